From an optimization exercise on the open Yosys and OpenROAD flow, aimed at small area and a short achievable clock period; shortcuts taken in it are not production practice.
At most, simulation tests tie the RTL to the original design; equivalence was not proved.
Order is by start time. A run may have started before the one above it ended, and the first run may already hold edits.
Not every run is shown, and edits may drop behaviour that the tests do not exercise.
No functional check of the RTL was part of runs 2 to 5.

$ cat config.mk
export PLATFORM = sky130hd
export DESIGN_NAME = vgg
export DESIGN_NICKNAME = vgg
export VERILOG_FILES = /design/flow/design.v
export SDC_FILE = /design/flow/constraint.sdc
export NUM_CORES = 8
export LEC_CHECK = 0
export CAP_MARGIN = 20
export CORE_MARGIN = 2
export CORE_UTILIZATION = 40
export SLEW_MARGIN = 20
$ cat constraint.sdc
create_clock -name core_clock -period 25.0 [get_ports {clk}]
set_input_delay 5.0000 -clock core_clock [delete_from_list [all_inputs] [get_ports {clk}]]
set_output_delay 5.0000 -clock core_clock [all_outputs]
set_load 0.01 [all_outputs]
$ cat design.v
module control #(
    parameter img_w = 32,
    parameter img_h = 32,
    parameter buffer_total_size = (img_w+2)*2+3,
    parameter convolution_times = (img_w+2)*img_h-2
) (
    input clk,reset,
    input start,
    output reg [3:0]  state,
    output reg [3:0]  next_state,
    output reg        mode,
    output reg        input_en,
    output reg [15:0] input_addr,
    output reg [5:0]  input_offset,
    output reg        read_en,
    output reg [15:0] read_addr,
    output reg        write_en,
    output reg [15:0] write_addr,
    output reg [7:0]  kernel_addr,
    output reg [5:0]  bias_addr,
    output reg        write_l1_picture_en,
    output reg [7:0]  write_picture_counter,
    output reg [15:0] write_picture_total_counter,
    output reg        finish
);
    localparam [15:0] input_last  = (img_w+2)*(img_h+2)-1;
    localparam [15:0] rw_last     = convolution_times-1;
    localparam [15:0] picture_last = img_w*img_h-1;
    localparam [7:0]  pad_col0    = img_w;
    localparam [7:0]  pad_col1    = img_w+1;
    always @(*) begin
        case(state)
            4'd0: begin
                if(start) next_state = 4'd1;
                else next_state = 4'd0; 
            end
            4'd1: begin
                next_state = 4'd2;
            end
            4'd2: begin
                if(input_addr >= buffer_total_size-1) next_state = 4'd3;
                else next_state = 4'd2;
            end
            4'd3: begin
                if(write_addr >= convolution_times-2) begin
                    case(mode)
                        1'b0: begin
                            if(kernel_addr >= 8'd7 && input_offset >= 6'd2) next_state = 4'd7;
                            else if(input_offset >= 6'd2) next_state = 4'd5;
                            else next_state = 4'd4;
                        end
                        1'b1: begin
                            if(kernel_addr >= 8'd7 && input_offset >= 6'd63) next_state = 4'd11;
                            else if(kernel_addr >= 8'd7) next_state = 4'd9;
                            else next_state = 4'd10;
                        end
                    endcase
                end
                else next_state = 4'd3;
            end
            4'd4: begin
                next_state = 4'd2;
            end
            4'd5: begin
                next_state = 4'd2;
            end
            4'd7: begin
                next_state = 4'd8;
            end
            4'd8: begin
                next_state = 4'd2;
            end
            4'd9: begin
                next_state = 4'd2;
            end
            4'd10: begin
                next_state = 4'd2;
            end
            4'd11: begin
                next_state = 4'd0; 
            end
            default: next_state = 4'd0;
        endcase
    end
    always @(posedge clk or posedge reset) begin
        if(reset) state <= 4'd0;
        else state <= next_state;	
    end
    always @(posedge clk or posedge reset) begin
        if(reset) mode <= 1'b0;
        else if(state == 4'd7) mode <= 1'b1;
        else mode <= mode;
    end
    always @(posedge clk or posedge reset) begin
        if(reset) input_en <= 1'b0;
        else begin
            if(input_addr >= input_last) input_en <= 1'b0;
            else if(next_state == 4'd2 || next_state == 4'd3) input_en <= 1'b1;
            else input_en <= 1'b0;
        end
    end
    always @(posedge clk or posedge reset) begin
        if(reset) input_addr <= 16'd0;
        else begin
            if (input_en) begin
                if (input_addr >= input_last) input_addr <= 16'd0;
                else input_addr <= input_addr + 16'd1;
            end
            else input_addr <= 16'd0;
        end
    end
    always @(posedge clk or posedge reset) begin
        if(reset) input_offset <= 6'd0;
        else begin
            case(mode)
                1'b0: begin
                    if(state == 4'd4 || state == 4'd5 || state == 4'd7) begin
                        if(input_offset >= 6'd2) input_offset <= 6'd0;
                        else input_offset <= input_offset + 16'd1;
                    end
                    else input_offset <= input_offset;
                end
                1'b1: begin
                     if(state == 4'd9) begin
                        if(input_offset >= 6'd63) input_offset <= 6'd0;
                        else input_offset <= input_offset + 16'd1;
                    end
                    else input_offset <= input_offset;
                end
            endcase
        end
    end
    always @(posedge clk or posedge reset) begin
        if(reset) read_en <= 16'd0;
        else begin
            if(read_addr == rw_last) read_en <= 1'b0;
            else if (next_state == 4'd3) read_en <= 1'b1;
            else read_en <= 1'b0;
        end
    end
    always @(posedge clk or posedge reset) begin
        if(reset) read_addr <= 16'd0;
        else begin
            if(read_en) begin
                if(read_addr >= rw_last) read_addr <= 16'd0; 
                else read_addr <= read_addr + 16'd1;
            end
            else read_addr <= 16'd0;   
        end
    end
    always @(posedge clk or posedge reset) begin
        if(reset) write_en <= 16'd0;
        else begin
            if(write_addr == rw_last) write_en <= 1'b0;
            else if (read_en) write_en <= 1'b1;
            else write_en <= 1'b0;
        end
    end
    always @(posedge clk or posedge reset) begin
        if(reset) write_addr <= 16'd0;
        else begin
            if(write_en) begin
                if(write_addr >= rw_last) write_addr <= 16'd0;
                else write_addr <= write_addr + 16'd1;
            end
            else write_addr <= 16'd0;
        end
    end
    always @(posedge clk or posedge reset) begin
        if(reset) kernel_addr <= 8'd0;
        else begin
            case(mode)
                1'b0: begin
                    if(state == 4'd5 || state == 4'd7) begin
                        if(kernel_addr >= 8'd7) kernel_addr <= 8'd0;
                        else kernel_addr <= kernel_addr + 8'd1;
                    end
                    else kernel_addr <= kernel_addr;
                end
                1'b1: begin
                    if(state == 4'd10 || state == 4'd9) begin
                        if(kernel_addr >= 8'd7) kernel_addr <= 8'd0;
                        else kernel_addr <= kernel_addr + 8'd1;
                    end
                    else kernel_addr <= kernel_addr;
                end
            endcase
        end
    end
    always @(posedge clk or posedge reset) begin
        if(reset) bias_addr <= 6'd0;
        else begin
            case(mode)
                1'b0: begin
                    if(state == 4'd5 || state == 4'd7) begin
                        if(bias_addr >= 6'd7) bias_addr <= 6'd0; 
                        else bias_addr <= bias_addr + 6'd1;
                    end
                    else bias_addr <= bias_addr;
                end
                1'b1: begin
                    if(state == 4'd10 || state == 4'd9) begin
                        if(bias_addr >= 6'd7) bias_addr <= 6'd0; 
                        else bias_addr <= bias_addr + 6'd1;
                    end
                    else bias_addr <= bias_addr;
                end
            endcase
        end
    end
    always @(posedge clk or posedge reset) begin
        if(reset) write_l1_picture_en <= 16'd0;
        else begin
            case(mode)
                1'b0: begin
                    if (input_offset >= 6'd2 && state == 4'd3) begin
                        if(write_picture_counter == pad_col0 || write_picture_counter == pad_col1) write_l1_picture_en <= 1'b0;
                        else write_l1_picture_en <= 1'b1;
                    end
                    else write_l1_picture_en <= 1'b0;
                end
                1'b1: begin
                    if (input_offset >= 6'd63 && state == 4'd3) begin
                        if(write_picture_counter == pad_col0 || write_picture_counter == pad_col1) write_l1_picture_en <= 1'b0;
                        else write_l1_picture_en <= 1'b1;
                    end
                    else write_l1_picture_en <= 1'b0;
                end
            endcase
        end
    end
    always @(posedge clk or posedge reset) begin
        if(reset) write_picture_counter <= 8'd0;
        else begin
            if(write_en) begin
                if(write_picture_counter >= pad_col1) write_picture_counter <= 8'd0;
                else write_picture_counter <= write_picture_counter + 8'd1;
            end
            else write_picture_counter <= 8'd0;
        end
    end
    always @(posedge clk or posedge reset) begin
        if(reset) write_picture_total_counter <= 16'd0;
        else begin
            if(write_en) begin
                if(write_picture_counter == pad_col0 || write_picture_counter == pad_col1) write_picture_total_counter <= write_picture_total_counter;
                else if(write_picture_total_counter >= picture_last) write_picture_total_counter <= 16'd0;
                else write_picture_total_counter <= write_picture_total_counter + 16'd1;
            end
            else write_picture_total_counter <= 16'd0;
        end
    end
    always @(posedge clk or posedge reset) begin
        if(reset) finish <= 1'b0;
        else begin
            if (state == 4'd11) finish <= 1'b1;
            else finish <= 1'b0;
        end
    end
endmodule
module line_buffer #(
    parameter line_buffer_size = 226,
    parameter buffer_bit = 9
) (
    input clk,reset,
    input [buffer_bit-1:0] data_in,
    output reg [buffer_bit*9-1:0] matrix
);
    localparam chain_len = 2*line_buffer_size+3;
    reg [buffer_bit*chain_len-1:0] chain;
    always @(*) begin
        matrix = {chain[(2*line_buffer_size+2)*buffer_bit +: buffer_bit],
                  chain[(2*line_buffer_size+1)*buffer_bit +: buffer_bit],
                  chain[(2*line_buffer_size  )*buffer_bit +: buffer_bit],
                  chain[(line_buffer_size+2)*buffer_bit +: buffer_bit],
                  chain[(line_buffer_size+1)*buffer_bit +: buffer_bit],
                  chain[(line_buffer_size  )*buffer_bit +: buffer_bit],
                  chain[2*buffer_bit +: buffer_bit],
                  chain[1*buffer_bit +: buffer_bit],
                  chain[0 +: buffer_bit]};
    end
    always @(posedge clk or posedge reset) begin
        if (reset) chain <= {buffer_bit*chain_len{1'b0}};
        else chain <= {data_in, chain[buffer_bit*chain_len-1:buffer_bit]};
    end
endmodule
module cnn #(
    parameter data_bit = 9,
    parameter ker_bias_bit = 16,
    parameter pixel_out_bit = 36,
    parameter matrix_num = 9,
    parameter matrix_in_bit = 9
) (
    input signed [matrix_in_bit*9-1:0] matrix_in,
    input signed [ker_bias_bit*9-1:0] kernel,
    output reg signed [pixel_out_bit-1:0] pixel
);
    integer i;
    reg signed [pixel_out_bit-1:0] matrix_temp [matrix_num-1:0];
    reg signed [pixel_out_bit-1:0] temp [5:0];
    always @(*) begin
        for(i = 0; i < matrix_num; i = i + 1) begin
            matrix_temp[i] = {{27{matrix_in[i * matrix_in_bit + 8]}},matrix_in[i * matrix_in_bit +: matrix_in_bit]} *
                     {{20{kernel[i * ker_bias_bit + 15]}},kernel[i * ker_bias_bit +: ker_bias_bit]};
        end
    end
    always @(*) begin
        temp[0] = matrix_temp[0] + matrix_temp[1];
        temp[1] = matrix_temp[2] + matrix_temp[3];
        temp[2] = matrix_temp[4] + matrix_temp[5];
        temp[3] = matrix_temp[6] + matrix_temp[7];
        temp[4] = temp[0] + temp[1];
        temp[5] = temp[2] + temp[3];
        pixel = temp[4] + temp[5] + matrix_temp[8];
    end
endmodule
module bias_relu #(
    parameter pixel_bit = 36,
    parameter ker_bias_bit = 16
) (
    input clk,reset,
    input mode,
    input [5:0] input_offset,
    input signed [ker_bias_bit-1:0] bias,
    input signed [pixel_bit-1:0] pixel_read,pixel,
    output reg signed [pixel_bit-1:0] pixel_write
);
    wire signed [pixel_bit-1:0] pixel_temp0,pixel_temp1,pixel_bias;
    wire signed [pixel_bit-1:0] pixel_temp2;
    assign pixel_temp0 = pixel;
    assign pixel_temp1 = pixel_read + pixel;
    assign pixel_bias = pixel_temp1 + bias;
    assign pixel_temp2 = (pixel_bias > 0) ? pixel_bias : 36'd0;
    always @(posedge clk or posedge reset) begin
        if(reset) pixel_write <= 36'd0;
        else begin
            case(mode)
                1'b0: begin
                    if(input_offset == 6'd0) pixel_write <= pixel_temp0;
                    else if(input_offset == 6'd2) pixel_write <= pixel_temp2;
                    else pixel_write <= pixel_temp1;
                end
                1'b1: begin
                    if(input_offset == 6'd0) pixel_write <= pixel_temp0;
                    else if(input_offset == 6'd63) pixel_write <= pixel_temp2;
                    else pixel_write <= pixel_temp1;
                end
            endcase
        end
    end
endmodule
module vgg #(
    parameter data_bit = 9,
    parameter pixel_bit = 36,
    parameter ker_bias_bit = 16,
    parameter matrix_num = 9,
    parameter parallelism = 8,
    parameter img_w = 32,
    parameter img_h = 32
) (
    input clk,reset,
    input start,
    input [data_bit-1:0] data_in,
    input signed [ker_bias_bit*matrix_num*parallelism-1:0] kernel,
    input signed [ker_bias_bit*parallelism-1:0] bias,
    input signed [pixel_bit*parallelism-1:0] pixel_read,
    output [3:0]  state,
    output [3:0]  next_state,
    output        mode,
    output        input_en,
    output [15:0] input_addr,
    output [5:0]  input_offset,
    output        read_en,
    output [15:0] read_addr,
    output        write_en,
    output [15:0] write_addr,
    output [7:0]  kernel_addr,
    output [5:0]  bias_addr,
    output        write_l1_picture_en,
    output [7:0]  write_picture_counter,
    output [15:0] write_picture_total_counter,
    output        finish,
    output signed [pixel_bit*parallelism-1:0] pixel_write
);
    wire [data_bit*matrix_num-1:0] matrix;
    wire signed [pixel_bit*parallelism-1:0] pixel;
    control #(.img_w(img_w), .img_h(img_h)) control
    (
        .clk(clk),.reset(reset),
        .start(start),
        .state(state),
        .next_state(next_state),
        .mode(mode),
        .input_en(input_en),
        .input_addr(input_addr),
        .input_offset(input_offset),
        .read_en(read_en),
        .read_addr(read_addr),
        .write_en(write_en),
        .write_addr(write_addr),
        .kernel_addr(kernel_addr),
        .bias_addr(bias_addr),
        .write_l1_picture_en(write_l1_picture_en),
        .write_picture_counter(write_picture_counter),
        .write_picture_total_counter(write_picture_total_counter),
        .finish(finish)
    );
    line_buffer #(.line_buffer_size(img_w+2)) line_buffer
    (
        .clk(clk),.reset(reset),
        .data_in(data_in),
        .matrix(matrix)
    );
    genvar i;
    generate
        for(i=0; i<parallelism; i=i+1) begin
            cnn cnn  
            (
                .matrix_in(matrix),
                .kernel(kernel[i*ker_bias_bit*matrix_num +: ker_bias_bit*matrix_num]),
                .pixel(pixel[i*pixel_bit +: pixel_bit])
            );
            bias_relu bias_relu
            (
                .clk(clk),.reset(reset),
                .mode(mode),
                .input_offset(input_offset),
                .bias(bias[i*ker_bias_bit +: ker_bias_bit]),
                .pixel_read(pixel_read[i*pixel_bit +: pixel_bit]),
                .pixel(pixel[i*pixel_bit +: pixel_bit]),
                .pixel_write(pixel_write[i*pixel_bit +: pixel_bit])
            );
        end
    endgenerate
endmodule
$ cat run.sh
#!/bin/bash
# synth_recipe.tcl (not shown) runs the flow's synth.tcl, then flattens the netlist and writes it again
# the make line also repeats each setting of config.mk as NAME=value (left out here)
make -C /OpenROAD-flow-scripts/flow DESIGN_CONFIG=/design/flow/config.mk WORK_HOME=/design/flow/orfs CLKGATE_MAP_FILE= SYNTH_SCRIPT=/design/flow/synth_recipe.tcl finish
==> run_results.csv, run 1 <==
group,metric,value,unit
cells_and_area,multi_input_area,385300,um^2
worst_setup_path,cp_slowest_cell,"a21boi_0",
sta,fin_skew,0.09720,ns
logic_synthesis,yosys.area.top_type_share,0.4412,
logic_synthesis,synth_seq_cells,1029,
cells_and_area,fin_nets,66466,
min_path,worstHoldStart,"line_buffer.chain[51]",
cells_and_area,num-fill-cells,112566,
clock_tree,clock_latency,1.12,ns
sta,max_slew.worst_pin.slew,1.318,ns
placed_design,dp_hpwl,1853,mm
die,num_rows,391,
logic_synthesis,synthCells,49477,
clock_tree,root_buffer,"clkbuf_16",
worst_setup_path,worstSetupPathType,"primary input to flip-flop",
routing,via_count,358491,
clock_tree,htree_levels,4,
cells_and_area,drive_gt1_frac,0.02073,
logic_synthesis,async_flop_share,1.000,
logic_synthesis,synth_top_area_cell,"fa_1",
clock_tree,cts_tree,"yes",
sta,final.min_clock_period,21.47,ns
worst_setup_path,slowest_delay,1.06,ns
sta,setup_viol,0,
clock_tree,cts-resized-gates,0,
placed_design,placed_cells,65219,
worst_setup_path,worstSetupStartpointType,"primary input",
sta,finalMaxSlewViolations,0,
clock_tree,cts_num_sinks,1029,
worst_setup_path,endpoint_kind,"flip-flop",
worst_setup_path,cp.arrival,22.35,ns
routing,firstDrtPassIters,12,
clock_tree,numCtsBuffers,161,
min_path,min_path_cells,0,
sta,slew_headroom,0.1153,
die,die_h,1.069,mm
global_routing,grt.total_usage,0.3651,
routing,drtIter0Drc,33635,
worst_setup_path,critPathMaxFanout,25,
worst_setup_path,crit_path_frequent_cell,"fa_1",
status,status,"complete, no violations",
worst_setup_path,crit_required,25.88,ns
global_routing,grt_pass1_wl,2871,mm
routing,drc_errors,0,
logic_synthesis,ys_top_cells_by_area,"fa_1 (44%), ha_1 (13%), inv_1 (8.2%), and2_1 (6.8%), dfrtp_1 (5.7%)",
sta,fin_crit_sh,0.8587,
sta,fmax,46.58,MHz
die,fp.dieArea,1144000,um^2
clock_tree,cts_setup_buffers,0,
worst_setup_path,reg2reg_slack,5.63,ns
logic_synthesis,yosysSeqAreaShare,0.05671,
routing,drt-total-wl,2100,mm
sta,rsz0062_at_grt,"false",
die,die_x,1.069,mm
global_routing,grt_pass1_vias,359489,
clock_tree,holdBufCountCts,0,
logic_synthesis,yosys_most_used_dff,"dfrtp_1",
placed_design,portBuffers,1973,
cells_and_area,final_cells,66389,
logic_synthesis,synth_edf_count,0,
placed_design,place_congestion,1.129,
routing,wl_per_cell,31.64,um
logic_synthesis,ys_warn_count,6,
die,start_util,0.4009,
logic_synthesis,synth_area,454100,um^2
sta,hold_violations,0,
min_path,hold-path-endpoint,"line_buffer.chain[42]",
global_routing,grt_max_degree,178,
run,max_cap_viol_count,0,
min_path,min_path_type,"flip-flop to flip-flop",
clock_tree,cts.clk_slew.worst_paths,0.08,ns
cells_and_area,sequential_cell_area,26050,um^2
worst_setup_path,reg2reg_depth,54,
die,boundaryPins,1974,
routing,ant_nets,0,
logic_synthesis,post_synth.cell_area_avg,9.177,um^2
logic_synthesis,synth_cell_types,103,
worst_setup_path,r2r-start,"line_buffer.chain[630]",
clock_tree,cts_max_path_buffers,5,
routing,via_per_inst,5.400,
sta,setup_tns,0,ns
worst_setup_path,worst_r2r_endpoint,"genblk1[7].bias_relu.pixel_write[17]",
global_routing,antenna_found_initial,926,
global_routing,grt_overflow_total,0,
cells_and_area,syn2layout_area_growth,9.684,%
die,core_area,1133000,um^2
-- worst max-delay path: cells and delay by family --
| family | cells | cell delay [ns] |
|---|---|---|
| fa+ha+maj | 13 | 6.39 |
| compound gates | 19 | 6.32 |
| simple gates | 11 | 2.51 |
| buf+inv | 7 | 1.39 |
| xor+xnor | 2 | 0.65 |
-- stage by stage --
stage / hold WS (ns) / util / cell area, um^2 / setup WS [ns]
finish: 0.2673 / 0.4397 / 498000 / 3.534
global route: 0.2664 / 0.4391 / 497300 / 3.052
CTS: 0.2697 / 0.4377 / 495700 / 4.080
detailed placement: 0.3347 / 0.4328 / 490200 / 3.054
global placement: 0.3311 / 0.4328 / 490200 / 3.020
floorplan: 0.3312 / - / 454100 / 5.816
-- state kept, by name, indices dropped and copies added (netlist names), 6 cells and up --
signal and count:
control.bias_addr 6, control.input_addr 16, control.input_offset 6, control.kernel_addr 8, control.read_addr 16, control.write_addr 16
control.write_picture_counter 8, control.write_picture_total_counter 16, genblk1.bias_relu.pixel_write 288, line_buffer.chain 639
-- cell families (layout without fill, tap and decap cells) --
group	after synthesis	after routing	share of synthesized area
AOI/OAI and AO/OA	5039	5039	0.07159
buffers and inverters	11651	12531	0.09639
and+or+nand+nor	14772	14772	0.1611
adders and majority gates	14633	14633	0.5687
other	1	903	0.000008259
DFF	1029	1029	0.05671
xor gates and xnor gates	2340	2340	0.04525
muxes	12	12	0.0002645
-- cell usage in the layout (no fill, tap or decap), types with 948 or more instances in the layout --
master and instances:
and2_1 4930, nand2_1 5292, inv_1 9881, xnor2_1 1533
clkdlybuf4s50_1 1971, ha_1 4625, dfrtp_1 948, nor2_1 1955
a21oi_1 1442, fa_1 10006, o21ai_0 1040
-- Yosys cell counts (160+ instances only) --
library cell,instances
a21boi_0,160
nand3_1,567
nor2_1,1960
o21ai_0,1047
fa_1,10008
nand2_1,5294
inv_1,9886
xor2_1,753
dfrtp_1,1029
nor3_1,572
buf_1,361
clkbuf_1,1383
and2_1,4932
a21o_1,492
xnor2_1,1583
a31oi_1,161
nor2b_1,192
nand2b_1,636
o21bai_1,236
a21oi_1,1453
ha_1,4625
o21a_1,284
-- worst max-delay path by stage --
| stage | start | end |
|---|---|---|
| after floorplan | reset | control.bias_addr[0] |
| after global placement | kernel[1143] | genblk1[7].bias_relu.pixel_write[17] |
| after detailed placement | kernel[1143] | genblk1[7].bias_relu.pixel_write[17] |
| after CTS | kernel[1143] | genblk1[7].bias_relu.pixel_write[17] |
| after global routing | kernel[1143] | genblk1[7].bias_relu.pixel_write[16] |
| final | kernel[1142] | genblk1[7].bias_relu.pixel_write[17] |
-- cell type report --
cell class,instances,area share
multi-input combinational,36813,0.7736
inverter,9891,0.07458
sequential,1029,0.05230
timing repair buffer,2357,0.04604
tap,15130,0.03801
clock buffer,206,0.008996
antenna,886,0.004452
clock inverter,77,0.002073
-- per-layer routing --
layer | GRT usage | vias to the layer above | wire (um)
li1 | - | 153522 | -
met1 | 0.4334 | 184516 | 761700
met2 | 0.5121 | 16121 | 858000
met3 | 0.1320 | 3978 | 239100
met4 | 0.3401 | 354 | 239000
met5 | 0 | - | 2663
Power of run 1 is left out: the tool's default activity adds up to more than one toggle a clock period on the data nets, which glitch-free logic cannot reach.
==> run 2: too many edits to list; what changed since run 1 <==
design.v: 435 -> 2857 lines; modules unchanged: 2
  cnn: edited, 30 -> 2436 lines, shown in part
  fa: new, 4 lines
  ha: new, 4 lines
  bias_relu: edited, 35 -> 22 lines
  vgg: edited, 84 -> 105 lines
==> module cnn, changes in run 2, first 44 of 2465 lines <==
@@ -1,30 +1,2436 @@
-module cnn #(
-    parameter data_bit = 9,
-    parameter ker_bias_bit = 16,
-    parameter pixel_out_bit = 36,
-    parameter matrix_num = 9,
-    parameter matrix_in_bit = 9
-) (
-    input signed [matrix_in_bit*9-1:0] matrix_in,
-    input signed [ker_bias_bit*9-1:0] kernel,
-    output reg signed [pixel_out_bit-1:0] pixel
+module cnn (
+    input [134:0] bs,
+    input [143:0] kernel,
+    input [15:0] bias,
+    input [35:0] pixel_read,
+    input offnz, last,
+    output [71:0] rows
 );
-    integer i;
-    reg signed [pixel_out_bit-1:0] matrix_temp [matrix_num-1:0];
-    reg signed [pixel_out_bit-1:0] temp [5:0];
-    always @(*) begin
-        for(i = 0; i < matrix_num; i = i + 1) begin
-            matrix_temp[i] = {{27{matrix_in[i * matrix_in_bit + 8]}},matrix_in[i * matrix_in_bit +: matrix_in_bit]} *
-                     {{20{kernel[i * ker_bias_bit + 15]}},kernel[i * ker_bias_bit +: ker_bias_bit]};
-        end
-    end
-    always @(*) begin
-        temp[0] = matrix_temp[0] + matrix_temp[1];
-        temp[1] = matrix_temp[2] + matrix_temp[3];
-        temp[2] = matrix_temp[4] + matrix_temp[5];
-        temp[3] = matrix_temp[6] + matrix_temp[7];
-        temp[4] = temp[0] + temp[1];
-        temp[5] = temp[2] + temp[3];
-        pixel = temp[4] + temp[5] + matrix_temp[8];
-    end
+    wire [15:0] k0 = kernel[0 +: 16];
+    wire p0_0_0 = (bs[0] & k0[0]) ^ bs[2];
+    wire p0_0_1 = ((bs[0] & k0[1]) | (bs[1] & k0[0])) ^ bs[2];
+    wire p0_0_2 = ((bs[0] & k0[2]) | (bs[1] & k0[1])) ^ bs[2];
+    wire p0_0_3 = ((bs[0] & k0[3]) | (bs[1] & k0[2])) ^ bs[2];
+    wire p0_0_4 = ((bs[0] & k0[4]) | (bs[1] & k0[3])) ^ bs[2];
+    wire p0_0_5 = ((bs[0] & k0[5]) | (bs[1] & k0[4])) ^ bs[2];
==> module fa as of run 2 <==
module fa (input a, b, c, output s, co);
    assign s = a ^ b ^ c;
    assign co = (a & b) | (a & c) | (b & c);
endmodule
==> module ha as of run 2 <==
module ha (input a, b, output s, co);
    assign s = a ^ b;
    assign co = a & b;
endmodule
==> module bias_relu as of run 2 <==
module bias_relu #(
    parameter pixel_bit = 36,
    parameter nrows = 2
) (
    input clk,reset,
    input last_q,
    input [nrows*pixel_bit-1:0] rows,
    output [pixel_bit-1:0] pixel_write
);
    reg [nrows*pixel_bit-1:0] acc;
    always @(posedge clk or posedge reset) begin
        if (reset) acc <= {nrows*pixel_bit{1'b0}};
        else acc <= rows;
    end
    reg [pixel_bit-1:0] sum;
    integer r;
    always @(*) begin
        sum = {pixel_bit{1'b0}};
        for (r = 0; r < nrows; r = r + 1) sum = sum + acc[r*pixel_bit +: pixel_bit];
    end
    assign pixel_write = (last_q & sum[pixel_bit-1]) ? {pixel_bit{1'b0}} : sum;
endmodule
==> module vgg as of run 2 <==
module vgg #(
    parameter data_bit = 9,
    parameter pixel_bit = 36,
    parameter ker_bias_bit = 16,
    parameter matrix_num = 9,
    parameter parallelism = 8,
    parameter img_w = 32,
    parameter img_h = 32
) (
    input clk,reset,
    input start,
    input [data_bit-1:0] data_in,
    input signed [ker_bias_bit*matrix_num*parallelism-1:0] kernel,
    input signed [ker_bias_bit*parallelism-1:0] bias,
    input signed [pixel_bit*parallelism-1:0] pixel_read,
    output [3:0]  state,
    output [3:0]  next_state,
    output        mode,
    output        input_en,
    output [15:0] input_addr,
    output [5:0]  input_offset,
    output        read_en,
    output [15:0] read_addr,
    output        write_en,
    output [15:0] write_addr,
    output [7:0]  kernel_addr,
    output [5:0]  bias_addr,
    output        write_l1_picture_en,
    output [7:0]  write_picture_counter,
    output [15:0] write_picture_total_counter,
    output        finish,
    output signed [pixel_bit*parallelism-1:0] pixel_write
);
    localparam rows = 2;
    wire [data_bit*matrix_num-1:0] matrix;
    control #(.img_w(img_w), .img_h(img_h)) control
    (
        .clk(clk),.reset(reset),
        .start(start),
        .state(state),
        .next_state(next_state),
        .mode(mode),
        .input_en(input_en),
        .input_addr(input_addr),
        .input_offset(input_offset),
        .read_en(read_en),
        .read_addr(read_addr),
        .write_en(write_en),
        .write_addr(write_addr),
        .kernel_addr(kernel_addr),
        .bias_addr(bias_addr),
        .write_l1_picture_en(write_l1_picture_en),
        .write_picture_counter(write_picture_counter),
        .write_picture_total_counter(write_picture_total_counter),
        .finish(finish)
    );
    line_buffer #(.line_buffer_size(img_w+2)) line_buffer
    (
        .clk(clk),.reset(reset),
        .data_in(data_in),
        .matrix(matrix)
    );
    wire offnz = (input_offset != 6'd0);
    wire last  = mode ? (input_offset == 6'd63) : (input_offset == 6'd2);
    reg  last_q;
    always @(posedge clk or posedge reset) begin
        if (reset) last_q <= 1'b0;
        else last_q <= last;
    end
    wire [134:0] bs;
    genvar t, j, i;
    generate
        for (t = 0; t < matrix_num; t = t + 1) begin : rec
            wire [8:0] w = matrix[t*data_bit +: data_bit];
            wire [10:0] x = {w[8], w, 1'b0};    
            for (j = 0; j < 5; j = j + 1) begin : dig
                wire b0 = x[2*j], b1 = x[2*j+1], b2 = x[2*j+2];
                assign bs[t*15 + j*3 + 0] = b1 ^ b0;
                assign bs[t*15 + j*3 + 1] = (b2 & ~b1 & ~b0) | (~b2 & b1 & b0);
                assign bs[t*15 + j*3 + 2] = b2 & ~(b1 & b0);
            end
        end
    endgenerate
    generate
        for (i = 0; i < parallelism; i = i + 1) begin : lane
            wire [rows*pixel_bit-1:0] r;
            cnn cnn
            (
                .bs(bs),
                .kernel(kernel[i*ker_bias_bit*matrix_num +: ker_bias_bit*matrix_num]),
                .bias(bias[i*ker_bias_bit +: ker_bias_bit]),
                .pixel_read(pixel_read[i*pixel_bit +: pixel_bit]),
                .offnz(offnz), .last(last),
                .rows(r)
            );
            bias_relu #(.nrows(rows)) bias_relu
            (
                .clk(clk),.reset(reset),
                .last_q(last_q),
                .rows(r),
                .pixel_write(pixel_write[i*pixel_bit +: pixel_bit])
            );
        end
    endgenerate
endmodule
--- a/config.mk
+++ b/config.mk
@@ -9,3 +9,4 @@
 export CORE_MARGIN = 2
 export CORE_UTILIZATION = 40
 export SLEW_MARGIN = 20
+export SYNTH_HIERARCHICAL = 1
==> run 2 against run 1 <==
  * Count of clock-buffer cells in the layout is 18 higher
  * Setup slack better by 9.4 ns
  * Maximum frequency up 79%
  * Highest routed layer unchanged
  * Area after synthesis decreased by 32%
  * Still clean on timing, DRC and antenna
  * Final area is 34% lower
  * Global-route usage up 5.7 points
  * Register-to-register slack improved by 10 ns
  * Clock skew shrank 0.0050 ns
  * Cell count is 44% lower
  * First-iteration DRC count up 7.3%
==> run_results.csv, run 2 <==
group,metric,value,unit
clock_tree,cts_max_path_buffers,4,
min_path,min_path_type,"flip-flop to flip-flop",
die,fp.dieArea,774400,um^2
sta,fin_crit_sh,0.4810,
worst_setup_path,crit_path_frequent_cell,"clkdlybuf4s50_1",
clock_tree,htree_levels,4,
logic_synthesis,synth_area,307000,um^2
worst_setup_path,cp.arrival,7.03,ns
sta,fin_skew,0.09225,ns
sta,slew_headroom,0.1265,
cells_and_area,largest_reg_flops,639,
clock_tree,cts_tree,"yes",
sta,setup_viol,0,
cells_and_area,syn2layout_area_growth,6.357,%
status,status,"complete, no violations",
cells_and_area,largestRegisters,"line_buffer.chain x639, lane.bias_relu.acc x576",
cells_and_area,fin_nets,34611,
worst_setup_path,critPathMaxFanout,2,
logic_synthesis,post_synth.cell_area_avg,11.34,um^2
routing,drtIter0Drc,36091,
die,start_util,0.4016,
worst_setup_path,worstSetupStartpointType,"primary input",
clock_tree,numCtsBuffers,171,
sta,fmax,83.16,MHz
worst_setup_path,crit_required,20.00,ns
logic_synthesis,synthCells,27074,
die,die_x,880.0,um
cells_and_area,num-fill-cells,72638,
sta,rsz0062_at_grt,"false",
routing,ant_nets,0,
cells_and_area,drive_gt1_frac,0.06386,
global_routing,antenna_found_initial,594,
clock_tree,cts_setup_buffers,0,
routing,via_count,245147,
placed_design,place_congestion,1.056,
routing,drc_errors,0,
cells_and_area,final_cell_mix,"fa_1 (6344), xnor2_1 (5847), a22oi_1 (3873)",
sta,max_slew.worst_pin.slew,1.310,ns
logic_synthesis,ys_warn_count,10,
worst_setup_path,worstPathCellList,"clkdlybuf4s50_1, a2111o_1, o31ai_1, o21ai_0, clkdlybuf4s50_1",
sta,final.min_clock_period,12.03,ns
sta,setup_tns,0,ns
worst_setup_path,slowest_delay,0.54,ns
clock_tree,root_buffer,"clkbuf_16",
clock_tree,cts-resized-gates,0,
sta,finalMaxSlewViolations,0,
placed_design,portBuffers,1973,
cells_and_area,final_common_cell,"fa_1",
cells_and_area,largest_register,"line_buffer.chain",
worst_setup_path,cp_num_buf_inv,2,
routing,firstDrtPassIters,10,
run,max_cap_viol_count,0,
placed_design,dp_hpwl,1302,mm
global_routing,grt_overflow_total,0,
clock_tree,cts_num_sinks,1318,
worst_setup_path,endpoint_kind,"output pin",
worst_setup_path,crit_family,"buffers and inverters",
die,die_h,880.0,um
die,boundaryPins,1974,
routing,via_per_inst,6.625,
global_routing,grt_pass1_vias,257249,
worst_setup_path,worstSetupPathType,"primary input to output pin",
worst_setup_path,cp_slowest_cell,"clkdlybuf4s50_1",
die,core_area,764300,um^2
global_routing,grt_pass1_wl,2235,mm
clock_tree,cts.clk_slew.worst_paths,0.07,ns
clock_tree,holdBufCountCts,0,
global_routing,grt_max_degree,201,
die,num_rows,321,
global_routing,grt.total_usage,0.4216,
routing,drt-total-wl,1665,mm
routing,wl_per_cell,45.01,um
sta,hold_violations,0,
clock_tree,clock_latency,1.05,ns
-- run 2: final cells by class --
cell class                 count  area [um^2]  area share
timing repair buffer        2603        25120     0.07693
multi-input combinational  22001       247900      0.7594
clock buffer                 224         4750     0.01455
tap                        10174        12730     0.03899
antenna                      428         1071    0.003280
clock inverter                91         1140    0.003491
sequential                  1318        33050      0.1012
inverter                     163        698.2    0.002138
-- run 2: worst paths after layout --
kind,from,to,slack [ns],cells past startpoint
max in group asynchronous,reset,line_buffer.chain[0],18.20,4
worst max register to register,line_buffer.chain[12],lane[1].bias_relu.acc[47],15.64,17
min in group asynchronous,reset,lane[1].bias_relu.acc[55],4.38,2
worst max-delay path,start,next_state[0],12.97,5
worst min-delay path,line_buffer.chain[225],line_buffer.chain[216],0.29,0
worst min register to register,line_buffer.chain[225],line_buffer.chain[216],0.29,0
-- run 2: through the flow --
stage                     std cells  cell area, um^2  hold slack [ns]  utilization  worst slack, ns
after CTS                     36570           325300           0.2813       0.4256            12.96
after floorplan               27178           307400           0.3312            -            2.099
after global placement        36254           319400           0.3314       0.4179            12.89
after detailed placement      36255           319400           0.3347       0.4179            12.97
final                         37002           326500           0.2855       0.4272            12.97
after global routing          36829           326100           0.2906       0.4266            12.86
-- run 2: routing by layer --
| layer | track usage | up-vias | share of wire | routed length [um] |
|---|---|---|---|---|
| met5 | 0.01403 | - | 0.0019 | 3195 |
| li1 | - | 88298 | - | - |
| met4 | 0.3254 | 304 | 0.097 | 161200 |
| met2 | 0.5873 | 22266 | 0.41 | 677900 |
| met3 | 0.2023 | 6658 | 0.15 | 248900 |
| met1 | 0.4973 | 127621 | 0.34 | 574200 |
Power of run 2 is left out for the same reason.
==> run 3: changes to the inputs <==
--- a/design.v
+++ b/design.v
@@ -7,7 +7,7 @@
     input clk,reset,
     input start,
     output reg [3:0]  state,
-    output reg [3:0]  next_state,
+    output     [3:0]  next_state,
     output reg        mode,
     output reg        input_en,
     output reg [15:0] input_addr,
@@ -28,60 +28,63 @@
     localparam [15:0] picture_last = img_w*img_h-1;
     localparam [7:0]  pad_col0    = img_w;
     localparam [7:0]  pad_col1    = img_w+1;
+    reg [3:0] ns_busy;
+    wire idle = (state == 4'd0);
     always @(*) begin
         case(state)
             4'd0: begin
-                if(start) next_state = 4'd1;
-                else next_state = 4'd0; 
+                ns_busy = 4'd0;      
             end
             4'd1: begin
-                next_state = 4'd2;
+                ns_busy = 4'd2;
             end
             4'd2: begin
-                if(input_addr >= buffer_total_size-1) next_state = 4'd3;
-                else next_state = 4'd2;
+                if(input_addr >= buffer_total_size-1) ns_busy = 4'd3;
+                else ns_busy = 4'd2;
             end
             4'd3: begin
                 if(write_addr >= convolution_times-2) begin
                     case(mode)
                         1'b0: begin
-                            if(kernel_addr >= 8'd7 && input_offset >= 6'd2) next_state = 4'd7;
-                            else if(input_offset >= 6'd2) next_state = 4'd5;
-                            else next_state = 4'd4;
+                            if(kernel_addr >= 8'd7 && input_offset >= 6'd2) ns_busy = 4'd7;
+                            else if(input_offset >= 6'd2) ns_busy = 4'd5;
+                            else ns_busy = 4'd4;
                         end
                         1'b1: begin
-                            if(kernel_addr >= 8'd7 && input_offset >= 6'd63) next_state = 4'd11;
-                            else if(kernel_addr >= 8'd7) next_state = 4'd9;
-                            else next_state = 4'd10;
+                            if(kernel_addr >= 8'd7 && input_offset >= 6'd63) ns_busy = 4'd11;
+                            else if(kernel_addr >= 8'd7) ns_busy = 4'd9;
+                            else ns_busy = 4'd10;
                         end
                     endcase
                 end
-                else next_state = 4'd3;
+                else ns_busy = 4'd3;
             end
             4'd4: begin
-                next_state = 4'd2;
+                ns_busy = 4'd2;
             end
             4'd5: begin
-                next_state = 4'd2;
+                ns_busy = 4'd2;
             end
             4'd7: begin
-                next_state = 4'd8;
+                ns_busy = 4'd8;
             end
             4'd8: begin
-                next_state = 4'd2;
+                ns_busy = 4'd2;
             end
             4'd9: begin
-                next_state = 4'd2;
+                ns_busy = 4'd2;
             end
             4'd10: begin
-                next_state = 4'd2;
+                ns_busy = 4'd2;
             end
             4'd11: begin
-                next_state = 4'd0; 
+                ns_busy = 4'd0; 
             end
-            default: next_state = 4'd0;
+            default: ns_busy = 4'd0;
         endcase
     end
+    assign next_state[3:1] = ns_busy[3:1];
+    ao21 ns0 (.a(idle), .b(start), .c(ns_busy[0]), .y(next_state[0]));
     always @(posedge clk or posedge reset) begin
         if(reset) state <= 4'd0;
         else state <= next_state;	
@@ -258,6 +261,9 @@
         end
     end
 endmodule
+module ao21 (input a, b, c, output y);
+    assign y = (a & b) | c;
+endmodule
 module line_buffer #(
     parameter line_buffer_size = 226,
     parameter buffer_bit = 9
@@ -268,21 +274,24 @@
 );
     localparam chain_len = 2*line_buffer_size+3;
     reg [buffer_bit*chain_len-1:0] chain;
-    always @(*) begin
-        matrix = {chain[(2*line_buffer_size+2)*buffer_bit +: buffer_bit],
-                  chain[(2*line_buffer_size+1)*buffer_bit +: buffer_bit],
-                  chain[(2*line_buffer_size  )*buffer_bit +: buffer_bit],
-                  chain[(line_buffer_size+2)*buffer_bit +: buffer_bit],
-                  chain[(line_buffer_size+1)*buffer_bit +: buffer_bit],
-                  chain[(line_buffer_size  )*buffer_bit +: buffer_bit],
-                  chain[2*buffer_bit +: buffer_bit],
-                  chain[1*buffer_bit +: buffer_bit],
-                  chain[0 +: buffer_bit]};
-    end
+    reg [6:0] fill;
     always @(posedge clk or posedge reset) begin
-        if (reset) chain <= {buffer_bit*chain_len{1'b0}};
-        else chain <= {data_in, chain[buffer_bit*chain_len-1:buffer_bit]};
+        if (reset) fill <= 7'd0;
+        else if (fill != chain_len) fill <= fill + 7'd1;
+    end
+    always @(posedge clk) begin
+        chain <= {data_in, chain[buffer_bit*chain_len-1:buffer_bit]};
     end
+    genvar t;
+    generate
+        for (t = 0; t < 9; t = t + 1) begin : win
+            localparam integer k = (t/3)*line_buffer_size + t%3;
+            always @(*) begin
+                matrix[t*buffer_bit +: buffer_bit] =
+                    (fill >= chain_len-k) ? chain[k*buffer_bit +: buffer_bit] : {buffer_bit{1'b0}};
+            end
+        end
+    endgenerate
 endmodule
 module cnn (
     input [134:0] bs,
@@ -2732,15 +2741,15 @@
     parameter pixel_bit = 36,
     parameter nrows = 2
 ) (
-    input clk,reset,
+    input clk,
+    input valid_q,
     input last_q,
     input [nrows*pixel_bit-1:0] rows,
     output [pixel_bit-1:0] pixel_write
 );
     reg [nrows*pixel_bit-1:0] acc;
-    always @(posedge clk or posedge reset) begin
-        if (reset) acc <= {nrows*pixel_bit{1'b0}};
-        else acc <= rows;
+    always @(posedge clk) begin
+        acc <= rows;
     end
     reg [pixel_bit-1:0] sum;
     integer r;
@@ -2748,7 +2757,7 @@
         sum = {pixel_bit{1'b0}};
         for (r = 0; r < nrows; r = r + 1) sum = sum + acc[r*pixel_bit +: pixel_bit];
     end
-    assign pixel_write = (last_q & sum[pixel_bit-1]) ? {pixel_bit{1'b0}} : sum;
+    assign pixel_write = (valid_q & ~(last_q & sum[pixel_bit-1])) ? sum : {pixel_bit{1'b0}};
 endmodule
 module vgg #(
     parameter data_bit = 9,
@@ -2814,10 +2823,16 @@
     );
     wire offnz = (input_offset != 6'd0);
     wire last  = mode ? (input_offset == 6'd63) : (input_offset == 6'd2);
-    reg  last_q;
+    reg  last_q, valid_q;
     always @(posedge clk or posedge reset) begin
-        if (reset) last_q <= 1'b0;
-        else last_q <= last;
+        if (reset) begin
+            last_q <= 1'b0;
+            valid_q <= 1'b0;
+        end
+        else begin
+            last_q <= last;
+            valid_q <= 1'b1;
+        end
     end
     wire [134:0] bs;
     genvar t, j, i;
@@ -2847,7 +2862,8 @@
             );
             bias_relu #(.nrows(rows)) bias_relu
             (
-                .clk(clk),.reset(reset),
+                .clk(clk),
+                .valid_q(valid_q),
                 .last_q(last_q),
                 .rows(r),
                 .pixel_write(pixel_write[i*pixel_bit +: pixel_bit])
==> flow/run.sh (new file) <==
#!/bin/bash
# Standard ORFS layout (standard.sh, standard synthesis unchanged),
# with repair_timing aiming for extra setup slack so that the achieved
# period, not only the 25 ns target, is optimised. Clock, I/O delays and
# loads are the design's (constraint.sdc is used as given).
set -euo pipefail
MARGIN=${MARGIN:-14}
bash standard.sh SETUP_SLACK_MARGIN=$MARGIN finish > flow_make.log 2>&1
==> standard.sh (new file) <==
#!/bin/bash
# synth_recipe.tcl (not shown) runs the flow's synth.tcl, then flattens the netlist and writes it again
# the make line also repeats each setting of config.mk as NAME=value (left out here)
make -C /OpenROAD-flow-scripts/flow DESIGN_CONFIG=/design/flow/config.mk WORK_HOME=/design/flow/orfs CLKGATE_MAP_FILE= SYNTH_SCRIPT=/design/flow/synth_recipe.tcl "${@:-finish}"
removed: run.sh
==> run 3 against run 2 <==
  * Via count is 1.7% lower
  * Largest cell class unchanged
  * Non-clock buffer count is 17 lower
  * Routed wire length is 1.3% lower
  * Cell count is 1.3% higher
  * Setup slack better by 1.0 ns
  * Utilization is 0.13 points lower
  * Count of clock-buffer cells in the layout is 9 higher
==> run_results.csv, run 3 <==
group,metric,value,unit
status,status,"complete, no violations",
logic_synthesis,synth_area,314300,um^2
sta,final.min_clock_period,10.99,ns
cells_and_area,largest_register,"line_buffer.chain",
die,start_util,0.4013,
die,boundaryPins,1974,
sta,hold_violations,0,
cells_and_area,multi_input_area,260600,um^2
die,core_area,783200,um^2
sta,fmax,90.99,MHz
run,max_cap_viol_count,0,
clock_tree,clock_latency,1.11,ns
clock_tree,root_buffer,"clkbuf_16",
global_routing,grt_pass1_vias,252568,
sta,rsz0062_at_grt,"false",
die,num_rows,325,
routing,drt-total-wl,1643,mm
logic_synthesis,ys_warn_count,10,
die,fp.dieArea,792900,um^2
die,die_h,890.4,um
logic_synthesis,synthCells,27232,
die,die_x,890.4,um
routing,drc_errors,0,
worst_setup_path,endpoint_kind,"output pin",
min_path,worstHoldStart,"line_buffer.chain[238]",
sta,fin_crit_sh,0.4396,
sta,setup_viol,0,
cells_and_area,final_common_cell,"fa_1",
routing,wl_per_cell,43.85,um
clock_tree,htree_levels,4,
cells_and_area,final_cell_mix,"fa_1 (6344), xnor2_1 (5840), a22oi_2 (2912)",
worst_setup_path,worstSetupStartpointType,"primary input",
worst_setup_path,worst_r2r_endpoint,"lane[5].bias_relu.acc[54]",
sta,finalMaxSlewViolations,0,
clock_tree,cts_max_path_buffers,4,
clock_tree,cts_num_sinks,1326,
worst_setup_path,reg2reg_depth,20,
clock_tree,cts_tree,"yes",
worst_setup_path,critPathMaxFanout,2,
global_routing,grt_max_degree,103,
cells_and_area,largest_reg_flops,639,
worst_setup_path,reg2reg_slack,14.17,ns
placed_design,place_congestion,1.080,
placed_design,portBuffers,1973,
worst_setup_path,worstPathCellList,"clkdlybuf4s50_1, a21o_1, clkdlybuf4s15_1",
clock_tree,holdBufCountCts,0,
worst_setup_path,cp_slowest_cell,"clkdlybuf4s50_1",
sta,slew_headroom,0.05371,
global_routing,antenna_found_initial,562,
worst_setup_path,cp.arrival,5.99,ns
global_routing,grt.total_usage,0.4056,
cells_and_area,drive_gt1_frac,0.1519,
min_path,hold-path-endpoint,"line_buffer.chain[229]",
routing,ant_nets,0,
global_routing,grt_pass1_wl,2213,mm
routing,drtIter0Drc,33712,
cells_and_area,largestRegisters,"line_buffer.chain x639, lane.bias_relu.acc x576",
cells_and_area,syn2layout_area_growth,6.106,%
sta,max_slew.worst_pin.slew,1.419,ns
cells_and_area,num-fill-cells,74542,
worst_setup_path,crit_required,20.00,ns
cells_and_area,sequential_cell_area,27110,um^2
worst_setup_path,slowest_delay,0.54,ns
routing,via_per_inst,6.433,
routing,via_count,241069,
clock_tree,numCtsBuffers,172,
routing,firstDrtPassIters,7,
sta,fin_skew,0.1932,ns
placed_design,dp_hpwl,1316,mm
sta,setup_tns,0,ns
min_path,min_path_type,"flip-flop to flip-flop",
worst_setup_path,worstSetupPathType,"primary input to output pin",
cells_and_area,fin_nets,34793,
global_routing,grt_overflow_total,0,
logic_synthesis,post_synth.cell_area_avg,11.54,um^2
worst_setup_path,r2r-start,"line_buffer.fill[6]",
clock_tree,cts.clk_slew.worst_paths,0.06,ns
min_path,min_path_cells,0,
==> run 3: cell count changes in the layout (fill, tap and decap cells not counted), moves of 38 or more <==
cell	change
nor2b_1	+67
nor3_1	+55
o21bai_1	-40
a22oi_2	+2464
and2_1	-50
and4_1	+38
nor4_1	-180
nor2_1	+285
a22oi_1	-2457
dfrtp_1	-1190
nand3_1	+51
dfxtp_1	+1215
==> run 3: area by class of cell <==
cell class / instances / area share
inverter: 118 / 0.001538
timing repair buffer: 2586 / 0.07530
multi-input combinational: 22233 / 0.7815
clock buffer: 233 / 0.01468
tap: 10464 / 0.03926
clock inverter: 81 / 0.003196
antenna: 433 / 0.003249
sequential: 1326 / 0.08128
==> run 3: layer usage <==
layer | track usage | wire length, um | vias to the layer above
li1 | - | - | 88722
met1 | 0.4887 | 580900 | 125898
met2 | 0.5706 | 671500 | 20670
met3 | 0.1512 | 214600 | 5555
met4 | 0.3464 | 174800 | 224
met5 | 0.001252 | 1450 | -
==> run 3: through the flow <==
step / cell area [um^2] / utilization / cells / setup WS, ns / hold WS (ns)
2_1_floorplan: 314700 / - / 27336 / 14.77 / 0.3096
4_1_cts: 332400 / 0.4244 / 37041 / 14.01 / 0.2585
6_report: 333500 / 0.4258 / 37474 / 14.01 / 0.2919
3_3_place_gp: 326300 / 0.4167 / 36721 / 13.71 / 0.3097
3_5_place_dp: 326400 / 0.4168 / 36726 / 13.70 / 0.3121
5_1_grt: 333100 / 0.4253 / 37304 / 14.01 / 0.2986
==> run 3: how the worst max path moves through the flow <==
stage,start,endpoint,cells after the start
after CTS,start,next_state[0],3
final,start,next_state[0],3
after floorplan,line_buffer.fill[1],lane[0].bias_relu.acc[54],19
after global placement,start,next_state[0],3
after global routing,start,next_state[0],3
after detailed placement,start,next_state[0],3
==> run 3: worst max-delay path: cells and delay by family <==
family | cells | cell delay [ns]
AO/OA/AOI/OAI | 1 | 0.19
buffers and inverters | 2 | 0.79
==> run 3: repair_timing <==
| item | CTS | global route |
|---|---|---|
| setup endpoints to repair | 1 | 0 |
| gates resized for setup | 2 | 0 |
| buffers inserted | 1 | 0 |
Power of run 3 is left out for the same reason.
## Run 4: large edit since run 3, in outline
design.v: 2873 -> 3609 lines; modules unchanged: 6
  cnn: edited, 2436 -> 3151 lines, shown in part
  bpp: new, 3 lines
  bppi: new, 3 lines
  bp1: new, 3 lines
  bp1i: new, 3 lines
  vgg: edited, 112 -> 121 lines
==> module cnn as of run 4, first 40 of 3151 lines <==
module cnn (
    input [134:0] bs,
    input [143:0] kernel,
    input [15:0] bias,
    input [35:0] pixel_read,
    input offnz, last,
    input [11:0] negsum,
    output [71:0] rows
);
    wire [15:0] k0 = kernel[0 +: 16];
    wire p0_0_0;
    bp1 up0_0_0 (.s(bs[0]), .a(k0[0]), .n(bs[2]), .y(p0_0_0));
    wire p0_0_1;
    bpp up0_0_1 (.s1(bs[0]), .a(k0[1]), .s2(bs[1]), .b(k0[0]), .n(bs[2]), .y(p0_0_1));
    wire p0_0_2;
    bpp up0_0_2 (.s1(bs[0]), .a(k0[2]), .s2(bs[1]), .b(k0[1]), .n(bs[2]), .y(p0_0_2));
    wire p0_0_3;
    bpp up0_0_3 (.s1(bs[0]), .a(k0[3]), .s2(bs[1]), .b(k0[2]), .n(bs[2]), .y(p0_0_3));
    wire p0_0_4;
    bpp up0_0_4 (.s1(bs[0]), .a(k0[4]), .s2(bs[1]), .b(k0[3]), .n(bs[2]), .y(p0_0_4));
    wire p0_0_5;
    bpp up0_0_5 (.s1(bs[0]), .a(k0[5]), .s2(bs[1]), .b(k0[4]), .n(bs[2]), .y(p0_0_5));
    wire p0_0_6;
    bpp up0_0_6 (.s1(bs[0]), .a(k0[6]), .s2(bs[1]), .b(k0[5]), .n(bs[2]), .y(p0_0_6));
    wire p0_0_7;
    bpp up0_0_7 (.s1(bs[0]), .a(k0[7]), .s2(bs[1]), .b(k0[6]), .n(bs[2]), .y(p0_0_7));
    wire p0_0_8;
    bpp up0_0_8 (.s1(bs[0]), .a(k0[8]), .s2(bs[1]), .b(k0[7]), .n(bs[2]), .y(p0_0_8));
    wire p0_0_9;
    bpp up0_0_9 (.s1(bs[0]), .a(k0[9]), .s2(bs[1]), .b(k0[8]), .n(bs[2]), .y(p0_0_9));
    wire p0_0_10;
    bpp up0_0_10 (.s1(bs[0]), .a(k0[10]), .s2(bs[1]), .b(k0[9]), .n(bs[2]), .y(p0_0_10));
    wire p0_0_11;
    bpp up0_0_11 (.s1(bs[0]), .a(k0[11]), .s2(bs[1]), .b(k0[10]), .n(bs[2]), .y(p0_0_11));
    wire p0_0_12;
    bpp up0_0_12 (.s1(bs[0]), .a(k0[12]), .s2(bs[1]), .b(k0[11]), .n(bs[2]), .y(p0_0_12));
    wire p0_0_13;
    bpp up0_0_13 (.s1(bs[0]), .a(k0[13]), .s2(bs[1]), .b(k0[12]), .n(bs[2]), .y(p0_0_13));
    wire p0_0_14;
    bpp up0_0_14 (.s1(bs[0]), .a(k0[14]), .s2(bs[1]), .b(k0[13]), .n(bs[2]), .y(p0_0_14));
==> module bpp as of run 4 <==
module bpp (input s1, a, s2, b, n, output y);
    assign y = ((s1 & a) | (s2 & b)) ^ n;
endmodule
==> module bppi as of run 4 <==
module bppi (input s1, a, s2, b, n, output y);
    assign y = ~(((s1 & a) | (s2 & b)) ^ n);
endmodule
==> module bp1 as of run 4 <==
module bp1 (input s, a, n, output y);
    assign y = (s & a) ^ n;
endmodule
==> module bp1i as of run 4 <==
module bp1i (input s, a, n, output y);
    assign y = ~((s & a) ^ n);
endmodule
==> module vgg, changes in run 4 <==
@@ -87,6 +87,14 @@
             end
         end
     endgenerate
+    reg [11:0] negsum;
+    integer tt, jj;
+    always @(*) begin
+        negsum = 12'd0;
+        for (tt = 0; tt < matrix_num; tt = tt + 1)
+            for (jj = 0; jj < 5; jj = jj + 1)
+                negsum = negsum + ({11'd0, bs[tt*15 + jj*3 + 2]} << (2*jj));
+    end
     generate
         for (i = 0; i < parallelism; i = i + 1) begin : lane
             wire [rows*pixel_bit-1:0] r;
@@ -97,6 +105,7 @@
                 .bias(bias[i*ker_bias_bit +: ker_bias_bit]),
                 .pixel_read(pixel_read[i*pixel_bit +: pixel_bit]),
                 .offnz(offnz), .last(last),
+                .negsum(negsum),
                 .rows(r)
             );
             bias_relu #(.nrows(rows)) bias_relu
==> flow/run.sh (replaced) <==
#!/bin/bash
# Layout flow: standard.sh (standard synthesis unchanged, then the
# ORFS flow) with two changes in how the layout is optimised:
#  - before global placement every cell is put at its smallest drive
#    strength (flow/downsize.tcl); repair_design / repair_timing size up
#    what slew, capacitance and timing need;
#  - repair_timing aims for SETUP_SLACK_MARGIN ns of extra setup slack, so
#    the achieved period is optimised, not only the 25 ns target.
# The clock, I/O delays and loads are the design's (constraint.sdc as given).
set -euo pipefail
MARGIN=${MARGIN:-14}
HERE=$(pwd)
bash standard.sh SETUP_SLACK_MARGIN=$MARGIN PRE_GLOBAL_PLACE_TCL=$HERE/flow/downsize.tcl finish > flow_make.log 2>&1
==> flow/downsize.tcl (new file) <==
# Put every standard cell at the smallest drive strength of its function
# (same cell name up to the _N drive suffix); the resizer's repair_design and
# repair_timing later size up what the timing and slew need.
set db [ord::get_db]
set block [[$db getChip] getBlock]
set n 0
set area_before 0.0
set area_after 0.0
array set best {}
foreach inst [$block getInsts] {
  set m [$inst getMaster]
  set name [$m getName]
  if {![regexp {^(sky130_fd_sc_hd__[a-z0-9]+)_([0-9]+)$} $name -> base drv]} { continue }
  if {[string match "*dfxtp*" $base] || [string match "*dfrtp*" $base] || [string match "*conb*" $base] || [string match "*tap*" $base] || [string match "*fill*" $base] || [string match "*decap*" $base]} { continue }
  if {![info exists best($base)]} {
    set bm ""
    set ba 1e9
    foreach d {0 1 2 4} {
      set cand [$db findMaster ${base}_$d]
      if {$cand == "NULL" || $cand == ""} { continue }
      set a [expr {[$cand getWidth] * [$cand getHeight]}]
      if {$a < $ba} { set ba $a; set bm $cand }
    }
    set best($base) $bm
  }
  set bm $best($base)
  if {$bm != "" && [$bm getName] != $name} {
    $inst swapMaster $bm
    incr n
  }
}
puts "downsize: swapped $n instances to their smallest drive"
==> run 4 against run 3 <==
  * Via count grew 0.61%
  * Critical path depth grew 10
  * Die area shrank 5.4%
  * Synthesized cell count shrank 10%
  * Cell count shrank 1.4%
  * Highest routed layer unchanged
  * First-iteration DRC count grew 20%
  * Routed wire length grew 0.87%
  * Still clean
  * Sequential share of layout area grew 0.47 points
  * Setup slack gained 0.012 ns
  * Flip-flop and latch count is the same
  * Register-to-register slack gained 0.18 ns
==> run_results.csv, run 4 <==
group,metric,value,unit
clock_tree,cts.clk_slew.worst_paths,0.07,ns
sta,final.min_clock_period,10.98,ns
cells_and_area,final_cell_mix,"fa_1 (6105), xnor2_1 (5854), a22oi_1 (4320)",
min_path,min_path_type,"flip-flop to flip-flop",
clock_tree,numCtsBuffers,173,
placed_design,place_congestion,1.049,
routing,via_count,242546,
worst_setup_path,worstPathCellList,"ha_1, and2_0, nand2_1, o2111ai_1, o21ai_0, o221ai_1, a21oi_1, buf_4, o2111ai_1, o2111ai_4, buf_4, nor2_1, clkdlybuf4s50_1",
clock_tree,clock_latency,1.13,ns
worst_setup_path,worstSetupPathType,"flip-flop to output pin",
die,die_x,866.3,um
worst_setup_path,crit_required,20.00,ns
die,core_area,740500,um^2
sta,hold_violations,0,
clock_tree,root_buffer,"clkbuf_16",
sta,fin_skew,0.1850,ns
worst_setup_path,endpoint_kind,"output pin",
sta,fmax,91.09,MHz
routing,firstDrtPassIters,8,
worst_setup_path,crit_family,"compound AO/OA/AOI/OAI gates",
worst_setup_path,cp_num_buf_inv,3,
worst_setup_path,critPathMaxFanout,20,
worst_setup_path,cp_slowest_cell,"clkdlybuf4s50_1",
routing,drt-total-wl,1658,mm
die,die_h,866.3,um
clock_tree,holdBufCountCts,0,
cells_and_area,largest_reg_flops,639,
global_routing,grt_pass1_vias,251520,
global_routing,grt_overflow_total,0,
cells_and_area,largestRegisters,"line_buffer.chain x639, lane.bias_relu.acc x576",
worst_setup_path,worstSetupStartpointType,"flip-flop",
logic_synthesis,post_synth.cell_area_avg,12.19,um^2
cells_and_area,final_common_cell,"fa_1",
worst_setup_path,slowest_delay,0.68,ns
status,status,"complete, no violations",
global_routing,antenna_found_initial,550,
sta,fin_crit_sh,0.4391,
logic_synthesis,synthCells,24395,
cells_and_area,design_area,315400,um^2
sta,slew_headroom,0.06129,
routing,drc_errors,0,
placed_design,portBuffers,1973,
clock_tree,htree_levels,4,
die,start_util,0.4016,
global_routing,grt_max_degree,97,
worst_setup_path,cp.arrival,5.98,ns
routing,ant_nets,0,
global_routing,grt_pass1_wl,2205,mm
logic_synthesis,ys_warn_count,10,
clock_tree,cts_num_sinks,1326,
clock_tree,cts_max_path_buffers,4,
die,fp.dieArea,750400,um^2
sta,rsz0062_at_grt,"true",
routing,wl_per_cell,44.86,um
cells_and_area,drive_gt1_frac,0.03998,
placed_design,postPlaceCellArea,308100,um^2
sta,max_slew.worst_pin.slew,1.408,ns
sta,finalMaxSlewViolations,0,
routing,drtIter0Drc,40576,
placed_design,dp_hpwl,1284,mm
global_routing,grt.total_usage,0.4302,
sta,setup_tns,0,ns
die,num_rows,316,
die,boundaryPins,1974,
sta,setup_viol,0,
logic_synthesis,synth_area,297400,um^2
cells_and_area,largest_register,"line_buffer.chain",
run,max_cap_viol_count,0,
cells_and_area,fin_nets,34766,
routing,via_per_inst,6.564,
cells_and_area,syn2layout_area_growth,6.060,%
clock_tree,cts_tree,"yes",
==> run 4: final cells by class <==
cell class | instances | area [um^2]
repair buffers | 2563 | 24900
clock buffers | 225 | 4787
diodes | 432 | 1081
inverters | 205 | 954.7
multi-input cells | 22254 | 243100
clock inverters | 89 | 1146
well taps | 9858 | 12330
fillers | 71062 | 425100
flip-flops and latches | 1326 | 27110
==> run 4: path summary, 6_finish.rpt <==
path                                           start                   endpoint  slack [ns]  cells past startpoint
min in group asynchronous                      reset                    valid_q        4.45                      3
setup reg to reg                 line_buffer.fill[0]  lane[6].bias_relu.acc[54]       14.35                     31
hold / removal                line_buffer.chain[320]     line_buffer.chain[311]        0.26                      0
setup / recovery           lane[6].bias_relu.acc[14]           pixel_write[238]       14.02                     13
hold reg to reg               line_buffer.chain[320]     line_buffer.chain[311]        0.26                      0
max in group asynchronous                      reset      control.write_addr[2]       19.08                      4
==> run 4: through the flow <==
step           setup WS (ns)  instances  hold slack (ns)  utilization
6_report               14.02      36952           0.2590       0.4259
5_1_grt                13.91      36831           0.2647       0.4255
4_1_cts                13.75      36510           0.2555       0.4241
3_5_place_dp           13.66      36195           0.3121       0.4160
3_3_place_gp           13.54      36193           0.3098       0.4160
2_1_floorplan          3.892      24499           0.3096            -
==> run 4: repair_timing <==
action	in CTS	in global routing
endpoints found under the setup margin	83	142
pin swaps	0	4
gates cloned	0	1
gates resized for setup	12	35
setup buffers	1	7
hold endpoints to repair	0	0
==> run 4: per-layer routing <==
metal | vias to the layer above | wire, um | GRT usage | share of wire
met4 | 161 | 182000 | 0.3743 | 0.11
li1 | 88291 | - | - | -
met5 | - | 1415 | 0.007176 | 0.00085
met3 | 6427 | 240000 | 0.1834 | 0.14
met1 | 123861 | 564600 | 0.5060 | 0.34
met2 | 23806 | 669500 | 0.5987 | 0.40
Power of run 4 is left out for the same reason.
==> run 5: changes to the inputs <==
--- a/design.v
+++ b/design.v
@@ -275,6 +275,7 @@
     localparam chain_len = 2*line_buffer_size+3;
     reg [buffer_bit*chain_len-1:0] chain;
     reg [6:0] fill;
+    reg [8:0] valid;
     always @(posedge clk or posedge reset) begin
         if (reset) fill <= 7'd0;
         else if (fill != chain_len) fill <= fill + 7'd1;
@@ -286,9 +287,13 @@
     generate
         for (t = 0; t < 9; t = t + 1) begin : win
             localparam integer k = (t/3)*line_buffer_size + t%3;
+            always @(posedge clk or posedge reset) begin
+                if (reset) valid[t] <= 1'b0;
+                else valid[t] <= (fill >= chain_len-k-1);
+            end
             always @(*) begin
                 matrix[t*buffer_bit +: buffer_bit] =
-                    (fill >= chain_len-k) ? chain[k*buffer_bit +: buffer_bit] : {buffer_bit{1'b0}};
+                    chain[k*buffer_bit +: buffer_bit] & {buffer_bit{valid[t]}};
             end
         end
     endgenerate
==> flow/run.sh (replaced) <==
#!/bin/bash
# Layout flow: standard.sh (standard synthesis unchanged, then the
# ORFS flow) with these changes in how the layout is optimised:
#  - before global placement every cell is put at its smallest drive
#    strength (flow/downsize.tcl); repair_design / repair_timing size up
#    what slew, capacitance and timing need;
#  - every port still gets a buffer, but a plain buf_1 instead of a
#    clkdlybuf4s50_1 delay cell (sized up by the repair steps as needed);
#  - repair_timing aims for SETUP_SLACK_MARGIN ns of extra setup slack, so
#    the achieved period is optimised, not only the 25 ns target.
# The clock, I/O delays and loads are the design's (constraint.sdc as given).
set -euo pipefail
MARGIN=${MARGIN:-14}
HERE=$(pwd)
bash standard.sh SETUP_SLACK_MARGIN=$MARGIN PRE_GLOBAL_PLACE_TCL=$HERE/flow/downsize.tcl \
  "BUFFER_PORTS_ARGS=-buffer_cell sky130_fd_sc_hd__buf_1" finish > flow_make.log 2>&1
==> run 5 against run 4 <==
  * Utilization decreased by 1.6 points
  * Area after synthesis about the same
  * Sequential share of layout area up 0.40 points
  * Flip-flop and latch count rose by 9
  * Maximum frequency increased by 0.59%
  * Die area about the same
  * Global-route usage is 1.4 points lower
  * Critical endpoint is now pixel_write[231]
  * Largest cell class unchanged
==> run_results.csv, run 5 <==
group,metric,value,unit
routing,via_per_inst,6.485,
sta,slew_headroom,0.08664,
worst_setup_path,cp_slowest_cell,"a211oi_2",
worst_setup_path,worst_r2r_endpoint,"lane[1].bias_relu.acc[47]",
die,num_rows,316,
worst_setup_path,critPathMaxFanout,19,
sta,setup_tns,0,ns
routing,drc_errors,0,
sta,finalMaxSlewViolations,0,
cells_and_area,final_cell_mix,"fa_1 (6105), xnor2_1 (5854), a22oi_1 (4320)",
routing,wl_per_cell,43.17,um
cells_and_area,drive_gt1_frac,0.04379,
routing,via_count,241011,
global_routing,grt.total_usage,0.4165,
sta,max_slew.worst_pin.slew,1.370,ns
worst_setup_path,reg2reg_depth,27,
worst_setup_path,reg2reg_slack,14.25,ns
logic_synthesis,synth_area,297500,um^2
worst_setup_path,worstSetupPathType,"flip-flop to output pin",
min_path,hold-path-endpoint,"line_buffer.chain[128]",
min_path,min_path_cells,0,
clock_tree,cts.clk_slew.worst_paths,0.07,ns
die,start_util,0.4016,
placed_design,dp_hpwl,1260,mm
die,fp.dieArea,750800,um^2
sta,fmax,91.62,MHz
worst_setup_path,worstPathCellList,"ha_1, a21oi_1, nor2_1, a211oi_2, o21ai_1, a21oi_2, or3_1, o2111ai_4, buf_4, nor2_1, buf_1",
min_path,worstHoldStart,"line_buffer.chain[137]",
die,boundaryPins,1974,
logic_synthesis,synthCells,24396,
sta,rsz0062_at_grt,"true",
cells_and_area,num-fill-cells,72734,
sta,fin_crit_sh,0.4366,
clock_tree,root_buffer,"clkbuf_16",
sta,setup_viol,0,
worst_setup_path,crit_required,20.00,ns
cells_and_area,largest_reg_flops,639,
worst_setup_path,endpoint_kind,"output pin",
min_path,min_path_type,"flip-flop to flip-flop",
cells_and_area,syn2layout_area_growth,2.145,%
routing,drtIter0Drc,40857,
worst_setup_path,crit_path_frequent_cell,"nor2_1",
global_routing,grt_pass1_vias,248307,
clock_tree,clock_latency,1.05,ns
routing,firstDrtPassIters,13,
placed_design,portBuffers,1973,
die,die_h,866.5,um
logic_synthesis,ys_warn_count,10,
logic_synthesis,post_synth.cell_area_avg,12.20,um^2
status,status,"complete, no violations",
global_routing,grt_max_degree,102,
clock_tree,numCtsBuffers,174,
cells_and_area,final_common_cell,"fa_1",
worst_setup_path,cp.arrival,5.91,ns
sta,final.min_clock_period,10.91,ns
clock_tree,htree_levels,4,
global_routing,grt_pass1_wl,2141,mm
cells_and_area,fin_nets,34892,
global_routing,grt_overflow_total,0,
run,max_cap_viol_count,0,
routing,drt-total-wl,1604,mm
placed_design,place_congestion,1.035,
sta,hold_violations,0,
cells_and_area,multi_input_area,242900,um^2
clock_tree,cts_max_path_buffers,4,
cells_and_area,largest_register,"line_buffer.chain",
clock_tree,cts_tree,"yes",
worst_setup_path,r2r-start,"line_buffer.chain[316]",
cells_and_area,largestRegisters,"line_buffer.chain x639, lane.bias_relu.acc x576",
global_routing,antenna_found_initial,695,
clock_tree,cts_num_sinks,1335,
die,die_x,866.5,um
cells_and_area,sequential_cell_area,27340,um^2
worst_setup_path,worstSetupStartpointType,"flip-flop",
die,core_area,740900,um^2
sta,fin_skew,0.1372,ns
worst_setup_path,slowest_delay,0.68,ns
routing,ant_nets,0,
[run 5: metrics by stage]
step	std cells	instance area, um^2	hold slack [ns]	setup WS [ns]	util
finish	37163	303900	0.2605	14.09	0.4102
detailed placement	36319	296600	0.3121	13.92	0.4002
CTS	36640	302500	0.2384	14.02	0.4083
global placement	36315	296500	0.3104	13.81	0.4001
floorplan	24500	303400	0.3096	6.674	-
global route	36981	303500	0.2516	13.99	0.4096
[run 5: repair_timing]
action | 4_1_cts | 5_1_grt
gates cloned | 2 | 2
resized for setup | 2 | 7
buffers inserted | 4 | 1
setup endpoints to repair | 19 | 31
hold buffers | 0 | 0
pin swaps | 1 | 2
[run 5: worst max path at each step]
stage / from / cells after the start / endpoint
2_1_floorplan: line_buffer.valid[5] / 14 / lane[4].bias_relu.acc[20]
3_3_place_gp: line_buffer.valid[5] / 27 / lane[5].bias_relu.acc[51]
3_5_place_dp: line_buffer.valid[5] / 25 / lane[7].bias_relu.acc[51]
4_1_cts: line_buffer.valid[4] / 27 / lane[5].bias_relu.acc[51]
5_1_grt: line_buffer.valid[0] / 28 / lane[5].bias_relu.acc[51]
6_report: lane[6].bias_relu.acc[8] / 11 / pixel_write[231]
[run 5: per-layer routing]
layer,share of wire,track usage,vias to the layer above
met1,0.36,0.5183,123186
met2,0.39,0.5486,23762
li1,-,-,88641
met3,0.16,0.1958,5132
met5,0.0015,0.001905,-
met4,0.096,0.3284,290
[run 5: area by class of cell]
cell class | count | area share
flip-flops and latches | 1335 | 0.08994
clock inverters | 94 | 0.003380
inverters | 205 | 0.003133
multi-input cells | 22252 | 0.7991
diodes | 517 | 0.004257
repair buffers | 2681 | 0.04347
clock buffers | 221 | 0.01614
well taps | 9858 | 0.04058
[run 5: worst max-delay path, delay by kind of cell, from the launching register on]
kind,cells,cell delay [ns]
AO/OA/AOI/OAI,5,2.46
AND/OR/NAND/NOR,3,0.90
buffers and inverters,2,0.70
adder cells (fa/ha/maj),1,0.40
flip-flops,1,0.35
Power of run 5 is left out for the same reason.
==> run 6: changes to the inputs <==
--- a/design.v
+++ b/design.v
@@ -270,7 +270,8 @@
 ) (
     input clk,reset,
     input [buffer_bit-1:0] data_in,
-    output reg [buffer_bit*9-1:0] matrix
+    output reg [buffer_bit*9-1:0] matrix,
+    output reg [buffer_bit*9-1:0] matrix_next    
 );
     localparam chain_len = 2*line_buffer_size+3;
     reg [buffer_bit*chain_len-1:0] chain;
@@ -287,13 +288,17 @@
     generate
         for (t = 0; t < 9; t = t + 1) begin : win
             localparam integer k = (t/3)*line_buffer_size + t%3;
+            wire valid_next = (fill >= chain_len-k-1);
             always @(posedge clk or posedge reset) begin
                 if (reset) valid[t] <= 1'b0;
-                else valid[t] <= (fill >= chain_len-k-1);
+                else valid[t] <= valid_next;
             end
             always @(*) begin
                 matrix[t*buffer_bit +: buffer_bit] =
                     chain[k*buffer_bit +: buffer_bit] & {buffer_bit{valid[t]}};
+                matrix_next[t*buffer_bit +: buffer_bit] =
+                    ((k == chain_len-1) ? data_in : chain[(k+1)*buffer_bit +: buffer_bit])
+                    & {buffer_bit{valid_next}};
             end
         end
     endgenerate
@@ -3479,18 +3484,256 @@
     input [nrows*pixel_bit-1:0] rows,
     output [pixel_bit-1:0] pixel_write
 );
-    reg [nrows*pixel_bit-1:0] acc;
+    reg [2*pixel_bit-1:0] acc;
     always @(posedge clk) begin
         acc <= rows;
     end
-    reg [pixel_bit-1:0] sum;
-    integer r;
-    always @(*) begin
-        sum = {pixel_bit{1'b0}};
-        for (r = 0; r < nrows; r = r + 1) sum = sum + acc[r*pixel_bit +: pixel_bit];
-    end
+    wire g0, p0;
+    ha h0 (.a(acc[0]), .b(acc[36]), .s(p0), .co(g0));
+    wire g1, p1;
+    ha h1 (.a(acc[1]), .b(acc[37]), .s(p1), .co(g1));
+    wire g2, p2;
+    ha h2 (.a(acc[2]), .b(acc[38]), .s(p2), .co(g2));
+    wire g3, p3;
+    ha h3 (.a(acc[3]), .b(acc[39]), .s(p3), .co(g3));
+    wire g4, p4;
+    ha h4 (.a(acc[4]), .b(acc[40]), .s(p4), .co(g4));
+    wire g5, p5;
+    ha h5 (.a(acc[5]), .b(acc[41]), .s(p5), .co(g5));
+    wire g6, p6;
+    ha h6 (.a(acc[6]), .b(acc[42]), .s(p6), .co(g6));
+    wire g7, p7;
+    ha h7 (.a(acc[7]), .b(acc[43]), .s(p7), .co(g7));
+    wire g8, p8;
+    ha h8 (.a(acc[8]), .b(acc[44]), .s(p8), .co(g8));
+    wire g9, p9;
+    ha h9 (.a(acc[9]), .b(acc[45]), .s(p9), .co(g9));
+    wire g10, p10;
+    ha h10 (.a(acc[10]), .b(acc[46]), .s(p10), .co(g10));
+    wire g11, p11;
+    ha h11 (.a(acc[11]), .b(acc[47]), .s(p11), .co(g11));
+    wire g12, p12;
+    ha h12 (.a(acc[12]), .b(acc[48]), .s(p12), .co(g12));
+    wire g13, p13;
+    ha h13 (.a(acc[13]), .b(acc[49]), .s(p13), .co(g13));
+    wire g14, p14;
+    ha h14 (.a(acc[14]), .b(acc[50]), .s(p14), .co(g14));
+    wire g15, p15;
+    ha h15 (.a(acc[15]), .b(acc[51]), .s(p15), .co(g15));
+    wire g16, p16;
+    ha h16 (.a(acc[16]), .b(acc[52]), .s(p16), .co(g16));
+    wire g17, p17;
+    ha h17 (.a(acc[17]), .b(acc[53]), .s(p17), .co(g17));
+    wire g18, p18;
+    ha h18 (.a(acc[18]), .b(acc[54]), .s(p18), .co(g18));
+    wire g19, p19;
+    ha h19 (.a(acc[19]), .b(acc[55]), .s(p19), .co(g19));
+    wire g20, p20;
+    ha h20 (.a(acc[20]), .b(acc[56]), .s(p20), .co(g20));
+    wire g21, p21;
+    ha h21 (.a(acc[21]), .b(acc[57]), .s(p21), .co(g21));
+    wire g22, p22;
+    ha h22 (.a(acc[22]), .b(acc[58]), .s(p22), .co(g22));
+    wire g23, p23;
+    ha h23 (.a(acc[23]), .b(acc[59]), .s(p23), .co(g23));
+    wire g24, p24;
+    ha h24 (.a(acc[24]), .b(acc[60]), .s(p24), .co(g24));
+    wire g25, p25;
+    ha h25 (.a(acc[25]), .b(acc[61]), .s(p25), .co(g25));
+    wire g26, p26;
+    ha h26 (.a(acc[26]), .b(acc[62]), .s(p26), .co(g26));
+    wire g27, p27;
+    ha h27 (.a(acc[27]), .b(acc[63]), .s(p27), .co(g27));
+    wire g28, p28;
+    ha h28 (.a(acc[28]), .b(acc[64]), .s(p28), .co(g28));
+    wire g29, p29;
+    ha h29 (.a(acc[29]), .b(acc[65]), .s(p29), .co(g29));
+    wire g30, p30;
+    ha h30 (.a(acc[30]), .b(acc[66]), .s(p30), .co(g30));
+    wire g31, p31;
+    ha h31 (.a(acc[31]), .b(acc[67]), .s(p31), .co(g31));
+    wire g32, p32;
+    ha h32 (.a(acc[32]), .b(acc[68]), .s(p32), .co(g32));
+    wire g33, p33;
+    ha h33 (.a(acc[33]), .b(acc[69]), .s(p33), .co(g33));
+    wire g34, p34;
+    ha h34 (.a(acc[34]), .b(acc[70]), .s(p34), .co(g34));
+    wire g35, p35;
+    ha h35 (.a(acc[35]), .b(acc[71]), .s(p35), .co(g35));
+    wire G1;
+    gc c1 (.gh(g1), .ph(p1), .gl(g0), .g(G1));
+    wire G2, P2;
+    pgc c2 (.gh(g3), .ph(p3), .gl(g2), .pl(p2), .g(G2), .p(P2));
+    wire G3, P3;
+    pgc c3 (.gh(g5), .ph(p5), .gl(g4), .pl(p4), .g(G3), .p(P3));
+    wire G4, P4;
+    pgc c4 (.gh(g7), .ph(p7), .gl(g6), .pl(p6), .g(G4), .p(P4));
+    wire G5, P5;
+    pgc c5 (.gh(g9), .ph(p9), .gl(g8), .pl(p8), .g(G5), .p(P5));
+    wire G6, P6;
+    pgc c6 (.gh(g11), .ph(p11), .gl(g10), .pl(p10), .g(G6), .p(P6));
+    wire G7, P7;
+    pgc c7 (.gh(g13), .ph(p13), .gl(g12), .pl(p12), .g(G7), .p(P7));
+    wire G8, P8;
+    pgc c8 (.gh(g15), .ph(p15), .gl(g14), .pl(p14), .g(G8), .p(P8));
+    wire G9, P9;
+    pgc c9 (.gh(g17), .ph(p17), .gl(g16), .pl(p16), .g(G9), .p(P9));
+    wire G10, P10;
+    pgc c10 (.gh(g19), .ph(p19), .gl(g18), .pl(p18), .g(G10), .p(P10));
+    wire G11, P11;
+    pgc c11 (.gh(g21), .ph(p21), .gl(g20), .pl(p20), .g(G11), .p(P11));
+    wire G12, P12;
+    pgc c12 (.gh(g23), .ph(p23), .gl(g22), .pl(p22), .g(G12), .p(P12));
+    wire G13, P13;
+    pgc c13 (.gh(g25), .ph(p25), .gl(g24), .pl(p24), .g(G13), .p(P13));
+    wire G14, P14;
+    pgc c14 (.gh(g27), .ph(p27), .gl(g26), .pl(p26), .g(G14), .p(P14));
+    wire G15, P15;
+    pgc c15 (.gh(g29), .ph(p29), .gl(g28), .pl(p28), .g(G15), .p(P15));
+    wire G16, P16;
+    pgc c16 (.gh(g31), .ph(p31), .gl(g30), .pl(p30), .g(G16), .p(P16));
+    wire G17, P17;
+    pgc c17 (.gh(g33), .ph(p33), .gl(g32), .pl(p32), .g(G17), .p(P17));
+    wire G18, P18;
+    pgc c18 (.gh(g35), .ph(p35), .gl(g34), .pl(p34), .g(G18), .p(P18));
+    wire G19;
+    gc c19 (.gh(G2), .ph(P2), .gl(G1), .g(G19));
+    wire G20, P20;
+    pgc c20 (.gh(G4), .ph(P4), .gl(G3), .pl(P3), .g(G20), .p(P20));
+    wire G21, P21;
+    pgc c21 (.gh(G6), .ph(P6), .gl(G5), .pl(P5), .g(G21), .p(P21));
+    wire G22, P22;
+    pgc c22 (.gh(G8), .ph(P8), .gl(G7), .pl(P7), .g(G22), .p(P22));
+    wire G23, P23;
+    pgc c23 (.gh(G10), .ph(P10), .gl(G9), .pl(P9), .g(G23), .p(P23));
+    wire G24, P24;
+    pgc c24 (.gh(G12), .ph(P12), .gl(G11), .pl(P11), .g(G24), .p(P24));
+    wire G25, P25;
+    pgc c25 (.gh(G14), .ph(P14), .gl(G13), .pl(P13), .g(G25), .p(P25));
+    wire G26, P26;
+    pgc c26 (.gh(G16), .ph(P16), .gl(G15), .pl(P15), .g(G26), .p(P26));
+    wire G27, P27;
+    pgc c27 (.gh(G18), .ph(P18), .gl(G17), .pl(P17), .g(G27), .p(P27));
+    wire G28;
+    gc c28 (.gh(G20), .ph(P20), .gl(G19), .g(G28));
+    wire G29, P29;
+    pgc c29 (.gh(G22), .ph(P22), .gl(G21), .pl(P21), .g(G29), .p(P29));
+    wire G30, P30;
+    pgc c30 (.gh(G24), .ph(P24), .gl(G23), .pl(P23), .g(G30), .p(P30));
+    wire G31, P31;
+    pgc c31 (.gh(G26), .ph(P26), .gl(G25), .pl(P25), .g(G31), .p(P31));
+    wire G32;
+    gc c32 (.gh(G29), .ph(P29), .gl(G28), .g(G32));
+    wire G33, P33;
+    pgc c33 (.gh(G31), .ph(P31), .gl(G30), .pl(P30), .g(G33), .p(P33));
+    wire G34;
+    gc c34 (.gh(G33), .ph(P33), .gl(G32), .g(G34));
+    wire G35;
+    gc c35 (.gh(G30), .ph(P30), .gl(G32), .g(G35));
+    wire G36;
+    gc c36 (.gh(G21), .ph(P21), .gl(G28), .g(G36));
+    wire G37;
+    gc c37 (.gh(G23), .ph(P23), .gl(G32), .g(G37));
+    wire G38;
+    gc c38 (.gh(G25), .ph(P25), .gl(G35), .g(G38));
+    wire G39;
+    gc c39 (.gh(G27), .ph(P27), .gl(G34), .g(G39));
+    wire G40;
+    gc c40 (.gh(G3), .ph(P3), .gl(G19), .g(G40));
+    wire G41;
+    gc c41 (.gh(G5), .ph(P5), .gl(G28), .g(G41));
+    wire G42;
+    gc c42 (.gh(G7), .ph(P7), .gl(G36), .g(G42));
+    wire G43;
+    gc c43 (.gh(G9), .ph(P9), .gl(G32), .g(G43));
+    wire G44;
+    gc c44 (.gh(G11), .ph(P11), .gl(G37), .g(G44));
+    wire G45;
+    gc c45 (.gh(G13), .ph(P13), .gl(G35), .g(G45));
+    wire G46;
+    gc c46 (.gh(G15), .ph(P15), .gl(G38), .g(G46));
+    wire G47;
+    gc c47 (.gh(G17), .ph(P17), .gl(G34), .g(G47));
+    wire G48;
+    gc c48 (.gh(g2), .ph(p2), .gl(G1), .g(G48));
+    wire G49;
+    gc c49 (.gh(g4), .ph(p4), .gl(G19), .g(G49));
+    wire G50;
+    gc c50 (.gh(g6), .ph(p6), .gl(G40), .g(G50));
+    wire G51;
+    gc c51 (.gh(g8), .ph(p8), .gl(G28), .g(G51));
+    wire G52;
+    gc c52 (.gh(g10), .ph(p10), .gl(G41), .g(G52));
+    wire G53;
+    gc c53 (.gh(g12), .ph(p12), .gl(G36), .g(G53));
+    wire G54;
+    gc c54 (.gh(g14), .ph(p14), .gl(G42), .g(G54));
+    wire G55;
+    gc c55 (.gh(g16), .ph(p16), .gl(G32), .g(G55));
+    wire G56;
+    gc c56 (.gh(g18), .ph(p18), .gl(G43), .g(G56));
+    wire G57;
+    gc c57 (.gh(g20), .ph(p20), .gl(G37), .g(G57));
+    wire G58;
+    gc c58 (.gh(g22), .ph(p22), .gl(G44), .g(G58));
+    wire G59;
+    gc c59 (.gh(g24), .ph(p24), .gl(G35), .g(G59));
+    wire G60;
+    gc c60 (.gh(g26), .ph(p26), .gl(G45), .g(G60));
+    wire G61;
+    gc c61 (.gh(g28), .ph(p28), .gl(G38), .g(G61));
+    wire G62;
+    gc c62 (.gh(g30), .ph(p30), .gl(G46), .g(G62));
+    wire G63;
+    gc c63 (.gh(g32), .ph(p32), .gl(G34), .g(G63));
+    wire G64;
+    gc c64 (.gh(g34), .ph(p34), .gl(G47), .g(G64));
+    wire [35:0] sum;
+    assign sum[0] = p0;
+    assign sum[1] = p1 ^ g0;
+    assign sum[2] = p2 ^ G1;
+    assign sum[3] = p3 ^ G48;
+    assign sum[4] = p4 ^ G19;
+    assign sum[5] = p5 ^ G49;
+    assign sum[6] = p6 ^ G40;
+    assign sum[7] = p7 ^ G50;
+    assign sum[8] = p8 ^ G28;
+    assign sum[9] = p9 ^ G51;
+    assign sum[10] = p10 ^ G41;
+    assign sum[11] = p11 ^ G52;
+    assign sum[12] = p12 ^ G36;
+    assign sum[13] = p13 ^ G53;
+    assign sum[14] = p14 ^ G42;
+    assign sum[15] = p15 ^ G54;
+    assign sum[16] = p16 ^ G32;
+    assign sum[17] = p17 ^ G55;
+    assign sum[18] = p18 ^ G43;
+    assign sum[19] = p19 ^ G56;
+    assign sum[20] = p20 ^ G37;
+    assign sum[21] = p21 ^ G57;
+    assign sum[22] = p22 ^ G44;
+    assign sum[23] = p23 ^ G58;
+    assign sum[24] = p24 ^ G35;
+    assign sum[25] = p25 ^ G59;
+    assign sum[26] = p26 ^ G45;
+    assign sum[27] = p27 ^ G60;
+    assign sum[28] = p28 ^ G38;
+    assign sum[29] = p29 ^ G61;
+    assign sum[30] = p30 ^ G46;
+    assign sum[31] = p31 ^ G62;
+    assign sum[32] = p32 ^ G34;
+    assign sum[33] = p33 ^ G63;
+    assign sum[34] = p34 ^ G47;
+    assign sum[35] = p35 ^ G64;
     assign pixel_write = (valid_q & ~(last_q & sum[pixel_bit-1])) ? sum : {pixel_bit{1'b0}};
 endmodule
+module pgc (input gh, ph, gl, pl, output g, p);
+    assign g = gh | (ph & gl);
+    assign p = ph & pl;
+endmodule
+module gc (input gh, ph, gl, output g);
+    assign g = gh | (ph & gl);
+endmodule
 module vgg #(
     parameter data_bit = 9,
     parameter pixel_bit = 36,
@@ -3525,7 +3768,7 @@
     output signed [pixel_bit*parallelism-1:0] pixel_write
 );
     localparam rows = 2;
-    wire [data_bit*matrix_num-1:0] matrix;
+    wire [data_bit*matrix_num-1:0] matrix, matrix_next;
     control #(.img_w(img_w), .img_h(img_h)) control
     (
         .clk(clk),.reset(reset),
@@ -3551,7 +3794,8 @@
     (
         .clk(clk),.reset(reset),
         .data_in(data_in),
-        .matrix(matrix)
+        .matrix(matrix),
+        .matrix_next(matrix_next)
     );
     wire offnz = (input_offset != 6'd0);
     wire last  = mode ? (input_offset == 6'd63) : (input_offset == 6'd2);
@@ -3580,13 +3824,21 @@
             end
         end
     endgenerate
-    reg [11:0] negsum;
+    reg [11:0] negsum, negsum_next;
     integer tt, jj;
+    reg [10:0] xn;
     always @(*) begin
-        negsum = 12'd0;
-        for (tt = 0; tt < matrix_num; tt = tt + 1)
+        negsum_next = 12'd0;
+        for (tt = 0; tt < matrix_num; tt = tt + 1) begin
+            xn = {matrix_next[tt*data_bit+8], matrix_next[tt*data_bit +: data_bit], 1'b0};
             for (jj = 0; jj < 5; jj = jj + 1)
-                negsum = negsum + ({11'd0, bs[tt*15 + jj*3 + 2]} << (2*jj));
+                negsum_next = negsum_next +
+                    ({11'd0, xn[2*jj+2] & ~(xn[2*jj+1] & xn[2*jj])} << (2*jj));
+        end
+    end
+    always @(posedge clk or posedge reset) begin
+        if (reset) negsum <= 12'd0;
+        else negsum <= negsum_next;
     end
     generate
         for (i = 0; i < parallelism; i = i + 1) begin : lane
--- a/config.mk
+++ b/config.mk
@@ -7,6 +7,8 @@
 export LEC_CHECK = 0
 export CAP_MARGIN = 20
 export CORE_MARGIN = 2
-export CORE_UTILIZATION = 40
+export CORE_UTILIZATION = 50
+export CTS_BUF_LIST = sky130_fd_sc_hd__clkbuf_8
+export CTS_CLUSTER_SIZE = 20
 export SLEW_MARGIN = 20
 export SYNTH_HIERARCHICAL = 1
==> run 6 against run 5 <==
  * Now fails the layout checks on slew limit
  * Flip-flop and latch count increased by 12
  * Routed wire length decreased by 6.9%
  * Utilization increased by 9.8 points
  * Clock skew increased by 0.025 ns
  * Cell count decreased by 7.8%
  * Synthesized cell count decreased by 3.2%
  * Setup slack got worse by 0.029 ns
  * Final area decreased by 2.0%
  * First-iteration DRC count decreased by 6.8%
  * Non-clock buffer count decreased by 126
==> run_results.csv, run 6 <==
group,metric,value,unit
status,status,"complete, but fails checks",
status,violations,"slew limit",
global_routing,grt_max_degree,113,
cells_and_area,final_core_util,0.5082,
placed_design,preCtsSetupSlack,14.11,ns
clock_tree,htree_levels,5,
min_path,min_path_cells,0,
min_path,min_path_type,"flip-flop to flip-flop",
clock_tree,cts_max_path_buffers,4,
cells_and_area,final_cells,34258,
logic_synthesis,synthCells,23612,
cells_and_area,drive_gt1_frac,0.04466,
die,num_rows,281,
clock_tree,holdBufCountCts,0,
sta,setup_tns,0,ns
clock_tree,cts.clk_slew.worst_paths,0.06,ns
placed_design,placed_cells,33331,
cells_and_area,largest_register,"line_buffer.chain",
global_routing,antenna_found_initial,639,
routing,wl_per_cell,43.60,um
sta,fin_skew,0.1624,ns
cells_and_area,syn2layout_area_growth,1.139,%
clock_tree,cts_tree,"yes",
worst_setup_path,reg2reg_depth,17,
sta,finalWorstSetupSlack,14.06,ns
sta,fin_crit_sh,0.4377,
clock_tree,numCtsBuffers,263,
die,fp.dieArea,595100,um^2
routing,via_count,234289,
routing,ant_nets,0,
global_routing,grt_pass1_wl,2011,mm
die,start_util,0.5024,
logic_synthesis,synth_area,294500,um^2
routing,drtIter0Drc,38067,
cells_and_area,largestRegisters,"line_buffer.chain x639, lane.bias_relu.acc x576",
logic_synthesis,ys_warn_count,10,
die,core_area,586100,um^2
sta,setup_viol,0,
global_routing,grt.total_usage,0.4940,
global_routing,use_met2,0.6795,
routing,drt-total-wl,1494,mm
clock_tree,cts_num_sinks,1347,
global_routing,met3_usage,0.2278,
worst_setup_path,worstSetupStartpointType,"flip-flop",
clock_tree,cts_setup_buffers,0,
logic_synthesis,post_synth.cell_area_avg,12.47,um^2
die,die_x,771.4,um
die,die_h,771.4,um
global_routing,grt_pass1_vias,241605,
cells_and_area,fin_nets,34061,
global_routing,gr-max-usage-layer,"met2",
placed_design,place_congestion,1.049,
global_routing,grt_use_met1,0.5843,
sta,finalMaxSlewViolations,17,
cells_and_area,final_cell_mix,"fa_1 (6097), xnor2_1 (5981), a22oi_1 (4320)",
clock_tree,cts-resized-gates,0,
cells_and_area,final_common_cell,"fa_1",
worst_setup_path,worstSetupPathType,"flip-flop to output pin",
run,max_cap_viol_count,0,
sta,max_slew.worst_pin.slew,1.533,ns
routing,drc_errors,0,
placed_design,portBuffers,1973,
placed_design,dp_hpwl,1152,mm
sta,final.min_clock_period,10.94,ns
die,boundaryPins,1974,
clock_tree,root_buffer,"clkbuf_8",
sta,rsz0062_at_grt,"false",
worst_setup_path,critPathMaxFanout,36,
sta,hold_violations,0,
worst_setup_path,crit_required,20.00,ns
routing,firstDrtPassIters,9,
worst_setup_path,endpoint_kind,"output pin",
sta,fmax,91.38,MHz
clock_tree,clock_latency,1.29,ns
worst_setup_path,cp.arrival,5.94,ns
global_routing,grt_overflow_total,0,
routing,via_per_inst,6.839,
sta,slew_headroom,-0.02193,
cells_and_area,largest_reg_flops,639,
-- run 6: critical path: stages (launching register included) --
cell	delay, ns
dfxtp_1	0.31
ha_1	0.33
and2_0	0.16
a21o_1	0.20
a21o_1	0.25
a21o_1	0.54
a21o_1	0.63
a21o_1	0.24
a21o_1	0.21
xor2_4	0.08
buf_4	0.29
a211oi_1	1.02
buf_1	0.44
-- run 6: final timing paths --
check	startpoint	end	slack [ns]
max	lane[6].bias_relu.acc[38]	pixel_write[250]	14.06
min	line_buffer.chain[587]	line_buffer.chain[578]	0.25
max reg2reg	line_buffer.valid[4]	lane[0].bias_relu.acc[51]	15.47
min reg2reg	line_buffer.chain[587]	line_buffer.chain[578]	0.25
max in group asynchronous	reset	control.write_picture_total_counter[12]	19.57
min in group asynchronous	reset	control.write_picture_counter[7]	4.18
-- run 6: metrics by stage --
step                      hold slack (ns)  area, um^2
after floorplan                    0.3096      301100
after global placement             0.3096      290700
after detailed placement           0.3121      290900
after CTS                          0.2467      296500
after global routing               0.2697      297400
final                              0.2493      297800
-- run 6: layer usage --
layer / vias up / wire length [um]
met5: - / 2943
li1: 85805 / -
met3: 6203 / 228400
met2: 22602 / 603300
met4: 372 / 154900
met1: 119307 / 504000
-- run 6: area by class of cell --
| class | count | area [um^2] |
|---|---|---|
| Antenna cell | 459 | 1149 |
| Clock buffer | 316 | 4349 |
| Clock inverter | 148 | 1314 |
| Fill cell | 54051 | 288300 |
| Inverter | 92 | 415.4 |
| Multi-Input combinational cell | 21559 | 240900 |
| Sequential cell | 1347 | 27680 |
| Tap cell | 7782 | 9737 |
| Timing Repair Buffer | 2555 | 12250 |
Power of run 6 is left out for the same reason.
==> run 7: changes to the inputs <==
--- a/flow/run.sh
+++ b/flow/run.sh
@@ -10,7 +10,7 @@
 #    the achieved period is optimised, not only the 25 ns target.
 # The clock, I/O delays and loads are the design's (constraint.sdc as given).
 set -euo pipefail
-MARGIN=${MARGIN:-14}
+MARGIN=${MARGIN:-14.7}
 HERE=$(pwd)
 bash standard.sh SETUP_SLACK_MARGIN=$MARGIN PRE_GLOBAL_PLACE_TCL=$HERE/flow/downsize.tcl \
   "BUFFER_PORTS_ARGS=-buffer_cell sky130_fd_sc_hd__buf_1" finish > flow_make.log 2>&1
--- a/config.mk
+++ b/config.mk
@@ -7,8 +7,6 @@
 export LEC_CHECK = 0
 export CAP_MARGIN = 20
 export CORE_MARGIN = 2
-export CORE_UTILIZATION = 50
-export CTS_BUF_LIST = sky130_fd_sc_hd__clkbuf_8
-export CTS_CLUSTER_SIZE = 20
+export CORE_UTILIZATION = 40
 export SLEW_MARGIN = 20
 export SYNTH_HIERARCHICAL = 1
==> run 7 against run 6 <==
  * Now clean on timing, DRC and antenna
  * Global-route usage shrank 9.6 points
  * Maximum frequency rose by 5.1%
  * Non-clock buffer count up 90
  * Via count decreased by 0.58%
  * Critical path depth decreased by 9
  * Area after synthesis stayed put
  * Die area up 25%
  * Cell count up 5.7%
  * Clock skew is 0.067 ns lower
  * Count of clock-buffer cells in the layout down 103
  * Highest routed layer unchanged
==> run_results.csv, run 7 <==
group,metric,value,unit
placed_design,postPlaceCellArea,294200,um^2
die,num_rows,315,
worst_setup_path,path_depth,3,
logic_synthesis,post_synth.cell_area_avg,12.47,um^2
sta,fin_skew,0.09542,ns
placed_design,place_congestion,1.063,
die,boundaryPins,1974,
routing,drt-total-wl,1513,mm
worst_setup_path,r2r-start,"line_buffer.valid[4]",
cells_and_area,largestRegisters,"line_buffer.chain x639, lane.bias_relu.acc x576",
sta,final.min_clock_period,10.41,ns
die,die_h,862.0,um
clock_tree,htree_levels,4,
cells_and_area,final_cells,36205,
routing,ant_nets,0,
cells_and_area,syn2layout_area_growth,2.331,%
die,die_x,862.0,um
logic_synthesis,ys_warn_count,10,
worst_setup_path,cp_slowest_cell,"a21o_1",
worst_setup_path,cp_num_buf_inv,2,
worst_setup_path,worstPathCellList,"buf_1, a21o_1, buf_2",
worst_setup_path,cp.arrival,5.41,ns
sta,fin_crit_sh,0.4164,
clock_tree,cts_tree,"yes",
sta,setup_tns,0,ns
routing,via_count,232926,
worst_setup_path,reg2reg_slack,15.52,ns
worst_setup_path,worstSetupStartpointType,"primary input",
logic_synthesis,synth_area,294500,um^2
cells_and_area,drive_gt1_frac,0.04373,
worst_setup_path,critPathMaxFanout,2,
cells_and_area,largest_register,"line_buffer.chain",
sta,max_slew.worst_pin.slew,1.316,ns
placed_design,dp_hpwl,1191,mm
sta,fmax,96.06,MHz
run,max_cap_viol_count,0,
cells_and_area,design_area,301300,um^2
global_routing,grt_pass1_vias,242348,
sta,finalMaxSlewViolations,0,
sta,rsz0062_at_grt,"true",
global_routing,grt_pass1_wl,2039,mm
placed_design,portBuffers,1973,
cells_and_area,final_common_cell,"fa_1",
logic_synthesis,synthCells,23612,
clock_tree,cts_num_sinks,1347,
cells_and_area,largest_reg_flops,639,
worst_setup_path,worstSetupPathType,"primary input to output pin",
worst_setup_path,crit_family,"buffers and inverters",
global_routing,grt_overflow_total,0,
global_routing,grt.total_usage,0.3979,
worst_setup_path,reg2reg_depth,16,
clock_tree,root_buffer,"clkbuf_16",
clock_tree,cts.clk_slew.worst_paths,0.06,ns
placed_design,placed_cells,35464,
worst_setup_path,endpoint,"next_state[0]",
routing,drc_errors,0,
die,start_util,0.4008,
sta,setup_viol,0,
die,fp.dieArea,743100,um^2
routing,wl_per_cell,41.79,um
worst_setup_path,endpoint_kind,"output pin",
worst_setup_path,worstSetupStartpoint,"start",
worst_setup_path,crit_required,20.00,ns
min_path,min_path_type,"flip-flop to flip-flop",
cells_and_area,final_cell_mix,"fa_1 (6097), xnor2_1 (5982), a22oi_1 (4320)",
routing,via_per_inst,6.434,
cells_and_area,fin_nets,34058,
worst_setup_path,slowest_delay,0.18,ns
routing,firstDrtPassIters,10,
clock_tree,cts_max_path_buffers,4,
global_routing,antenna_found_initial,559,
clock_tree,numCtsBuffers,170,
die,core_area,734700,um^2
global_routing,grt_max_degree,97,
worst_setup_path,worst_r2r_endpoint,"lane[3].bias_relu.acc[51]",
clock_tree,clock_latency,1.01,ns
status,status,"complete, no violations",
cells_and_area,final_core_util,0.4102,
sta,hold_violations,0,
routing,drtIter0Drc,39095,
sta,slew_headroom,0.1227,
run 7: worst reg2reg max path, stage by stage (launching register included):
cell and delay [ns]:
dfrtp_1 0.48, and2_4 0.90, nor2b_4 1.16, buf_4 0.88, buf_4 0.79, a22oi_1 0.29
xnor2_1 0.20, fa_1 0.44, fa_1 0.43, fa_1 0.48, fa_1 0.46, fa_1 0.50
fa_1 0.51, fa_1 0.44, fa_1 0.47, fa_1 0.46, fa_1 0.47
run 7: per-layer routing:
metal,GRT usage,share of wire
met5,0.002753,0.00092
met4,0.3362,0.11
met3,0.1709,0.15
met2,0.5500,0.40
met1,0.4745,0.34
run 7: metrics by stage:
stage | hold slack, ns | worst slack (ns)
6_report | 0.2471 | 14.59
5_1_grt | 0.2394 | 14.58
4_1_cts | 0.2346 | 14.60
3_5_place_dp | 0.3121 | 14.04
3_3_place_gp | 0.3095 | 14.08
2_1_floorplan | 0.3096 | 6.661
run 7: final cells by class:
type | instances | area, um^2
inverter | 92 | 410.4
multi-input combinational | 21559 | 240900
clock buffer | 213 | 4678
antenna | 425 | 1064
sequential | 1347 | 27680
fill | 71678 | 433300
tap | 9827 | 12300
clock inverter | 97 | 1237
timing repair buffer | 2645 | 13050
run 7: worst min path at each step:
stage | startpoint | endpoint | slack, ns | cells after the start
6_report | line_buffer.chain[213] | line_buffer.chain[204] | 0.25 | 0
2_1_floorplan | line_buffer.chain[109] | line_buffer.chain[100] | 0.31 | 0
5_1_grt | line_buffer.chain[213] | line_buffer.chain[204] | 0.24 | 0
3_3_place_gp | line_buffer.chain[293] | line_buffer.chain[284] | 0.31 | 0
4_1_cts | line_buffer.chain[99] | line_buffer.chain[90] | 0.23 | 0
3_5_place_dp | line_buffer.chain[371] | line_buffer.chain[362] | 0.31 | 0
run 7: timing repair:
item	in CTS	in global routing
pin swaps	0	1
endpoints found under the hold margin	0	0
buffers inserted	1	0
gates cloned	0	0
hold buffers	0	0
setup endpoints to repair	7	4
resized for setup	7	1
Power of run 7 is left out for the same reason.
==> run 8: too many edits to list; what changed since run 7 <==
design.v: 3866 -> 3817 lines; modules unchanged: 5
  control: edited, 263 -> 265 lines
  nand2: new, 3 lines
  cnn: edited, 3151 -> 3172 lines, shown in part
  ppa: new, 3 lines
  ppb: new, 3 lines
  pp4: new, 3 lines
  pps: new, 3 lines
  bias_relu: edited, 253 -> 174 lines
  vgg: edited, 130 -> 137 lines
  removed: ao21, bpp, bppi, bp1, bp1i
==> module control, changes in run 8 <==
@@ -84,7 +84,9 @@
         endcase
     end
     assign next_state[3:1] = ns_busy[3:1];
-    ao21 ns0 (.a(idle), .b(start), .c(ns_busy[0]), .y(next_state[0]));
+    wire ns0_start_n;
+    nand2 ns0a (.a(idle), .b(start), .y(ns0_start_n));
+    nand2 ns0b (.a(ns0_start_n), .b(~ns_busy[0]), .y(next_state[0]));
     always @(posedge clk or posedge reset) begin
         if(reset) state <= 4'd0;
         else state <= next_state;	
==> module nand2 as of run 8 <==
module nand2 (input a, b, output y);
    assign y = ~(a & b);
endmodule
==> module cnn, changes in run 8, first 34 of 4650 lines <==
@@ -1,5 +1,5 @@
 module cnn (
-    input [134:0] bs,
+    input [179:0] bs,
     input [143:0] kernel,
     input [15:0] bias,
     input [35:0] pixel_read,
@@ -8,1526 +8,1535 @@
     output [71:0] rows
 );
     wire [15:0] k0 = kernel[0 +: 16];
+    wire [15:0] kn0 = ~k0;
     wire p0_0_0;
-    bp1 up0_0_0 (.s(bs[0]), .a(k0[0]), .n(bs[2]), .y(p0_0_0));
+    ppb up0_0_0 (.a1(bs[0]), .a2(k0[0]), .b1(bs[1]), .b2(kn0[0]), .c(bs[2]), .y(p0_0_0));
     wire p0_0_1;
-    bpp up0_0_1 (.s1(bs[0]), .a(k0[1]), .s2(bs[1]), .b(k0[0]), .n(bs[2]), .y(p0_0_1));
+    ppa up0_0_1 (.a1(bs[0]), .a2(k0[1]), .b1(bs[1]), .b2(kn0[1]), .c1(bs[2]), .c2(kn0[0]), .y(p0_0_1));
     wire p0_0_2;
-    bpp up0_0_2 (.s1(bs[0]), .a(k0[2]), .s2(bs[1]), .b(k0[1]), .n(bs[2]), .y(p0_0_2));
+    ppa up0_0_2 (.a1(bs[0]), .a2(k0[2]), .b1(bs[1]), .b2(kn0[2]), .c1(bs[2]), .c2(kn0[1]), .y(p0_0_2));
     wire p0_0_3;
-    bpp up0_0_3 (.s1(bs[0]), .a(k0[3]), .s2(bs[1]), .b(k0[2]), .n(bs[2]), .y(p0_0_3));
+    ppa up0_0_3 (.a1(bs[0]), .a2(k0[3]), .b1(bs[1]), .b2(kn0[3]), .c1(bs[2]), .c2(kn0[2]), .y(p0_0_3));
     wire p0_0_4;
-    bpp up0_0_4 (.s1(bs[0]), .a(k0[4]), .s2(bs[1]), .b(k0[3]), .n(bs[2]), .y(p0_0_4));
+    ppa up0_0_4 (.a1(bs[0]), .a2(k0[4]), .b1(bs[1]), .b2(kn0[4]), .c1(bs[2]), .c2(kn0[3]), .y(p0_0_4));
     wire p0_0_5;
-    bpp up0_0_5 (.s1(bs[0]), .a(k0[5]), .s2(bs[1]), .b(k0[4]), .n(bs[2]), .y(p0_0_5));
+    ppa up0_0_5 (.a1(bs[0]), .a2(k0[5]), .b1(bs[1]), .b2(kn0[5]), .c1(bs[2]), .c2(kn0[4]), .y(p0_0_5));
     wire p0_0_6;
-    bpp up0_0_6 (.s1(bs[0]), .a(k0[6]), .s2(bs[1]), .b(k0[5]), .n(bs[2]), .y(p0_0_6));
+    ppa up0_0_6 (.a1(bs[0]), .a2(k0[6]), .b1(bs[1]), .b2(kn0[6]), .c1(bs[2]), .c2(kn0[5]), .y(p0_0_6));
     wire p0_0_7;
==> module ppa as of run 8 <==
module ppa (input a1, a2, b1, b2, c1, c2, output y);
    assign y = ~((a1 & a2) | (b1 & b2) | (c1 & c2));
endmodule
==> module ppb as of run 8 <==
module ppb (input a1, a2, b1, b2, c, output y);
    assign y = ~((a1 & a2) | (b1 & b2) | c);
endmodule
==> module pp4 as of run 8 <==
module pp4 (input a1, a2, b1, b2, output y);
    assign y = ~((a1 & a2) | (b1 & b2));
endmodule
==> module pps as of run 8 <==
module pps (input a1, a2, b1, b2, output y);
    assign y = (a1 & a2) | (b1 & b2);
endmodule
==> module bias_relu as of run 8 <==
module bias_relu #(
    parameter pixel_bit = 36,
    parameter nrows = 2
) (
    input clk,
    input valid_q,
    input last_q,
    input [nrows*pixel_bit-1:0] rows,
    output [pixel_bit-1:0] pixel_write
);
    reg [pixel_bit+22-1:0] acc;
    always @(posedge clk) begin
        acc <= {rows[pixel_bit+27:pixel_bit+6], rows[pixel_bit-1:0]};
    end
    wire g0, p0;
    ha h0 (.a(acc[6]), .b(acc[36]), .s(p0), .co(g0));
    wire g1, p1;
    ha h1 (.a(acc[7]), .b(acc[37]), .s(p1), .co(g1));
    wire g2, p2;
    ha h2 (.a(acc[8]), .b(acc[38]), .s(p2), .co(g2));
    wire g3, p3;
    ha h3 (.a(acc[9]), .b(acc[39]), .s(p3), .co(g3));
    wire g4, p4;
    ha h4 (.a(acc[10]), .b(acc[40]), .s(p4), .co(g4));
    wire g5, p5;
    ha h5 (.a(acc[11]), .b(acc[41]), .s(p5), .co(g5));
    wire g6, p6;
    ha h6 (.a(acc[12]), .b(acc[42]), .s(p6), .co(g6));
    wire g7, p7;
    ha h7 (.a(acc[13]), .b(acc[43]), .s(p7), .co(g7));
    wire g8, p8;
    ha h8 (.a(acc[14]), .b(acc[44]), .s(p8), .co(g8));
    wire g9, p9;
    ha h9 (.a(acc[15]), .b(acc[45]), .s(p9), .co(g9));
    wire g10, p10;
    ha h10 (.a(acc[16]), .b(acc[46]), .s(p10), .co(g10));
    wire g11, p11;
    ha h11 (.a(acc[17]), .b(acc[47]), .s(p11), .co(g11));
    wire g12, p12;
    ha h12 (.a(acc[18]), .b(acc[48]), .s(p12), .co(g12));
    wire g13, p13;
    ha h13 (.a(acc[19]), .b(acc[49]), .s(p13), .co(g13));
    wire g14, p14;
    ha h14 (.a(acc[20]), .b(acc[50]), .s(p14), .co(g14));
    wire g15, p15;
    ha h15 (.a(acc[21]), .b(acc[51]), .s(p15), .co(g15));
    wire g16, p16;
    ha h16 (.a(acc[22]), .b(acc[52]), .s(p16), .co(g16));
    wire g17, p17;
    ha h17 (.a(acc[23]), .b(acc[53]), .s(p17), .co(g17));
    wire g18, p18;
    ha h18 (.a(acc[24]), .b(acc[54]), .s(p18), .co(g18));
    wire g19, p19;
    ha h19 (.a(acc[25]), .b(acc[55]), .s(p19), .co(g19));
    wire g20, p20;
    ha h20 (.a(acc[26]), .b(acc[56]), .s(p20), .co(g20));
    wire g21, p21;
    ha h21 (.a(acc[27]), .b(acc[57]), .s(p21), .co(g21));
    wire G1;
    gc c1 (.gh(g1), .ph(p1), .gl(g0), .g(G1));
    wire G2, P2;
    pgc c2 (.gh(g3), .ph(p3), .gl(g2), .pl(p2), .g(G2), .p(P2));
    wire G3, P3;
    pgc c3 (.gh(g5), .ph(p5), .gl(g4), .pl(p4), .g(G3), .p(P3));
    wire G4, P4;
    pgc c4 (.gh(g7), .ph(p7), .gl(g6), .pl(p6), .g(G4), .p(P4));
    wire G5, P5;
    pgc c5 (.gh(g9), .ph(p9), .gl(g8), .pl(p8), .g(G5), .p(P5));
    wire G6, P6;
    pgc c6 (.gh(g11), .ph(p11), .gl(g10), .pl(p10), .g(G6), .p(P6));
    wire G7, P7;
    pgc c7 (.gh(g13), .ph(p13), .gl(g12), .pl(p12), .g(G7), .p(P7));
    wire G8, P8;
    pgc c8 (.gh(g15), .ph(p15), .gl(g14), .pl(p14), .g(G8), .p(P8));
    wire G9, P9;
    pgc c9 (.gh(g17), .ph(p17), .gl(g16), .pl(p16), .g(G9), .p(P9));
    wire G10, P10;
    pgc c10 (.gh(g19), .ph(p19), .gl(g18), .pl(p18), .g(G10), .p(P10));
    wire G11, P11;
    pgc c11 (.gh(g21), .ph(p21), .gl(g20), .pl(p20), .g(G11), .p(P11));
    wire G12;
    gc c12 (.gh(G2), .ph(P2), .gl(G1), .g(G12));
    wire G13, P13;
    pgc c13 (.gh(G4), .ph(P4), .gl(G3), .pl(P3), .g(G13), .p(P13));
    wire G14, P14;
    pgc c14 (.gh(G6), .ph(P6), .gl(G5), .pl(P5), .g(G14), .p(P14));
    wire G15, P15;
    pgc c15 (.gh(G8), .ph(P8), .gl(G7), .pl(P7), .g(G15), .p(P15));
    wire G16, P16;
    pgc c16 (.gh(G10), .ph(P10), .gl(G9), .pl(P9), .g(G16), .p(P16));
    wire G17;
    gc c17 (.gh(G13), .ph(P13), .gl(G12), .g(G17));
    wire G18, P18;
    pgc c18 (.gh(G15), .ph(P15), .gl(G14), .pl(P14), .g(G18), .p(P18));
    wire G19;
    gc c19 (.gh(G18), .ph(P18), .gl(G17), .g(G19));
    wire G20;
    gc c20 (.gh(G14), .ph(P14), .gl(G17), .g(G20));
    wire G21;
    gc c21 (.gh(G16), .ph(P16), .gl(G19), .g(G21));
    wire G22;
    gc c22 (.gh(G3), .ph(P3), .gl(G12), .g(G22));
    wire G23;
    gc c23 (.gh(G5), .ph(P5), .gl(G17), .g(G23));
    wire G24;
    gc c24 (.gh(G7), .ph(P7), .gl(G20), .g(G24));
    wire G25;
    gc c25 (.gh(G9), .ph(P9), .gl(G19), .g(G25));
    wire G26;
    gc c26 (.gh(G11), .ph(P11), .gl(G21), .g(G26));
    wire G27;
    gc c27 (.gh(g2), .ph(p2), .gl(G1), .g(G27));
    wire G28;
    gc c28 (.gh(g4), .ph(p4), .gl(G12), .g(G28));
    wire G29;
    gc c29 (.gh(g6), .ph(p6), .gl(G22), .g(G29));
    wire G30;
    gc c30 (.gh(g8), .ph(p8), .gl(G17), .g(G30));
    wire G31;
    gc c31 (.gh(g10), .ph(p10), .gl(G23), .g(G31));
    wire G32;
    gc c32 (.gh(g12), .ph(p12), .gl(G20), .g(G32));
    wire G33;
    gc c33 (.gh(g14), .ph(p14), .gl(G24), .g(G33));
    wire G34;
    gc c34 (.gh(g16), .ph(p16), .gl(G19), .g(G34));
    wire G35;
    gc c35 (.gh(g18), .ph(p18), .gl(G25), .g(G35));
    wire G36;
    gc c36 (.gh(g20), .ph(p20), .gl(G21), .g(G36));
    wire [35:0] sum;
    assign sum[5:0] = acc[5:0];
    assign sum[6] = p0;
    assign sum[7] = p1 ^ g0;
    assign sum[8] = p2 ^ G1;
    assign sum[9] = p3 ^ G27;
    assign sum[10] = p4 ^ G12;
    assign sum[11] = p5 ^ G28;
    assign sum[12] = p6 ^ G22;
    assign sum[13] = p7 ^ G29;
    assign sum[14] = p8 ^ G17;
    assign sum[15] = p9 ^ G30;
    assign sum[16] = p10 ^ G23;
    assign sum[17] = p11 ^ G31;
    assign sum[18] = p12 ^ G20;
    assign sum[19] = p13 ^ G32;
    assign sum[20] = p14 ^ G24;
    assign sum[21] = p15 ^ G33;
    assign sum[22] = p16 ^ G19;
    assign sum[23] = p17 ^ G34;
    assign sum[24] = p18 ^ G25;
    assign sum[25] = p19 ^ G35;
    assign sum[26] = p20 ^ G21;
    assign sum[27] = p21 ^ G36;
    wire cH = G26;
    wire [7:0] t;
    assign t[0] = 1'b1;
    assign t[1] = t[0] & acc[28];
    assign t[2] = t[1] & acc[29];
    assign t[3] = t[2] & acc[30];
    assign t[4] = t[3] & acc[31];
    assign t[5] = t[4] & acc[32];
    assign t[6] = t[5] & acc[33];
    assign t[7] = t[6] & acc[34];
    assign sum[28] = acc[28] ^ (cH & t[0]);
    assign sum[29] = acc[29] ^ (cH & t[1]);
    assign sum[30] = acc[30] ^ (cH & t[2]);
    assign sum[31] = acc[31] ^ (cH & t[3]);
    assign sum[32] = acc[32] ^ (cH & t[4]);
    assign sum[33] = acc[33] ^ (cH & t[5]);
    assign sum[34] = acc[34] ^ (cH & t[6]);
    assign sum[35] = acc[35] ^ (cH & t[7]);
    assign pixel_write = (valid_q & ~(last_q & sum[pixel_bit-1])) ? sum : {pixel_bit{1'b0}};
endmodule
==> module vgg, changes in run 8 <==
@@ -74,34 +74,41 @@
             valid_q <= 1'b1;
         end
     end
-    wire [134:0] bs;
+    wire [179:0] bs;
     genvar t, j, i;
     generate
         for (t = 0; t < matrix_num; t = t + 1) begin : rec
-            wire [8:0] w = matrix[t*data_bit +: data_bit];
-            wire [10:0] x = {w[8], w, 1'b0};    
+            wire [9:0] x = {matrix[t*data_bit+8], matrix[t*data_bit +: data_bit]};
+            wire [5:0] c;
+            assign c[0] = 1'b0;
             for (j = 0; j < 5; j = j + 1) begin : dig
-                wire b0 = x[2*j], b1 = x[2*j+1], b2 = x[2*j+2];
-                assign bs[t*15 + j*3 + 0] = b1 ^ b0;
-                assign bs[t*15 + j*3 + 1] = (b2 & ~b1 & ~b0) | (~b2 & b1 & b0);
-                assign bs[t*15 + j*3 + 2] = b2 & ~(b1 & b0);
+                wire b0 = x[2*j], b1 = x[2*j+1], ci = c[j];
+                assign bs[(t*5+j)*4 + 0] = (b1 & b0 & ~ci) | (b1 & ~b0 & ci);    
+                assign bs[(t*5+j)*4 + 1] = (~b1 & b0 & ~ci) | (~b1 & ~b0 & ci);  
+                assign bs[(t*5+j)*4 + 2] = (b1 & ~b0 & ~ci) | (~b1 & b0 & ci);   
+                assign bs[(t*5+j)*4 + 3] = (~b1 & (b0 | ci)) | (b1 & ~b0 & ~ci);  
+                assign c[j+1] = b1 & (b0 | ci);
             end
         end
     endgenerate
     reg [11:0] negsum, negsum_next;
     integer tt, jj;
-    reg [10:0] xn;
+    reg [9:0] xn;
+    reg cn;
     always @(*) begin
         negsum_next = 12'd0;
         for (tt = 0; tt < matrix_num; tt = tt + 1) begin
-            xn = {matrix_next[tt*data_bit+8], matrix_next[tt*data_bit +: data_bit], 1'b0};
-            for (jj = 0; jj < 5; jj = jj + 1)
+            xn = {matrix_next[tt*data_bit+8], matrix_next[tt*data_bit +: data_bit]};
+            cn = 1'b0;
+            for (jj = 0; jj < 5; jj = jj + 1) begin
                 negsum_next = negsum_next +
-                    ({11'd0, xn[2*jj+2] & ~(xn[2*jj+1] & xn[2*jj])} << (2*jj));
+                    ({11'd0, ~((~xn[2*jj+1] & (xn[2*jj] | cn)) | (xn[2*jj+1] & ~xn[2*jj] & ~cn))} << (2*jj));
+                cn = xn[2*jj+1] & (xn[2*jj] | cn);
+            end
         end
     end
     always @(posedge clk or posedge reset) begin
-        if (reset) negsum <= 12'd0;
+        if (reset) negsum <= 12'd3069;    
         else negsum <= negsum_next;
     end
     generate
--- a/config.mk
+++ b/config.mk
@@ -6,7 +6,9 @@
 export NUM_CORES = 8
 export LEC_CHECK = 0
 export CAP_MARGIN = 20
+export CELL_PAD_IN_SITES_DETAIL_PLACEMENT = 1
 export CORE_MARGIN = 2
 export CORE_UTILIZATION = 40
+export PLACE_DENSITY = 0.45
 export SLEW_MARGIN = 20
 export SYNTH_HIERARCHICAL = 1
==> run 8 against run 7 <==
  * Sequential share of layout area rose by 0.45 points
  * Clock skew fell by 0.0092 ns
  * Critical path depth rose by 9
  * Via count down 0.13%
  * Maximum frequency is 0.55% higher
  * Still clean
  * Final area fell by 12%
  * Utilization is 2.3 points higher
  * Flip-flop and latch count is 112 lower
==> run_results.csv, run 8 <==
group,metric,value,unit
status,status,"complete, no violations",
global_routing,grt_max_degree,97,
worst_setup_path,crit_required,20.00,ns
global_routing,met3_usage,0.2244,
logic_synthesis,synthCells,18371,
sta,hold_violations,0,
sta,max_slew.worst_pin.slew,1.297,ns
worst_setup_path,critPathMaxFanout,31,
sta,finalMaxSlewViolations,0,
logic_synthesis,synth_area,244600,um^2
placed_design,postPlaceCellArea,256400,um^2
worst_setup_path,cp.arrival,5.35,ns
global_routing,use_met2,0.7039,
clock_tree,cts.clk_slew.worst_paths,0.07,ns
routing,via_per_inst,7.884,
sta,rsz0062_at_grt,"true",
min_path,worstHoldStart,"line_buffer.chain[573]",
sta,fmax,96.58,MHz
sta,setup_tns,0,ns
sta,setup_viol,0,
worst_setup_path,r2r-start,"line_buffer.valid[7]",
clock_tree,holdBufCountCts,0,
routing,drtIter0Drc,70281,
cells_and_area,fin_nets,28775,
die,num_rows,287,
global_routing,grt_use_met1,0.5955,
min_path,min_path_cells,0,
die,fp.dieArea,617800,um^2
global_routing,grt_pass1_vias,237793,
die,boundaryPins,1974,
routing,drt-total-wl,1629,mm
worst_setup_path,worst_r2r_endpoint,"lane[2].bias_relu.acc[44]",
logic_synthesis,ys_warn_count,10,
global_routing,gr-max-usage-layer,"met2",
routing,wl_per_cell,55.21,um
clock_tree,root_buffer,"clkbuf_16",
worst_setup_path,reg2reg_depth,20,
clock_tree,clock_latency,1.02,ns
sta,slew_headroom,0.1350,
sta,fin_skew,0.08620,ns
cells_and_area,design_area,264000,um^2
placed_design,place_congestion,1.045,
sta,fin_crit_sh,0.4141,
die,die_h,786.0,um
placed_design,dp_hpwl,1329,mm
logic_synthesis,post_synth.cell_area_avg,13.32,um^2
cells_and_area,largestRegisters,"line_buffer.chain x639, lane.bias_relu.acc x464",
clock_tree,numCtsBuffers,162,
worst_setup_path,reg2reg_slack,14.84,ns
placed_design,portBuffers,1973,
min_path,hold-path-endpoint,"line_buffer.chain[564]",
global_routing,grt_overflow_total,0,
die,start_util,0.4010,
global_routing,grt.total_usage,0.5164,
cells_and_area,largest_register,"line_buffer.chain",
routing,firstDrtPassIters,28,
routing,via_count,232624,
routing,ant_nets,0,
clock_tree,cts_num_sinks,1235,
cells_and_area,final_common_cell,"fa_1",
cells_and_area,syn2layout_area_growth,7.931,%
global_routing,antenna_found_initial,746,
run,max_cap_viol_count,0,
clock_tree,cts_tree,"yes",
die,die_x,786.0,um
min_path,min_path_type,"flip-flop to flip-flop",
clock_tree,cts_max_path_buffers,4,
worst_setup_path,endpoint_kind,"output pin",
sta,final.min_clock_period,10.35,ns
routing,drc_errors,0,
cells_and_area,largest_reg_flops,639,
cells_and_area,drive_gt1_frac,0.05171,
die,core_area,610100,um^2
global_routing,grt_pass1_wl,2152,mm
worst_setup_path,worstSetupStartpointType,"flip-flop",
clock_tree,htree_levels,4,
worst_setup_path,worstSetupPathType,"flip-flop to output pin",
cells_and_area,final_cell_mix,"fa_1 (6209), a222oi_1 (4320), buf_1 (1963)",
## run 8: routing by layer
metal	up-vias	routed length, um	share of wire
met5	-	1887	0.0012
met3	6188	248100	0.15
met1	120318	523700	0.32
li1	81368	-	-
met2	24480	658200	0.40
met4	270	197000	0.12
## run 8: area by class of cell
type	count	area [um^2]
multi-input combinational	15385	204100
timing repair buffer	2550	12300
tap	8092	10120
clock inverter	84	1140
fill	64615	346100
clock buffer	205	4499
sequential	1235	25450
antenna	700	1752
inverter	1254	4712
## run 8: metrics by stage
| stage | hold WS (ns) | cells | utilization | worst slack, ns |
|---|---|---|---|---|
| 5_1_grt | 0.3086 | 29264 | 0.4318 | 14.63 |
| 6_report | 0.3033 | 29505 | 0.4328 | 14.65 |
| 3_3_place_gp | 0.3096 | 28499 | 0.4200 | 13.64 |
| 4_1_cts | 0.2923 | 28794 | 0.4297 | 14.52 |
| 2_1_floorplan | 0.3096 | 18475 | - | 14.84 |
| 3_5_place_dp | 0.3132 | 28503 | 0.4202 | 13.65 |
## run 8: critical path, stage by stage (launching register included)
cell and delay, ns:
dfxtp_1 0.38, ha_1 0.36, and2_0 0.17, and2_0 0.13, a21o_1 0.44, a21o_1 0.34
a21o_1 0.22, a21o_1 0.21, nand4_1 0.38, o21ba_1 0.30, buf_4 0.26, nor3_1 0.90
buf_1 0.23
## run 8: timing repair
action                                  in CTS  in global routing
endpoints found under the setup margin      43                 92
pin swaps                                    3                  4
setup buffers                                2                  8
resized for setup                           31                 17
## run 8: how the worst max path moves through the flow
stage	from	endpoint	slack, ns	cells after the start
3_5_place_dp	kernel[603]	lane[4].bias_relu.acc[45]	13.65	12
6_report	lane[6].bias_relu.acc[43]	pixel_write[244]	14.65	12
5_1_grt	start	next_state[0]	14.63	4
4_1_cts	lane[4].bias_relu.acc[7]	pixel_write[149]	14.52	12
3_3_place_gp	kernel[603]	lane[4].bias_relu.acc[45]	13.64	12
2_1_floorplan	start	next_state[0]	14.84	2
Power of run 8 is not shown: the default activity estimate is doubtful for this run.
==> run 9: changes to the inputs <==
--- a/config.mk
+++ b/config.mk
@@ -6,9 +6,8 @@
 export NUM_CORES = 8
 export LEC_CHECK = 0
 export CAP_MARGIN = 20
-export CELL_PAD_IN_SITES_DETAIL_PLACEMENT = 1
 export CORE_MARGIN = 2
-export CORE_UTILIZATION = 40
+export CORE_UTILIZATION = 30
 export PLACE_DENSITY = 0.45
 export SLEW_MARGIN = 20
 export SYNTH_HIERARCHICAL = 1
==> run 9 against run 8 <==
  * Final area is 1.6% higher
  * Critical path depth is 8 lower
  * Worst hold slack worse by 0.038 ns
  * Clock skew is 0.057 ns higher
  * Largest cell class unchanged
  * Via count is 0.40% higher
  * Routed wire length is 5.1% higher
  * Die area is 33% higher
  * Synthesized cell count stayed put
  * Setup slack worse by 0.024 ns
  * Maximum frequency is 0.23% lower
==> run_results.csv, run 9 <==
group,metric,value,unit
status,status,"complete, no violations",
die,die_x,907.0,um
cells_and_area,largest_reg_flops,639,
clock_tree,htree_levels,4,
global_routing,grt_max_degree,81,
global_routing,grt_pass1_vias,233654,
sta,finalMaxSlewViolations,0,
sta,fmax,96.37,MHz
worst_setup_path,endpoint_kind,"output pin",
routing,firstDrtPassIters,33,
die,core_area,812600,um^2
global_routing,grt.total_usage,0.4015,
sta,slew_headroom,0.09725,
cells_and_area,final_common_cell,"fa_1",
routing,drt-total-wl,1711,mm
sta,setup_viol,0,
cells_and_area,design_area,268300,um^2
clock_tree,cts_tree,"yes",
sta,rsz0062_at_grt,"true",
sta,finalWorstSetupSlack,14.62,ns
die,die_h,907.0,um
routing,via_count,233544,
sta,fin_crit_sh,0.4151,
placed_design,preCtsSetupSlack,13.68,ns
logic_synthesis,ys_warn_count,10,
routing,drtIter0Drc,71376,
global_routing,antenna_found_initial,851,
cells_and_area,fin_nets,28832,
run,max_cap_viol_count,0,
die,num_rows,331,
sta,fin_skew,0.1431,ns
cells_and_area,largestRegisters,"line_buffer.chain x639, lane.bias_relu.acc x464",
routing,wl_per_cell,52.75,um
clock_tree,cts.clk_slew.worst_paths,0.07,ns
clock_tree,root_buffer,"clkbuf_16",
sta,setup_tns,0,ns
clock_tree,cts_max_path_buffers,4,
cells_and_area,largest_register,"line_buffer.chain",
cells_and_area,drive_gt1_frac,0.05500,
worst_setup_path,reg2reg_depth,19,
placed_design,place_congestion,1.027,
placed_design,portBuffers,1973,
clock_tree,cts_num_sinks,1235,
placed_design,postPlaceCellArea,260200,um^2
min_path,min_path_type,"flip-flop to flip-flop",
min_path,min_path_cells,0,
global_routing,grt_pass1_wl,2225,mm
worst_setup_path,crit_required,20.00,ns
routing,ant_nets,0,
logic_synthesis,synth_area,244600,um^2
placed_design,placed_cells,31292,
die,fp.dieArea,822700,um^2
worst_setup_path,critPathMaxFanout,2,
cells_and_area,final_cell_mix,"fa_1 (6209), a222oi_1 (4320), buf_1 (1965)",
cells_and_area,syn2layout_area_growth,9.670,%
sta,max_slew.worst_pin.slew,1.354,ns
clock_tree,numCtsBuffers,166,
die,start_util,0.3011,
worst_setup_path,cp.arrival,5.38,ns
sta,final.min_clock_period,10.38,ns
clock_tree,clock_latency,1.04,ns
cells_and_area,final_cells,32442,
placed_design,dp_hpwl,1422,mm
routing,drc_errors,0,
worst_setup_path,worstSetupStartpointType,"primary input",
die,boundaryPins,1974,
worst_setup_path,worstSetupPathType,"primary input to output pin",
logic_synthesis,post_synth.cell_area_avg,13.32,um^2
sta,hold_violations,0,
global_routing,grt_overflow_total,0,
logic_synthesis,synthCells,18371,
routing,via_per_inst,7.199,
[run 9: final timing paths]
check,start,to,slack [ns]
min in group asynchronous,reset,control.kernel_addr[3],4.34
min,line_buffer.chain[504],line_buffer.chain[495],0.27
min reg2reg,line_buffer.chain[504],line_buffer.chain[495],0.27
max in group asynchronous,reset,control.input_addr[3],19.30
max reg2reg,line_buffer.valid[0],lane[0].bias_relu.acc[45],14.80
max,start,next_state[0],14.62
[run 9: final cells by class]
cell class,instances,area [um^2]
Sequential cell,1235,25450
Clock buffer,225,4720
Timing Repair Buffer,2603,12570
Clock inverter,78,1011
Inverter,1254,4721
Multi-Input combinational cell,15385,204200
Antenna cell,840,2102
Fill cell,82916,544300
Tap cell,10822,13540
[run 9: routing by layer]
layer / share of wire / routed length, um / vias to the layer above / GRT usage
met5: 0.0020 / 3346 / - / 0.005379
met4: 0.093 / 159700 / 402 / 0.3189
met3: 0.16 / 267200 / 5221 / 0.1926
met2: 0.40 / 681900 / 24758 / 0.5389
met1: 0.35 / 599200 / 121449 / 0.4867
li1: - / - / 81714 / -
[run 9: critical path, cell delays in order]
cell and delay, ns:
buf_12 0.12, nand2_4 0.06, nand2_4 0.05, buf_6 0.14
[run 9: what timing repair did]
| item | 4_1_cts | 5_1_grt |
|---|---|---|
| hold buffers | 0 | 0 |
| endpoints found under the setup margin | 89 | 78 |
| gates resized for setup | 35 | 13 |
| pin swaps | 9 | 7 |
| buffers inserted | 2 | 4 |
[run 9: through the flow]
step	util	hold slack (ns)
2_1_floorplan	-	0.3096
6_report	0.3302	0.2655
5_1_grt	0.3292	0.2650
3_3_place_gp	0.3201	0.3096
3_5_place_dp	0.3202	0.3121
4_1_cts	0.3275	0.2467
Power of run 9 is not shown: the default activity estimate is doubtful for this run.

==> what the ideal ports hide <==
The results above use ideal ports. As a check the final layouts listed here were re-extracted and re-timed, cells and wires unchanged. Step 1 sets driving cells, clkbuf_16 on the clock port and buf_2 on the other inputs (assumed; they add their load-dependent delay and slew). Step 2 moves the port delays by t, midway between the first and last clock arrival at a register: inputs arrive t later, outputs are due t later. That takes back most of the time a late clock gives input paths. a / b / c = ideal ports / drivers / drivers and shift; a / b = the first two.
run | t (ns) | setup WS [ns] | worst setup path at the end | worst slew at a driven data input, ns | cell pins on the clock port's net
run 1 | 1.240 | 3.534 / 3.645 / 2.406 | input to register | 0.80 | 1
run 2 | 1.172 | 12.974 / 12.947 / 12.947 | input to output | 0.48 | 1
run 3 | 1.153 | 14.009 / 13.976 / 13.666 | input to register | 0.52 | 1
run 4 | 1.171 | 14.022 / 13.883 / 13.392 | input to register | 0.47 | 1
run 5 | 1.110 | 14.086 / 13.956 / 13.693 | input to register | 0.73 | 1
run 6 | 1.349 | 14.056 / 13.907 / 13.919 | input to register | 0.48 | 1
run 7 | 1.113 | 14.589 / 14.569 / 13.848 | input to register | 0.49 | 1
run 8 | 1.131 | 14.646 / 14.487 / 13.563 | input to register | 0.68 | 1
run 9 | 1.111 | 14.623 / 14.564 / 13.473 | input to register | 0.57 | 1
For run 9, which loses most, drivers alone change the setup slack by -0.059 ns; drivers and shift together by -1.150 ns.
